Context: an optimization exercise on an open-source flow, tuned for small area and a short achievable clock period. The choices shown serve that exercise and are no tape-out recipe.
The RTL was checked by simulation tests, not by an equivalence proof against the original design.
Runs are listed by start time; runs that overlapped did not see each other's results, and the first one shown may already differ from the original design.
The series may have gaps, and a smaller design here may also do less where the tests do not look.
Power and IR drop assume default switching activity.

File: design/flow/config.mk
export PLATFORM = sky130hd
export DESIGN_NAME = SimpleQuaternion_mul
export DESIGN_NICKNAME = SimpleQuaternion_mul
export VERILOG_FILES = /design/flow/design.v
export SDC_FILE = /design/flow/constraint.sdc
export NUM_CORES = 4
export LEC_CHECK = 0
export CAP_MARGIN = 20
export CORE_MARGIN = 2
export CORE_UTILIZATION = 40
export SLEW_MARGIN = 20
File: design/flow/constraint.sdc
create_clock -name core_clock -period 22.0 [get_ports {clk}]
set_input_delay 4.4000 -clock core_clock [delete_from_list [all_inputs] [get_ports {clk}]]
set_output_delay 4.4000 -clock core_clock [all_outputs]
set_load 0.01 [all_outputs]
File: design/flow/design.v
`timescale 1ns / 1ps
module Full_Adder(   
	input signed p,
    input signed q,
    input signed cin,
    output signed cout,
    output signed sum
    );
    wire signed w1, w2, w3, w4;
    xor(w1, p, q);
    xor(sum, w1, cin);
    and(w2, p, q);
    and(w3, p, cin);
    and(w4, q, cin);
    or(cout, w2, w3, w4);
endmodule
`timescale 1ns / 1ps
module Adder(
    input signed [15:0] p,
    input signed [15:0] q,
    input signed cin,
    output signed [15:0] sum,
    output signed cout
);
    wire [15:0] t;
    assign t={16{cin}} ^q ;
    wire signed [15:0] carry;
    Full_Adder FA0 (
        .p(p[0]),
        .q(t[0]),
        .cin(cin),
        .sum(sum[0]),
        .cout(carry[0])
    );
    genvar i;
    generate
        for (i = 1; i < 16; i = i + 1) begin : full_adder_chain
            Full_Adder FA (
                .p(p[i]),
                .q(t[i]),
                .cin(carry[i-1]),
                .sum(sum[i]),
                .cout(carry[i])
            );
        end
    endgenerate
    assign cout = carry[15];
endmodule
`timescale 1ns / 1ps
module Multiplication(
    input signed [15:0] a,
    input signed [15:0] b,
    output reg signed [15:0] out    
);
    reg signed [15:0] accm;
    reg signed [15:0] tempb;
    reg signed [16:0] sum;
    reg signed carry;
    integer i;
    reg [31:0] temmmp;
    always @(*) begin
        accm = 0;
        tempb = b;
        carry = 0;
        for (i = 0; i < 16; i = i + 1) begin
            if (tempb[0] == 0) begin
                tempb = {accm[0], tempb[15:1]};
                accm = {carry, accm[15:1]};
            end
            else begin
                sum = accm + a;
                carry = sum[16];
                accm = sum[15:0];
                tempb = {accm[0], tempb[15:1]};
                accm = {carry, accm[15:1]};
            end
        end
         temmmp= {accm, tempb};
         out=temmmp[15:0];
    end
endmodule
module SimpleQuaternion_mul(
    input signed [15:0] x0, x1, x2, x3,
    input signed [15:0] b0, b1, b2, b3,
    input clk,
    output reg signed [15:0] y0, y1, y2, y3
);
wire signed [15:0] O0, O1, O2, O3;
wire signed [15:0] O4, O5, O6, O7;
wire signed [15:0] O8, O9, O10, O11;
wire signed [15:0] O12, O13, O14, O15;
Multiplication M0  (.a(x0), .b(b0), .out(O0));
Multiplication M1  (.a(x1), .b(b1), .out(O1));
Multiplication M2  (.a(x2), .b(b2), .out(O2));
Multiplication M3  (.a(x3), .b(b3), .out(O3));
Multiplication M4  (.a(x0), .b(b1), .out(O4));
Multiplication M5  (.a(x1), .b(b0), .out(O5));
Multiplication M6  (.a(x2), .b(b3), .out(O6));
Multiplication M7  (.a(x3), .b(b2), .out(O7));
Multiplication M8  (.a(x0), .b(b2), .out(O8));
Multiplication M9  (.a(x1), .b(b3), .out(O9));
Multiplication M10 (.a(x2), .b(b0), .out(O10));
Multiplication M11 (.a(x3), .b(b1), .out(O11));
Multiplication M12 (.a(x0), .b(b3), .out(O12));
Multiplication M13 (.a(x1), .b(b2), .out(O13));
Multiplication M14 (.a(x2), .b(b1), .out(O14));
Multiplication M15 (.a(x3), .b(b0), .out(O15));
reg signed [15:0] m0, m1, m2, m3;
reg signed [15:0] m4, m5, m6, m7;
reg signed [15:0] m8, m9, m10, m11;
reg signed [15:0] m12, m13, m14, m15;
always @(posedge clk) begin
    m0  <= O0;   m1  <= O1;   m2  <= O2;   m3  <= O3;
    m4  <= O4;   m5  <= O5;   m6  <= O6;   m7  <= O7;
    m8  <= O8;   m9  <= O9;   m10 <= O10;  m11 <= O11;
    m12 <= O12;  m13 <= O13;  m14 <= O14;  m15 <= O15;
end
wire signed [31:0] t0, t1, t2, t3;
Adder A0 (.p(m1),  .q(m2),   .cin(1'd0), .sum(t0), .cout());
Adder A1 (.p(m4),  .q(m5),   .cin(1'd0), .sum(t1), .cout());
Adder A2 (.p(m8),  .q(m10),  .cin(1'd0), .sum(t2), .cout());
Adder A3 (.p(m12), .q(m13),  .cin(1'd0), .sum(t3), .cout());
reg signed [15:0] T0, T1, T2, T3;
reg signed [15:0] m0_R, m3_R, m6_R, m7_R;
reg signed [15:0] m9_R, m11_R, m14_R, m15_R;
always @(posedge clk) begin
    T0 <= t0;   T1 <= t1;   T2 <= t2;   T3 <= t3;
    m0_R  <= m0;    m3_R  <= m3;    m6_R  <= m6;    m7_R  <= m7;
    m9_R  <= m9;    m11_R <= m11;   m14_R <= m14;   m15_R <= m15;
end
wire signed [31:0] t4, t5, t6, t7;
Adder A4 (.p(T0),  .q(m3_R),   .cin(1'd0), .sum(t4), .cout());
Adder A5 (.p(T1),  .q(m6_R),   .cin(1'd0), .sum(t5), .cout());
Adder A6 (.p(T2),  .q(m11_R),  .cin(1'd0), .sum(t6), .cout());
Adder A7 (.p(T3),  .q(m15_R),  .cin(1'd0), .sum(t7), .cout());
reg signed [15:0] T4, T5, T6, T7;
reg signed [15:0] m0_r1, m7_r1, m9_r1, m14_r1;
always @(posedge clk) begin
    T4 <= t4;    T5 <= t5;    T6 <= t6;    T7 <= t7;
    m0_r1  <= m0_R;   m7_r1  <= m7_R;
    m9_r1  <= m9_R;   m14_r1 <= m14_R;
end
wire signed [31:0] y0_wire, y1_wire, y2_wire, y3_wire;
    Adder S0 (.p(m0_r1),  .q(T4),    .cin(1'd1), .sum(y0_wire), .cout());
   Adder S1 (.p(T5),     .q(m7_r1), .cin(1'd1), .sum(y1_wire), .cout());
   Adder S2 (.p(T6),     .q(m9_r1), .cin(1'd1), .sum(y2_wire), .cout());
   Adder S3 (.p(T7),     .q(m14_r1),.cin(1'd1), .sum(y3_wire), .cout());
always @(posedge clk) begin
    y0 <= y0_wire;
    y1 <= y1_wire;
    y2 <= y2_wire;
    y3 <= y3_wire;
end
endmodule
File: design/flow/run.sh
#!/bin/bash
# synth_recipe.tcl (not shown) runs the flow's synth.tcl, then flattens the netlist and writes it again
# the make line also repeats each setting of config.mk as NAME=value (left out here)
make -C /OpenROAD-flow-scripts/flow DESIGN_CONFIG=/design/flow/config.mk WORK_HOME=/design/flow/orfs CLKGATE_MAP_FILE= SYNTH_SCRIPT=/design/flow/synth_recipe.tcl finish
==> results.txt, run 1 <==
Clocking
Counting along the longest clock path gives a buffer depth of 3. TritonCTS created 79 clock buffers. The later pin in the worst-skew pair is clocked with a latency of 760 ps. The clock net in this run drives a total of 640 sinks. After clock tree synthesis, the clock-pin slew on the worst setup and hold paths is 80 ps. Buffers inserted to repair hold after CTS numbered 0. The number of H-tree branching levels is 3. The tree is rooted in a sky130_fd_sc_hd__clkbuf_16. TritonCTS built the clock tree.

Final layout
Of the cells placed in the final design, the portion with a size suffix greater than 1 is 0.0781. After filler insertion, the fill cell instance count of the layout stands at 27500. The area of all sequential standard cells is 12800 sq um. The share of the core filled with cells in the final layout is 0.439.

Compared with the post-synthesis result, the final layout area differs by 9.13%. The final net count is 16400. The footprint of the multi-input gates is 91700 sq um.

Power
The static power due to leakage is 56.0 nW. The power density over the cells is 204 nW/um^2. After layout, the design draws a total of 24.6 mW. VDD sags by at most 0.000147 V.

Run
The max-cap check violation count is 0.

GRT
In the global route stage, overall resource usage came out at 0.293. The sum of overflow across all layers after global routing is 0. The pin count of the biggest net entering global routing is 62.

The wire length of the first global-routing pass is 621 mm. The number of global-route vias before repair is 96000. The number of antenna violations at the first check in global routing is 44.

Logic synthesis
The biggest area consumer among synthesized cells is sky130_fd_sc_hd__ha_1. Of the post-synthesis cell area, the dominant cell type holds 0.194. By area the synthesized netlist is led by sky130_fd_sc_hd__ha_1 19%, sky130_fd_sc_hd__dfxtp_1 12%, sky130_fd_sc_hd__xnor2_1 8.0%, sky130_fd_sc_hd__fa_1 6.8%, sky130_fd_sc_hd__a21oi_1 5.2%.

The Yosys step of the flow raised 14 warnings. The number of flops mapped to enable cells by yosys is 0. Counting flops with an async set or reset pin after synthesis yields a share of 0. Synthesis produced a netlist with a net count of 16200. The number of storage elements in the synthesis netlist is 640. The share of the yosys chip area belonging to registers is 0.116. Synthesis instantiated 92 different standard cells from the library.

The most repeated cell in the gate-level netlist after synthesis is sky130_fd_sc_hd__ha_1. Synthesis handed over a netlist of 14000 instances. The most used flip-flop cell after synthesis is sky130_fd_sc_hd__dfxtp_1. The post-synth design cell area is 110000 sq um. The synthesized area per cell is 7.85 sq um. Ranked by instance count, the synthesized netlist is headed by 1708 x sky130_fd_sc_hd__ha_1, 1385 x sky130_fd_sc_hd__nand2_1, 1143 x sky130_fd_sc_hd__a21oi_1.

Worst setup path
The critical path is of the primary input to flip-flop type. The data arrival time of the critical path is 21510 ps. Together, buffers and inverters on the worst path number 4. The stage delay of the slowest cell on the critical path is 470 ps. The reg-to-reg endpoint is y3[15]. The critical path's slowest cell is sky130_fd_sc_hd__fa_1.

Setup slack on the worst reg-to-reg path comes out at 14450 ps. The required time at the endpoint of the critical path is 22630 ps. The worst flop-to-flop path startpoint is T7[0].

Among the stages of the critical path, the cell type that occurs most often is sky130_fd_sc_hd__ha_1. In this design, the largest share of critical-path delay is due to adder cells. STA classifies the critical path endpoint as a flip-flop. The worst setup path is launched from a primary input.

The worst reg2reg path depth is 18. The top fanout value on the critical path is 19.

Drt
The routed design has 422 mm of wire. The post-detailed-route DRC marker count is 0. The detailed router placed 103000 vias in this run.

The count of TritonRoute iterations in the first routing pass is 8. Once detail routing completed, the nets flagged for antenna violations numbered 0. The iteration-0 DRC count of the detailed router is 9425. In the routed layout, each cell is associated on average with a via count of 5.80. In the final routed layout, each cell accounts on average for 23.6 microns.

Run status
The run finished with no timing, DRC or antenna violations.

Timing
Derived from the worst setup path, the maximum achievable clock frequency is 47.9 MHz. The hold violation total from the final report was 0. For the pin with the worst max-slew slack, the measured transition is 1250 ps. The clock arrives with 82.2 ps of skew. After layout, the minimum clock period comes to 20890 ps. The relative slew slack is 0.165.

The number of slew-limit violations in the final report was 0. The count of final setup violators is 0. The portion of the clock cycle consumed by the worst path in the final layout is 0.949.

Min path
The class of the worst hold path is flip-flop to flip-flop. The capture endpoint of the worst hold path is m14_r1[12]. The cell depth of the worst hold path is 0. The hold path startpoint is m14_R[12].

Die
The die boundary height is 529 microns. Row generation in the floorplan step produced 192 rows. The number of top-level design ports is 193. The chip width is 529 microns. For this configuration, the core starts out at a cell density of 0.402. The core region is 274000 sq um. The die outline area is 279000 sq um.

Placed design
The number of I/O port buffers is 192. The congestion estimate from routability-driven global placement came to 0.979. The placed wire-length estimate after detailed placement is 340 mm.
[per-stage QoR]
step	std cells	worst slack [ps]	TNS (ps)	cell area, sq um	hold WS [ps]
5_1_grt	17800	-16.0	-16.0	120000	310
6_report	17800	1110	0	120000	309
3_3_place_gp	17700	344	0	117000	310
2_1_floorplan	14000	896	0	110000	310
4_1_cts	17800	945	0	120000	302
3_5_place_dp	17700	308	0	117000	312
[kinds of logic after synthesis]
logic type / synth area share
adders and majority gates: 0.263
and+or+nand+nor: 0.150
muxes: 0.0590
AOI/OAI and AO/OA: 0.239
buffers and inverters: 0.0521
xor gates and xnor gates: 0.120
DFF: 0.116
[repair_timing]
action / 4_1_cts / 5_1_grt
gates resized for setup: 0 / 39
endpoints found under the setup margin: 0 / 8
buffers inserted: 0 / 0
[layout by cell type, fill, tap and decap left out, types with 231 or more instances in the layout]
cell type                 instances
sky130_fd_sc_hd__nand2_1       1385
sky130_fd_sc_hd__xnor2_1       1000
sky130_fd_sc_hd__fa_1           376
sky130_fd_sc_hd__a21o_1         511
sky130_fd_sc_hd__xor2_1         446
sky130_fd_sc_hd__dfxtp_1        640
sky130_fd_sc_hd__a21oi_1       1142
sky130_fd_sc_hd__o21ai_0       1013
sky130_fd_sc_hd__and2_1         231
sky130_fd_sc_hd__o21a_1         234
sky130_fd_sc_hd__ha_1          1708
sky130_fd_sc_hd__mux2_2         389
sky130_fd_sc_hd__nor2_1         851
sky130_fd_sc_hd__buf_4          349
sky130_fd_sc_hd__nor2b_1        275
sky130_fd_sc_hd__inv_1         1033
[metal layers]
layer	up-vias	GRT usage	wire [microns]
li1	50000	-	-
met1	49100	0.405	189000
met2	3694	0.446	176000
met3	598	0.0421	33600
met4	12	0.137	23200
met5	-	0	79
[how the worst max path moves through the flow]
stage	startpoint	to	cells past startpoint	slack [ps]
3_5_place_dp	b0[0]	m10[15]	88	310
3_3_place_gp	b1[0]	m4[15]	80	340
6_report	x2[1]	m14[15]	79	1110
5_1_grt	x0[2]	m8[15]	89	-20
4_1_cts	b0[0]	m10[15]	88	950
2_1_floorplan	x0[1]	m0[15]	81	900
[layout make-up]
type,count,area share
Sequential cell,640,0.107
Multi-Input combinational cell,11900,0.763
Clock inverter,51,0.00614
Timing Repair Buffer,534,0.0358
Inverter,1052,0.0329
Antenna cell,18,0.000375
Tap cell,3589,0.0374
Clock buffer,96,0.0177
[where the power goes]
group	internal [mW]	switching (mW)	total, mW
Combinational	9.75	11.2	20.9
Sequential	1.79	0.412	2.21
Clock	0.833	0.626	1.46
[worst register-to-register path, stage by stage (launching register included)]
cell                      delay, ps
sky130_fd_sc_hd__dfxtp_1        310
sky130_fd_sc_hd__inv_1           40
sky130_fd_sc_hd__ha_1           290
sky130_fd_sc_hd__fa_1           500
sky130_fd_sc_hd__fa_1           420
sky130_fd_sc_hd__fa_1           390
sky130_fd_sc_hd__fa_1           460
sky130_fd_sc_hd__fa_1           440
sky130_fd_sc_hd__fa_1           420
sky130_fd_sc_hd__fa_1           410
sky130_fd_sc_hd__fa_1           410
sky130_fd_sc_hd__fa_1           650
sky130_fd_sc_hd__fa_1           500
sky130_fd_sc_hd__fa_1           390
sky130_fd_sc_hd__fa_1           390
sky130_fd_sc_hd__fa_1           390
sky130_fd_sc_hd__fa_1           390
sky130_fd_sc_hd__xnor2_1        150
sky130_fd_sc_hd__xnor2_1        410
## Run 2: large edit since run 1, in outline
design/flow/design.v: 154 -> 3810 lines; modules unchanged: 0
  Full_Adder: edited, 15 -> 10 lines
  Half_Adder: new, 9 lines
  Adder: edited, 31 -> 15 lines
  Booth_Encoder: new, 12 lines
  Booth_Row: new, 11 lines
  SimpleQuaternion_mul: edited, 73 -> 3753 lines, shown in part
  removed: Multiplication
  code outside the modules changed too, not shown
==> module Full_Adder as of run 2 <==
module Full_Adder(
    input p,
    input q,
    input cin,
    output cout,
    output sum
);
    assign sum  = p ^ q ^ cin;
    assign cout = (p & q) | (p & cin) | (q & cin);
endmodule
==> module Half_Adder as of run 2 <==
module Half_Adder(
    input p,
    input q,
    output cout,
    output sum
);
    assign sum  = p ^ q;
    assign cout = p & q;
endmodule
==> module Adder as of run 2 <==
module Adder(
    input [15:0] p,
    input [15:0] q,
    output [15:0] sum
);
    wire [15:0] carry;
    Half_Adder HA0 (.p(p[0]), .q(q[0]), .sum(sum[0]), .cout(carry[0]));
    genvar i;
    generate
        for (i = 1; i < 15; i = i + 1) begin : chain
            Full_Adder FA (.p(p[i]), .q(q[i]), .cin(carry[i-1]), .sum(sum[i]), .cout(carry[i]));
        end
    endgenerate
    assign sum[15] = p[15] ^ q[15] ^ carry[14];
endmodule
==> module Booth_Encoder as of run 2 <==
module Booth_Encoder(
    input b2,
    input b1,
    input b0,
    output one,
    output two,
    output neg
);
    assign one = b1 ^ b0;
    assign two = (b2 & ~b1 & ~b0) | (~b2 & b1 & b0);
    assign neg = b2;
endmodule
==> module Booth_Row as of run 2 <==
module Booth_Row #(parameter N = 16) (
    input [N-1:0] x1,
    input [N-1:0] x2,
    input one,
    input two,
    input neg,
    output [N-1:0] pp
);
    wire [N-1:0] sel = ({N{one}} & x1) | ({N{two}} & x2);
    assign pp = {sel[N-1:1] ^ {(N-1){neg}}, sel[0]};
endmodule
==> module SimpleQuaternion_mul as of run 2, first 112 of 3753 lines <==
module SimpleQuaternion_mul(
    input signed [15:0] x0, x1, x2, x3,
    input signed [15:0] b0, b1, b2, b3,
    input clk,
    output reg signed [15:0] y0, y1, y2, y3
);
  reg [15:0] xr0, xr1, xr2, xr3, br0, br1, br2, br3;
  always @(posedge clk) begin
    xr0 <= x0; xr1 <= x1; xr2 <= x2; xr3 <= x3;
    br0 <= b0; br1 <= b1; br2 <= b2; br3 <= b3;
  end
  wire [15:0] pp1;
  wire h2;
  wire [13:0] pp3;
  wire h4;
  wire [11:0] pp5;
  wire h6;
  wire [9:0] pp7;
  wire h8;
  wire [7:0] pp9;
  wire h10;
  wire [5:0] pp11;
  wire h12;
  wire [3:0] pp13;
  wire h14;
  wire [1:0] pp15;
  wire h16;
  wire [15:0] pp17;
  wire h18;
  wire [13:0] pp19;
  wire h20;
  wire [11:0] pp21;
  wire h22;
  wire [9:0] pp23;
  wire h24;
  wire [7:0] pp25;
  wire h26;
  wire [5:0] pp27;
  wire h28;
  wire [3:0] pp29;
  wire h30;
  wire [1:0] pp31;
  wire h32;
  wire [15:0] pp33;
  wire h34;
  wire [13:0] pp35;
  wire h36;
  wire [11:0] pp37;
  wire h38;
  wire [9:0] pp39;
  wire h40;
  wire [7:0] pp41;
  wire h42;
  wire [5:0] pp43;
  wire h44;
  wire [3:0] pp45;
  wire h46;
  wire [1:0] pp47;
  wire h48;
  wire [15:0] pp49;
  wire h50;
  wire [13:0] pp51;
  wire h52;
  wire [11:0] pp53;
  wire h54;
  wire [9:0] pp55;
  wire h56;
  wire [7:0] pp57;
  wire h58;
  wire [5:0] pp59;
  wire h60;
  wire [3:0] pp61;
  wire h62;
  wire [1:0] pp63;
  wire h64;
  wire s65;
  wire c66;
  wire s67;
  wire c68;
  wire s69;
  wire c70;
  wire s71;
  wire c72;
  wire s73;
  wire c74;
  wire s75;
  wire c76;
  wire s77;
  wire c78;
  wire s79;
  wire c80;
  wire s81;
  wire c82;
  wire s83;
  wire c84;
  wire s85;
  wire c86;
  wire s87;
  wire c88;
  wire s89;
  wire c90;
  wire s91;
  wire c92;
  wire s93;
  wire c94;
  wire s95;
  wire c96;
  wire s97;
  wire c98;
  wire s99;
  wire c100;
  wire s101;
==> results.txt, run 2 <==
GRT
The number of antenna violations at the first check in global routing is 48. The all-layer global routing usage is 0.495. The sum of overflow across all layers after global routing is 0. The number of global-route vias before repair came to 67700.

The first global-routing pass estimated 589 mm of wire. Entering global routing, the biggest net connects 150 pins.

Drt
The via total after detailed routing is 74100. For this run, design rule violations remaining after detail routing come to 0. The count of antenna-violating nets left after detailed routing is 0.

After the first detailed-routing iteration, the DRC count stood at 14600. For this run, the detailed router's first-pass iteration total came to 10. The wire length reported by the detailed router is 439 mm. In the routed layout, each cell is associated on average with a via count of 7.09. After detailed routing, the average wire length per cell comes to 42.0 microns.

Timing
In the final timing run, aggregate negative setup slack is 0 ps. The hold violation total from the final report is 0. Of the available clock period, the critical path in the final layout requires 0.423.

The smallest clock period supported by the final layout is computed as 9310 ps. Setup violations remaining at the end of the flow were counted as 0. Headroom to the max-slew limit came out at 0.0976. The final worst setup slack is 12690 ps. The number of slew-limit violations in the final report is 0. For the pin with the worst max-slew slack, the measured transition is 1350 ps.

The post-route clock skew is 80.8 ps. Setup repair after global routing left no endpoint under its margin. Timing would allow up to 107 MHz.

Run status
The flow ran to the end and the layout has no timing, DRC or antenna violations.

Die
The die is 416 microns tall. The die covers 173000 sq um. 193 I/O pins were placed.

The total area inside the core boundary comes to 169000 sq um. The initial utilization of the core area, before any placement, comes to 0.401. The chip width is 416 microns.

The floorplan row count is 151.

Power
The design draws 14.5 mW. The clock group share of total power is 0.057. Summed over all nets, the switching power comes to 7.72 mW.

The static power due to leakage is 28.9 nW. Of the total power, the share spent switching nets is 0.533. The worst-case IR drop observed on VDD is 0.000330 V. The fraction of power consumed by combinational cells is 0.857.

The proportion of power drawn by flip-flops and latches is 0.086. Cell internal power was estimated by the tool at 6.76 mW. The power density over the cells is 198 nW/um^2.

Clocking
At the later pin of the worst-skew pair, clock insertion delay measures 730 ps. Once the clock tree was built, the setup fixing pass inserted 0 buffers. The number of gates resized after CTS was 0.

The CTS buffer count is 45. The cell sitting at the root of the clock tree is a sky130_fd_sc_hd__clkbuf_16. TritonCTS built the clock tree. Counting along the longest clock path gives a buffer depth of 3.

The number of H-tree branching levels is 2. The number of clock sinks is 352. The post-CTS clock slew at the launch and capture registers of the worst setup and hold paths is 60 ps. In this run, post-CTS hold repair placed 0 buffers.

Worst setup path
On the worst path, the slowest cell contributes a delay of 860 ps. The type of origin of the critical path is a flip-flop. Traced cell by cell, the critical path runs through buf_4, buf_4, and2_1, a211oi_1, o21ai_0, fa_1, fa_1, fa_1, fa_1, fa_1, fa_1, inv_1, fa_1, xnor2_1, xnor2_1, xnor3_1, xnor2_1, xnor2_1, xnor3_1. The most numerous cell type found on the critical path is sky130_fd_sc_hd__fa_1. The number of buffers and inverters on the critical path is 3. STA puts the critical path data required time at 22580 ps. The critical path's slowest cell is sky130_fd_sc_hd__and2_1. The worst setup path is of the flip-flop to flip-flop kind. The worst setup path is captured at a flip-flop. The data arrival time of the critical path is 9900 ps. The cell family contributing the most delay on the critical path is adder cells. Of all nets on the critical path, the largest fanout is 58.

Final layout
The proportion of layout cells with a drive suffix above 1 is 0.0736. In the final design database the tool counted 9250 nets. In the layout the commonest cells are 1118 x sky130_fd_sc_hd__a21oi_1, 956 x sky130_fd_sc_hd__fa_1, 766 x sky130_fd_sc_hd__inv_1, 592 x sky130_fd_sc_hd__nor2_1, 515 x sky130_fd_sc_hd__nand2_1. The filler cells instantiated in the layout total 17200. Leaving out fill and tap cells, the most frequent cell in the layout is sky130_fd_sc_hd__a21oi_1.

Relative to the synthesized area, the layout overhead comes to 7.69%. The finished layout holds 10400 standard cells, fillers aside.

Min path
The class of the worst hold path is flip-flop to flip-flop.

Logic synthesis
Counting instances in the post-synthesis netlist gives the leading cell types as 1122 x sky130_fd_sc_hd__a21oi_1, 956 x sky130_fd_sc_hd__fa_1, 896 x sky130_fd_sc_hd__clkbuf_1. Of the synthesized area, sequential elements account for 0.104. For this run, the number of Yosys warnings is 1. The most repeated cell in the gate-level netlist after synthesis is sky130_fd_sc_hd__a21oi_1. For this run, the leading register cell type out of synthesis is sky130_fd_sc_hd__dfxtp_1. The synthesized design contains 0 enable-type register cells.

The share of synthesized flip-flops with an asynchronous set or reset is 0. The post-synth design cell area is 67800 sq um. The number of storage elements in the synthesis netlist is 352.

The synthesized netlist contains 61 unique library cells. The biggest area contributor in the post-synthesis netlist is sky130_fd_sc_hd__fa_1. Yosys attributes the largest share of cell area to sky130_fd_sc_hd__fa_1 28%, sky130_fd_sc_hd__dfxtp_1 10%, sky130_fd_sc_hd__a21oi_1 8.3%, sky130_fd_sc_hd__clkbuf_1 5.0%, sky130_fd_sc_hd__inv_1 4.3%. The synthesized area per cell is 7.78 sq um. The total nets after synthesis is 9824.

The share of synthesized area in the top cell type comes to 0.282. In the synthesized netlist, the number of instances is 8707.

Placed design
The congestion estimate from routability-driven global placement came to 1.08. Timing analysis after detailed placement gives a worst setup slack of 13050 ps. Port buffering added 192 buffers. The HPWL after detailed placement is 307 mm.

The cell count after placement is 10300.

Run
The max-cap check violation count is 0.
run 2: cell count changes in the layout (fill, tap and decap cells not counted), sizes merged, moves of 288 or more:
| cell | change |
|---|---|
| ha | -1676 |
| nand2 | -865 |
| xnor2 | -756 |
| o21ai | -645 |
| fa | +580 |
| a21o | -484 |
| mux2 | -384 |
| dfxtp | -288 |
run 2: path summary, 6_finish.rpt:
check               from  cells past startpoint  slack (ps)       to
hold reg to reg   rr3[7]                      0         320    y3[7]
setup reg to reg  br3[1]                     19       12690  ca3[15]
setup / recovery  br3[1]                     19       12690  ca3[15]
hold / removal    rr3[7]                      0         320    y3[7]
run 2: stage by stage:
stage / area (sq um) / hold slack, ps / utilization
6_report: 73000 / 321 / 0.432
4_1_cts: 72700 / 320 / 0.430
3_3_place_gp: 71000 / 310 / 0.421
3_5_place_dp: 71100 / 312 / 0.421
2_1_floorplan: 67800 / 310 / -
5_1_grt: 72900 / 321 / 0.432
run 2: layout make-up:
type / count / area [sq um] / share of cell area
diodes: 64 / 160 / 0.00219
clock buffers: 59 / 1250 / 0.0171
clock inverters: 22 / 354 / 0.00485
inverters: 793 / 2980 / 0.0408
multi-input cells: 6391 / 53500 / 0.733
flip-flops and latches: 352 / 7250 / 0.0993
well taps: 2218 / 2780 / 0.0380
repair buffers: 550 / 4690 / 0.0642
run 2: cell families (layout without fill, tap and decap cells):
group,Yosys count,count (layout),share of synthesized area
compound gates,3043,3043,0.285
flops,352,352,0.104
other cells,0,64,0
simple gates,1736,1736,0.123
mux,16,16,0.00249
xor+xnor,527,527,0.0753
fa+ha+maj,1069,1069,0.300
buf+inv,1964,1424,0.110
run 2: metal layers:
layer / GRT usage / vias up / part of all wire
met3: 0.208 / 2168 / 0.15
met1: 0.587 / 36000 / 0.34
met4: 0.438 / 30 / 0.12
met2: 0.680 / 7223 / 0.39
li1: - / 28800 / -
met5: 0 / - / 0.00039
run 2: power by group through the flow:
stage	Sequential, mW	Clock [mW]	Combinational [mW]
2_1_floorplan	1.19	0	7.42
3_3_place_gp	1.24	0	12.0
3_5_place_dp	1.25	0	12.1
4_1_cts	1.24	0.843	12.2
5_1_grt	1.26	0.858	13.3
6_report	1.24	0.825	12.4
--- run 3: outline of the changes from run 2 ---
design/flow/design.v: 3810 -> 6363 lines; modules unchanged: 2
  Booth_Encoder: edited, 12 -> 16 lines
  SimpleQuaternion_mul: edited, 3753 -> 6328 lines, shown in part
  removed: Adder, Booth_Row
==> module Booth_Encoder as of run 3 <==
module Booth_Encoder(
    input [15:0] b,
    output [7:0] one,
    output [7:0] two,
    output [7:0] neg
);
    wire [16:0] e = {b, 1'b0};
    genvar r;
    generate
        for (r = 0; r < 8; r = r + 1) begin : dig
            assign one[r] = e[2*r+1] ^ e[2*r];
            assign two[r] = (e[2*r+2] & ~e[2*r+1] & ~e[2*r]) | (~e[2*r+2] & e[2*r+1] & e[2*r]);
            assign neg[r] = e[2*r+2];
        end
    endgenerate
endmodule
==> module SimpleQuaternion_mul, changes in run 3, first 74 of 7475 lines <==
@@ -6,327 +6,339 @@
 );
-  reg [15:0] xr0, xr1, xr2, xr3, br0, br1, br2, br3;
+  wire [7:0] one0_d, two0_d, neg0_d;
+  Booth_Encoder be0 (.b(b0), .one(one0_d), .two(two0_d), .neg(neg0_d));
+  wire [7:0] one1_d, two1_d, neg1_d;
+  Booth_Encoder be1 (.b(b1), .one(one1_d), .two(two1_d), .neg(neg1_d));
+  wire [7:0] one2_d, two2_d, neg2_d;
+  Booth_Encoder be2 (.b(b2), .one(one2_d), .two(two2_d), .neg(neg2_d));
+  wire [7:0] one3_d, two3_d, neg3_d;
+  Booth_Encoder be3 (.b(b3), .one(one3_d), .two(two3_d), .neg(neg3_d));
+  reg [15:0] xr0, xr1, xr2, xr3;
+  reg [7:0] one0, one1, one2, one3, two0, two1, two2, two3, neg0, neg1, neg2, neg3;
   always @(posedge clk) begin
     xr0 <= x0; xr1 <= x1; xr2 <= x2; xr3 <= x3;
-    br0 <= b0; br1 <= b1; br2 <= b2; br3 <= b3;
+    one0 <= one0_d; two0 <= two0_d; neg0 <= neg0_d;
+    one1 <= one1_d; two1 <= two1_d; neg1 <= neg1_d;
+    one2 <= one2_d; two2 <= two2_d; neg2 <= neg2_d;
+    one3 <= one3_d; two3 <= two3_d; neg3 <= neg3_d;
   end
-  wire [15:0] pp1;
+  wire a1;
   wire h2;
-  wire [13:0] pp3;
-  wire h4;
-  wire [11:0] pp5;
-  wire h6;
-  wire [9:0] pp7;
-  wire h8;
-  wire [7:0] pp9;
-  wire h10;
-  wire [5:0] pp11;
-  wire h12;
-  wire [3:0] pp13;
-  wire h14;
-  wire [1:0] pp15;
-  wire h16;
-  wire [15:0] pp17;
-  wire h18;
-  wire [13:0] pp19;
-  wire h20;
-  wire [11:0] pp21;
-  wire h22;
-  wire [9:0] pp23;
-  wire h24;
-  wire [7:0] pp25;
-  wire h26;
-  wire [5:0] pp27;
-  wire h28;
-  wire [3:0] pp29;
-  wire h30;
-  wire [1:0] pp31;
-  wire h32;
-  wire [15:0] pp33;
+  wire p3;
+  wire p4;
+  wire p5;
+  wire p6;
+  wire p7;
+  wire p8;
+  wire p9;
+  wire p10;
+  wire p11;
+  wire p12;
+  wire p13;
+  wire p14;
+  wire p15;
+  wire p16;
+  wire p17;
+  wire a18;
+  wire h19;
+  wire p20;
+  wire p21;
==> results.txt, run 3 <==
Clocking
The number of setup buffers added after CTS is 0. Clock-pin slew was measured on the worst setup and hold paths at 70 ps. Counting the buffers created by CTS gives 52. The post-cts resize count is 0. The clock passes through at most 3 buffers.

The number of H-tree branching levels is 2. The clock latency of the later-clocked register in the worst-skew pair is 700 ps. The cell sitting at the root of the clock tree is a sky130_fd_sc_hd__clkbuf_16. The CTS tree is built.

The cts-stage hold buffer count is 0. CTS saw 412 sinks.

Final layout
The signed area change from the synthesized netlist to the final layout is 10.1%. For this run, the post-layout net count is 6397. The footprint of the multi-input gates is 40000 sq um. The filler cells instantiated in the layout total 12800.

At the end of the flow the core is filled with cells to 0.443. The commonest non-fill, non-tap cell in the layout is sky130_fd_sc_hd__a22oi_1. Registers take 8420 sq um. After routing the design area is 59000 sq um. In the final layout, the share of cells above drive strength 1 is 0.0703.

Leaving out fill and tap cells, the most frequent cells in the layout are 1022 x sky130_fd_sc_hd__a22oi_1, 956 x sky130_fd_sc_hd__fa_1, 856 x sky130_fd_sc_hd__inv_1, 632 x sky130_fd_sc_hd__xnor2_1, 583 x sky130_fd_sc_hd__xor2_1.

Timing
Across the routed clock network, the largest skew measured is 67.9 ps. The tightest hold path in the finished design has a slack of 317 ps. The routed design could run at a clock period as short as 5990 ps. For the pin with the worst max-slew slack, the measured transition is 1300 ps.

The setup TNS after final layout is 0 ps. For this run, the top clock speed supported by timing is 167 MHz. The count of final setup violators is 0. Setup repair after global routing left no endpoint under its margin. In the finished design, the share of the clock period the worst path needs comes to 0.272. The number of slew-limit violations in the final report is 0. The relative slew slack is 0.133.

The hold violation total from the final report came to 0.

Worst setup path
The cell family contributing the most delay on the critical path is buffers and inverters. The worst register-to-register path has a depth of 15. STA classifies the critical path endpoint as a primary output. The signal on the critical path passes through clkdlybuf4s50_1.

Together, buffers and inverters on the worst path number 1. The worst flop-to-flop path startpoint is xr0[0]. For flop-to-flop paths, the worst setup slack is 16260 ps.

The stage delay of the slowest cell on the critical path is 590 ps. The slowest stage of the critical path belongs to the cell sky130_fd_sc_hd__clkdlybuf4s50_1. The required time at the endpoint of the critical path is 17600 ps. The top fanout value on the critical path is 1.

The critical path start-end classification is flip-flop to primary output. The worst register-to-register path ends at q1_s1753. The data arrival time of the critical path is 1590 ps. The type of origin of the critical path is a flip-flop.

Drt
Dividing the detail-routed wire length by the instance count gives 35.0 microns. In this run the remaining antenna-violating nets after routing total 0. After the first detailed-routing iteration, the DRC count stood at 8566. For this block, the via count after detailed routing is 45800.

The wire length reported by the detailed router is 248 mm. After detailed routing, the number of remaining DRC violations is 0. The vias per cell is 6.45. The pre-antenna-repair detailed-routing pass consisted of 12 iterations.

Power
Across the VDD grid, the largest voltage drop is 0.000158 V. The share of total power dissipated in combinational logic is 0.788. The share of total power dissipated in the clock network is 0.087. In this run the power spent charging and discharging nets is 5.68 mW. The static power due to leakage is 24.5 nW. Of the total power, the share spent switching nets is 0.506. The internal power summed over all cells is 5.55 mW. Of the total power, registers draw 0.125. The power density over the cells is 190 nW/um^2.

Logic synthesis
The total nets after synthesis is 6542. The synthesized netlist contains 28 unique library cells. The share of the Yosys chip area taken by registers is 0.154.

The share of synthesized flip-flops with an asynchronous set or reset is 0. Ranked by total cell area, the synthesized netlist is headed by sky130_fd_sc_hd__fa_1 36%, sky130_fd_sc_hd__dfxtp_1 15%, sky130_fd_sc_hd__a22oi_1 14%, sky130_fd_sc_hd__xnor2_1 10%, sky130_fd_sc_hd__xor2_1 9.5%. Of the post-synthesis cell area, the dominant cell type holds 0.357. For this run, the number of Yosys warnings is 1. The biggest area consumer among synthesized cells is sky130_fd_sc_hd__fa_1. The number of flops mapped to enable cells by yosys is 0.

The flip-flop cell with the highest count after synthesis is sky130_fd_sc_hd__dfxtp_1. The number of storage elements in the synthesis netlist is 412. The cell area that synthesis handed to floorplanning was 53600 sq um.

After synthesis, the most frequently instantiated cells are 1022 x sky130_fd_sc_hd__a22oi_1, 956 x sky130_fd_sc_hd__fa_1, 856 x sky130_fd_sc_hd__inv_1. The synthesized area per cell is 9.88 sq um. The synthesized netlist cell count is 5425. Among all cell types in the netlist, the one instantiated most often is sky130_fd_sc_hd__a22oi_1.

Die
The number of top-level design ports is 193. The chip width is 370 microns. The floorplan row count is 134.

The floorplan core area is 133000 sq um. The initial utilization of the core area, before any placement, comes to 0.402. The die is 370 microns tall. The die covers 137000 sq um.

Min path
The capture endpoint of the worst hold path is y0[0]. The class of the worst hold path is flip-flop to flip-flop. The worst hold path was traced through 0 stages.

The hold path startpoint is q2_s323.

Placed design
The number of I/O port buffers is 192. The HPWL after detailed placement is 151 mm. At the end of routability-driven placement, the weighted congestion stood at 0.991. The post-detailed-placement cell area is 57100 sq um.

Run
The max-cap check violation count is 0.

GRT
The pin count of the biggest net entering global routing is 52. For this run, the total global-route usage over all layers was measured as 0.359. Summed over all layers, the global routing overflow is 0.

The number of antenna violations at the first check in global routing was 7. The number of global-route vias before repair is 48100. The wire length of the first global-routing pass is 350 mm.

Run status
The flow ran to the end and the layout has no timing, DRC or antenna violations.
-- run 3: changes by cell type in the layout (fill, tap and decap cells not counted), sizes merged, moves of 218 or more --
cell | previous run | this run
nor2 | 607 | 21
nand2 | 520 | 49
o22ai | 313 | 1
xnor2 | 246 | 633
a22oi | 337 | 1022
o21ai | 395 | 31
a221oi | 218 | 0
xor2 | 246 | 584
a211oi | 301 | 0
a21oi | 1122 | 12
-- run 3: layout make-up --
cell class / instances / share of cell area
Multi-Input combinational cell: 3588 / 0.677
Antenna cell: 8 / 0.000339
Timing Repair Buffer: 370 / 0.0552
Tap cell: 1768 / 0.0375
Clock inverter: 29 / 0.00706
Clock buffer: 68 / 0.0260
Sequential cell: 412 / 0.143
Inverter: 856 / 0.0544
-- run 3: kinds of logic after synthesis --
logic type	share of synthesized area
fa+ha+maj	0.365
xor+xnor	0.199
buf+inv	0.101
flops	0.154
simple gates	0.0343
compound gates	0.148
-- run 3: power by group through the flow --
stage | combinational, mW | sequential, mW | clock (mW)
2_1_floorplan | 5.79 | 1.36 | 0
3_3_place_gp | 8.63 | 1.40 | 0
3_5_place_dp | 8.76 | 1.41 | 0
4_1_cts | 8.85 | 1.40 | 1.01
5_1_grt | 10.0 | 1.42 | 1.03
6_report | 8.85 | 1.40 | 0.980
-- run 3: per-layer routing --
metal  global-route usage  vias to the layer above  share of wire
met4                0.248                       16          0.095
li1                     -                    16800              -
met5             0.000350                        -        0.00063
met2                0.488                     5130           0.38
met1                0.435                    22200           0.34
met3                0.188                     1692           0.18
-- run 3: worst max path at each step --
stage	slack, ps	from	end	depth (start not counted)
floorplan	17140	xr1[3]	q1_s2633	17
CTS	15970	y3[2]	y3[2]	1
global placement	16170	b0[1]	two0[1]	3
finish	16010	y3[2]	y3[2]	1
global route	15970	y3[2]	y3[2]	1
detailed placement	16120	b0[1]	two0[1]	3
-- run 3: through the flow --
step | setup slack (ps) | total power [mW] | instances
after floorplan | 17140 | 7.14 | 5425
after global placement | 16170 | 10.0 | 6994
after detailed placement | 16120 | 10.2 | 6994
after CTS | 15970 | 11.3 | 7091
after global routing | 15970 | 12.5 | 7091
final | 16010 | 11.2 | 7099
## Run 4: large edit since run 3, in outline
design/flow/design.v: 6363 -> 6487 lines; modules unchanged: 3
  SimpleQuaternion_mul: edited, 6328 -> 6452 lines, shown in part
==> module SimpleQuaternion_mul, changes in run 4, first 127 of 7887 lines <==
@@ -837,70 +837,70 @@
   wire c814;
-  wire s815;
-  wire c816;
-  wire s817;
-  wire c818;
-  wire s819;
-  wire c820;
-  wire s821;
-  wire c822;
-  wire s823;
-  wire c824;
-  wire s825;
-  wire c826;
-  wire s827;
-  wire c828;
-  wire s829;
-  wire c830;
-  wire s831;
-  wire c832;
-  wire s833;
-  wire c834;
-  wire s835;
-  wire c836;
-  wire s837;
-  wire c838;
-  wire s839;
-  wire c840;
-  wire s841;
-  wire c842;
-  wire s843;
-  wire c844;
-  wire s845;
-  wire c846;
-  wire s847;
-  wire c848;
-  wire s849;
-  wire c850;
-  wire s851;
-  wire c852;
-  wire s853;
-  wire c854;
-  wire s855;
-  wire c856;
-  wire s857;
-  wire c858;
-  wire s859;
-  wire c860;
-  wire s861;
-  wire c862;
-  wire s863;
-  wire c864;
-  wire s865;
-  wire c866;
-  wire s867;
-  wire c868;
-  wire s869;
-  wire c870;
-  wire s871;
-  wire c872;
-  wire s873;
-  wire c874;
-  wire s875;
-  wire c876;
-  wire s877;
-  wire c878;
-  wire s879;
-  wire c880;
-  wire a881;
-  wire h882;
+  wire x815;
+  wire x816;
+  wire x817;
+  wire x818;
+  wire x819;
+  wire x820;
+  wire x821;
+  wire x822;
+  wire x823;
+  wire x824;
+  wire x825;
+  wire x826;
+  wire x827;
+  wire x828;
+  wire x829;
+  wire x830;
+  wire x831;
+  wire x832;
+  wire x833;
+  wire x834;
+  wire x835;
+  wire x836;
+  wire x837;
+  wire x838;
+  wire x839;
+  wire x840;
+  wire x841;
+  wire x842;
+  wire x843;
+  wire x844;
+  wire x845;
+  wire x846;
+  wire x847;
+  wire x848;
+  wire x849;
+  wire x850;
+  wire x851;
+  wire x852;
+  wire x853;
+  wire x854;
+  wire x855;
+  wire x856;
+  wire x857;
+  wire x858;
+  wire x859;
+  wire x860;
+  wire x861;
+  wire x862;
+  wire x863;
+  wire x864;
+  wire x865;
+  wire x866;
+  wire x867;
+  wire x868;
+  wire x869;
+  wire x870;
+  wire x871;
removed: design/flow/run.sh
==> design/flow/flow/run.sh (new file) <==
#!/bin/bash
set -euo pipefail
export BUFFER_PORTS_ARGS="-buffer_cell sky130_fd_sc_hd__buf_2"
bash standard.sh finish > standard_flow.log 2>&1
==> design/flow/standard.sh (new file) <==
#!/bin/bash
# synth_recipe.tcl (not shown) runs the flow's synth.tcl, then flattens the netlist and writes it again
# the make line also repeats each setting of config.mk as NAME=value (left out here)
make -C /OpenROAD-flow-scripts/flow DESIGN_CONFIG=/design/flow/config.mk WORK_HOME=/design/flow/orfs CLKGATE_MAP_FILE= SYNTH_SCRIPT=/design/flow/synth_recipe.tcl "${@:-finish}"
--- a/design/flow/config.mk
+++ b/design/flow/config.mk
@@ -11 +11,3 @@
 export SLEW_MARGIN = 20
+export SYNTH_HIERARCHICAL = 1
+export SYNTH_MINIMUM_KEEP_SIZE = 0
==> results.txt, run 4 <==
Timing
Between clock sinks in the finished design, the worst skew comes to 67.4 ps. The setup TNS after final layout is 0 ps. The transition time of the tightest slew-check pin is 1350 ps. The portion of the clock cycle consumed by the worst path in the final layout is 0.270. The relative slew slack is 0.0992.

The final worst setup slack is 16060 ps. Derived from the worst setup path, the maximum achievable clock frequency is 168 MHz. The final critical delay including setup and external delays is 5940 ps. Setup repair after global routing left no endpoint under its margin. The hold violation total from the final report is 0. The count of final setup violators is 0. The number of slew-limit violations in the final report is 0.

Clocking
Buffers added to address setup during post-CTS repair amount to 0. The number of clock sinks is 412. The maximum buffer depth of the clock tree is 3. The post-cts resize count is 0.

After clock tree synthesis, the clock-pin slew on the worst setup and hold paths is 70 ps. The cts-stage hold buffer count is 0. TritonCTS built the clock tree.

The number of H-tree branching levels is 2. The later pin in the worst-skew pair is clocked with a latency of 700 ps. The CTS buffer count is 51.

The library cell used as clock root buffer is sky130_fd_sc_hd__clkbuf_16.

Worst setup path
The setup check on the worst reg-to-reg path leaves a slack of 16060 ps. The type of origin of the critical path is a flip-flop. The worst reg2reg path depth is 14. The most critical setup path has its endpoint at q1_x3513. In this run the critical register-to-register path is captured at q1_x3513.

The worst setup path is captured at a flip-flop. For the worst setup path, the data required time is 22570 ps. The critical path start-end classification is flip-flop to flip-flop. The worst register-to-register path begins at xr0[13].

The launch point of the worst path is xr0[13]. The data arrival time of the critical path is 6510 ps. Along the worst path, the maximum fanout reaches 12.

GRT
Across every metal layer, demand over resource in global routing totals 0.353. For this run the aggregate overflow at the end of global routing stands at 0. The met1 track utilization from global routing is 0.443. The wire length of the first global-routing pass is 329 mm. For met2 alone, demand over resource in global routing was 0.468.

Entering global routing, the biggest net connects 68 pins. The number of antenna violations at the first check in global routing came to 6. The global-route track usage on met3 is 0.192.

met2 is the most crowded layer. The number of global-route vias before repair is 44800.

Die
The initial standard-cell utilization of the core is 0.404. The die boundary height is 360 microns. The region available for standard cell placement spans 126000 sq um. The number of top-level design ports is 193. In this run the core area contains 130 standard-cell rows. The die outline area is 130000 sq um.

The chip width is 360 microns.

Logic synthesis
For this run, asynchronously set or reset flops after synthesis account for 0. sky130_fd_sc_hd__fa_1 takes more of the synthesized area than any other cell. The count of yosys warnings during synthesis is 7. The number of storage elements in the synthesis netlist is 412. The most repeated cell in the gate-level netlist after synthesis is sky130_fd_sc_hd__a22oi_1. The cell area that synthesis handed to floorplanning was 50700 sq um.

The share of the synthesized area in the top cell type is 0.377. The synthesized netlist contains 28 unique library cells. The synthesized area per cell is 11.0 sq um. The commonest cells after synthesis are 1022 x sky130_fd_sc_hd__a22oi_1, 956 x sky130_fd_sc_hd__fa_1, 794 x sky130_fd_sc_hd__xnor2_1. The synthesized netlist cell count is 4594. The share of the yosys chip area belonging to registers is 0.163. For this run, the leading register cell type out of synthesis is sky130_fd_sc_hd__dfxtp_1.

The total nets after synthesis is 5711. Ranked by total cell area, the synthesized netlist is headed by sky130_fd_sc_hd__fa_1 38%, sky130_fd_sc_hd__dfxtp_1 16%, sky130_fd_sc_hd__a22oi_1 15%, sky130_fd_sc_hd__xnor2_1 14%, sky130_fd_sc_hd__xor2_1 7.1%. Yosys mapped a number of flops with a built-in enable equal to 0.

Min path
The tightest min-delay check is of the flip-flop to flip-flop type.

Final layout
The signed area change from the synthesized netlist to the final layout is 6.70%. The count of fill cells added during filler insertion is 11900. The proportion of layout cells with a drive suffix above 1 is 0.110.

The library cell used most frequently in the layout, excluding fill and tap cells, is sky130_fd_sc_hd__a22oi_1. The final net count is 5454. Leaving out fill and tap cells, the most frequent cells in the layout are 1022 x sky130_fd_sc_hd__a22oi_1, 956 x sky130_fd_sc_hd__fa_1, 794 x sky130_fd_sc_hd__xnor2_1, 410 x sky130_fd_sc_hd__xor2_1, 319 x sky130_fd_sc_hd__dfxtp_1. Leaving out filler cells and counting taps, the final layout contains 6035.

Drt
The via total after detailed routing is 42200. The count of antenna-violating nets left after detailed routing is 0. Wires add up to 233 mm.

After the first detailed-routing iteration, the DRC count stood at 7917. The post-detailed-route DRC marker count is 0. Dividing the detail-routed via count by the number of cells gives 7.00. In the final routed layout, each cell accounts on average for 38.6 microns. The count of TritonRoute iterations in the first routing pass is 13.

Placed design
During placement, the flow inserted port buffers numbering 192. The placed wire-length estimate after detailed placement is 123 mm. Once placement completed, the tool counted placed cells totaling 5932. At the end of routability-driven placement, the weighted congestion stood at 0.944. At the placement stage, the worst setup path has a slack of 16340 ps.

Run status
The run finished with no timing, DRC or antenna violations.

Power
The static power due to leakage is 19.6 nW. The power density over the cells is 193 nW/um^2. IR analysis of the VDD net gives a maximum drop of 0.000250 V. The total chip power is 10.4 mW.

Run
Across the run, the number of max-cap violations was 0.
run 4: cell types whose count changed after synthesis, moves of 7 or more:
cell / previous run / this run
sky130_fd_sc_hd__buf_4: 5 / 39
sky130_fd_sc_hd__xnor2_1: 632 / 794
sky130_fd_sc_hd__and2_1: 104 / 128
sky130_fd_sc_hd__o21ai_0: 31 / 2
sky130_fd_sc_hd__nor2b_1: 22 / 74
sky130_fd_sc_hd__inv_1: 856 / 0
sky130_fd_sc_hd__nand2b_1: 70 / 30
sky130_fd_sc_hd__buf_1: 169 / 159
sky130_fd_sc_hd__or2_2: 18 / 0
sky130_fd_sc_hd__o21ai_1: 0 / 24
sky130_fd_sc_hd__xor2_1: 583 / 410
sky130_fd_sc_hd__nand2_1: 49 / 4
sky130_fd_sc_hd__buf_2: 12 / 19
sky130_fd_sc_hd__nor2_1: 21 / 47
run 4: metrics by stage:
stage / instance area (sq um) / hold slack (ps) / util
global placement: 52300 / 313 / 0.416
finish: 54100 / 316 / 0.431
floorplan: 50700 / 310 / -
global route: 54100 / 318 / 0.430
detailed placement: 52300 / 312 / 0.416
CTS: 54100 / 316 / 0.430
run 4: worst max-delay path: stages, from the launching register on:
cell and delay [ps]:
sky130_fd_sc_hd__dfxtp_1 1140, sky130_fd_sc_hd__a22oi_1 250, sky130_fd_sc_hd__xnor2_1 890, sky130_fd_sc_hd__fa_1 590, sky130_fd_sc_hd__fa_1 470, sky130_fd_sc_hd__fa_1 460, sky130_fd_sc_hd__fa_1 500, sky130_fd_sc_hd__fa_1 420
sky130_fd_sc_hd__xnor2_1 150, sky130_fd_sc_hd__xnor2_1 200, sky130_fd_sc_hd__xnor2_1 160, sky130_fd_sc_hd__xnor2_1 170, sky130_fd_sc_hd__xnor2_1 120, sky130_fd_sc_hd__xnor2_1 160, sky130_fd_sc_hd__xnor2_1 130
run 4: how the worst min path moves through the flow:
stage                        start       end  slack (ps)  cells past startpoint
after global routing      q2_s3020     y3[4]         320                      0
after detailed placement  q2_s1262     y1[4]         310                      0
after global placement    q1_s2982  q2_s2982         310                      0
after floorplan           q1_s1202  q2_s1202         310                      0
after CTS                 q2_s3020     y3[4]         320                      0
final                     q2_s3020     y3[4]         320                      0
run 4: power breakdown:
| group | switching [mW] | internal (mW) |
|---|---|---|
| Sequential | 0.270 | 1.23 |
| Combinational | 4.22 | 3.82 |
| Clock | 0.376 | 0.524 |
| Total | 4.87 | 5.57 |
run 4: cell type report:
cell class,instances,area [sq um],area share
clock buffer,65,1460,0.0270
sequential,412,8460,0.156
timing repair buffer,292,1740,0.0322
antenna,6,15.0,0.000277
clock inverter,30,348,0.00643
tap,1650,2060,0.0381
multi-input combinational,3580,40000,0.740
run 4: cells by family (layout without fill, tap and decap cells):
logic type	Yosys count	in the layout	synth area share
flip-flops	412	412	0.163
XOR/XNOR	1212	1212	0.211
AND/OR/NAND/NOR	313	313	0.0369
adder cells (fa/ha/maj)	988	988	0.385
other	0	6	0
buffers and inverters	602	387	0.0482
AO/OA/AOI/OAI	1067	1067	0.156
run 4: Yosys stat by module (local to each module, per instance):
| module | flops+latches | cell area (sq um) | cells inside | copies in the design |
|---|---|---|---|---|
| SimpleQuaternion_mul | 412 | 30100 | 3454 | 1 |
| Full_Adder | 0 | 20.0 | 1 | 956 |
| Booth_Encoder | 0 | 264 | 38 | 4 |
| Half_Adder | 0 | 12.5 | 1 | 32 |
run 4: metal layers:
layer,wire [microns],part of all wire
met5,170,0.00073
met2,88000,0.38
met4,20200,0.087
met1,80500,0.35
met3,43800,0.19
## Run 5: large edit since run 4, in outline
design/flow/design.v: 6487 -> 6567 lines; modules unchanged: 3
  SimpleQuaternion_mul: edited, 6452 -> 6532 lines, shown in part
==> module SimpleQuaternion_mul, changes in run 5, first 25 of 1591 lines <==
@@ -3861,5 +3861,5 @@
   Half_Adder u324 (.p(a241), .q(s321), .sum(s323), .cout(c324));
-  Full_Adder u326 (.p(p3), .q(p83), .cin(p163), .sum(s325), .cout(c326));
-  Full_Adder u328 (.p(p243), .q(h2), .cin(h82), .sum(s327), .cout(c328));
-  Full_Adder u330 (.p(h162), .q(h242), .cin(c322), .sum(s329), .cout(c330));
+  Full_Adder u326 (.p(h2), .q(h82), .cin(h162), .sum(s325), .cout(c326));
+  Full_Adder u328 (.p(h242), .q(p3), .cin(p83), .sum(s327), .cout(c328));
+  Full_Adder u330 (.p(p163), .q(p243), .cin(c322), .sum(s329), .cout(c330));
   Full_Adder u332 (.p(c324), .q(s325), .cin(s327), .sum(s331), .cout(c332));
@@ -3872,6 +3872,6 @@
   Full_Adder u346 (.p(s341), .q(c334), .cin(s343), .sum(s345), .cout(c346));
-  Full_Adder u348 (.p(p5), .q(p20), .cin(p85), .sum(s347), .cout(c348));
-  Full_Adder u350 (.p(p100), .q(p165), .cin(p180), .sum(s349), .cout(c350));
-  Full_Adder u352 (.p(p245), .q(p260), .cin(h19), .sum(s351), .cout(c352));
-  Full_Adder u354 (.p(h99), .q(h179), .cin(h259), .sum(s353), .cout(c354));
+  Full_Adder u348 (.p(h19), .q(h99), .cin(h179), .sum(s347), .cout(c348));
+  Full_Adder u350 (.p(h259), .q(p5), .cin(p20), .sum(s349), .cout(c350));
+  Full_Adder u352 (.p(p85), .q(p100), .cin(p165), .sum(s351), .cout(c352));
+  Full_Adder u354 (.p(p180), .q(p245), .cin(p260), .sum(s353), .cout(c354));
   Full_Adder u356 (.p(c336), .q(c338), .cin(s347), .sum(s355), .cout(c356));
@@ -3888,11 +3888,11 @@
   Full_Adder u378 (.p(s369), .q(s371), .cin(c356), .sum(s377), .cout(c378));
-  Full_Adder u380 (.p(s373), .q(c358), .cin(s375), .sum(s379), .cout(c380));
+  Full_Adder u380 (.p(c358), .q(s373), .cin(s375), .sum(s379), .cout(c380));
   Full_Adder u382 (.p(c360), .q(s377), .cin(s379), .sum(s381), .cout(c382));
==> results.txt, run 5 <==
Run status
The run finished with no timing, DRC or antenna violations.

Placed design
Once placement completed, the tool counted placed cells totaling 5989. At the placement stage, the worst setup path has a slack of 16810 ps. The wire-length estimate of the detail-placed layout is 127 mm. The number of I/O port buffers is 192. Routability-driven placement finished with a final weighted congestion of 0.950.

Clocking
The maximum buffer depth of the clock tree is 3. The post-cts resize count is 0. TritonCTS created 57 clock buffers. TritonCTS built the clock tree. The post-CTS clock slew at the launch and capture registers of the worst setup and hold paths is 50 ps. The number of clock sinks is 452. In this run, post-CTS hold repair placed 0 buffers. The root buffer cell chosen for the clock tree is sky130_fd_sc_hd__clkbuf_16.

At the later pin of the worst-skew pair, clock insertion delay measures 700 ps. CTS built an H-tree with a depth of 2. The number of setup buffers added after CTS is 0.

Power
The switching part of the total power is 0.461. For this design the ratio of total power to cell area is 170 nW/um^2. The largest vdd supply drop is 0.000138 V. The static power due to leakage is 20.1 nW. Power comes to 9.36 mW. The fraction of power consumed by combinational cells is 0.726.

Of the total power, the clock network draws 0.103. The internal power summed over all cells is 5.04 mW. Summed over all nets, the switching power comes to 4.31 mW.

Of the total power, registers draw 0.170.

Logic synthesis
Counting flops and latches in the post-synthesis netlist gives 452. The share of the yosys chip area belonging to registers is 0.176. Yosys printed 7 warnings. The count of cell types in the netlist is 23. The post-synth design cell area is 51500 sq um. The total nets after synthesis is 5743.

Of the post-synthesis cell area, the dominant cell type holds 0.371. Among all cell types in the netlist, the one instantiated most often is sky130_fd_sc_hd__a22oi_1. The share of synthesized flip-flops with an asynchronous set or reset is 0.

The biggest area contributor in the post-synthesis netlist is sky130_fd_sc_hd__fa_1. Synthesis produced a netlist whose cell count is 4626. Sorting the synthesized cells by area gives the leading types as sky130_fd_sc_hd__fa_1 37%, sky130_fd_sc_hd__dfxtp_1 18%, sky130_fd_sc_hd__a22oi_1 15%, sky130_fd_sc_hd__xnor2_1 13%, sky130_fd_sc_hd__xor2_1 7.0%.

The commonest cells after synthesis are 1024 x sky130_fd_sc_hd__a22oi_1, 956 x sky130_fd_sc_hd__fa_1, 793 x sky130_fd_sc_hd__xnor2_1. A synthesized cell averages 11.1 sq um. The number of flops mapped to enable cells by yosys is 0. The most used flip-flop cell after synthesis is sky130_fd_sc_hd__dfxtp_1.

Worst setup path
For this run, the slowest stage of the critical path takes 370 ps. The endpoint type of the worst setup path is a primary output. The critical path is of the flip-flop to primary output type. The signal on the critical path passes through buf_2. The slowest stage of the critical path is the sky130_fd_sc_hd__dfxtp_1 cell. The cell family contributing the most delay on the critical path is flip-flops.

For the worst flop-to-flop path, the logic depth is 13. For the worst setup path, the data arrival time is 1180 ps. The type of origin of the critical path is a flip-flop.

The required time at the endpoint of the critical path is 17600 ps. The critical path ends at y0[3]. The launch point of the worst path is y0[3]. The worst reg-to-reg setup slack is 16540 ps. In this run the number of cells on the critical path is 1. The number of buffers and inverters on the critical path is 1. Of all nets on the critical path, the largest fanout is 1. The worst flop-to-flop path startpoint is xr2[2].

The reg-to-reg endpoint is q1_x873.

Timing
In the post-route analysis, the smallest setup slack over all paths is 16420 ps. Setup repair after global routing left no endpoint under its margin. The post-route clock skew is 54.1 ps.

The hold violation total from the final report is 0. The transition time of the tightest slew-check pin is 1350 ps. The final critical delay including setup and external delays is 5580 ps.

The count of final setup violators is 0. After routing, the total negative slack on setup checks comes to 0 ps. The relative slew slack is 0.0988. The number of slew-limit violations in the final report is 0. The portion of the clock cycle consumed by the worst path in the final layout is 0.254. The maximum clock frequency is 179 MHz.

Drt
The wire length reported by the detailed router is 233 mm. The vias per cell is 7.06. In this run the remaining antenna-violating nets after routing total 0.

Dividing the detail-routed wire length by the instance count gives 38.1 microns. The via total after detailed routing is 43100. The count of TritonRoute iterations in the first routing pass is 12.

The iteration-0 DRC count of the detailed router is 8692. The post-detailed-route DRC marker count is 0.

Die
The floorplan row count is 131. The die boundary height is 363 microns. The number of top-level design ports is 193. The chip width is 363 microns. The die covers 132000 sq um. The initial standard-cell utilization of the core is 0.404.

The floorplan core area is 128000 sq um.

Final layout
The signed area change from the synthesized netlist to the final layout is 6.92%. The post-layout instance count excluding filler cells is 6102. Once layout is complete, the utilization of the core stands at 0.432. In the final layout, the share of cells above drive strength 1 is 0.110. In the layout the commonest cells are 1024 x sky130_fd_sc_hd__a22oi_1, 956 x sky130_fd_sc_hd__fa_1, 793 x sky130_fd_sc_hd__xnor2_1, 413 x sky130_fd_sc_hd__xor2_1, 361 x sky130_fd_sc_hd__dfxtp_1.

After the last flow step, the layout net total stands at 5503. The commonest non-fill, non-tap cell in the layout is sky130_fd_sc_hd__a22oi_1.

GRT
The pin count of the biggest net entering global routing is 69. The number of global-route vias before repair is 45100. The number of antenna violations at the first check in global routing came to 7. The first global-routing pass estimated 328 mm of wire. The sum of overflow across all layers after global routing is 0. Across every metal layer, demand over resource in global routing totals 0.349.

Run
Across the run, the number of max-cap violations was 0.

Min path
The class of the worst hold path is flip-flop to flip-flop.
## run 5: final cells by class
type | count | area, sq um
multi-input cells | 3574 | 40100
clock buffers | 73 | 1590
clock inverters | 34 | 315
repair buffers | 301 | 1780
well taps | 1662 | 2080
fillers | 12000 | 72600
diodes | 6 | 15.0
flip-flops and latches | 452 | 9250
## run 5: routing by layer
| metal | share of wire | track usage |
|---|---|---|
| met4 | 0.087 | 0.211 |
| met5 | 0.00069 | 0.0160 |
| met3 | 0.18 | 0.190 |
| met2 | 0.38 | 0.467 |
| met1 | 0.35 | 0.434 |
## run 5: worst min-delay path by stage
stage | from | end | cells past startpoint
2_1_floorplan | q1_s1202 | q2_s1202 | 0
3_3_place_gp | q2_s3280 | y3[11] | 0
3_5_place_dp | q1_s2960 | q2_s2960 | 0
4_1_cts | q1_s3000 | q2_s3000 | 0
5_1_grt | q2_s2982 | y3[2] | 0
6_report | q2_s1386 | y1[8] | 0
## run 5: cell families after synthesis
family          share of synthesized area
fa+ha+maj                           0.379
xor+xnor                            0.210
flops                               0.176
compound gates                      0.154
simple gates                       0.0348
buf+inv                            0.0468
## run 5: power by group through the flow
stage                     registers [mW]  logic [mW]  clock network, mW
final                               1.59        6.80              0.968
after global routing                1.61        7.53               1.02
after CTS                           1.58        6.82              0.991
after detailed placement            1.59        6.78                  0
after global placement              1.59        6.69                  0
after floorplan                     1.46        4.58                  0
## run 5: modules after synthesis, one instance, submodules excluded
module,cell area [sq um],flops+latches,cells inside
Full_Adder,20.0,0,1
Booth_Encoder,264,0,38
SimpleQuaternion_mul,31000,452,3486
Half_Adder,12.5,0,1
## run 5: through the flow
| step | instance area, sq um | hold WS [ps] |
|---|---|---|
| floorplan | 51500 | 310 |
| global route | 55100 | 329 |
| finish | 55100 | 324 |
| global placement | 53200 | 313 |
| CTS | 55100 | 322 |
| detailed placement | 53200 | 312 |
==> run 6: changes to the inputs <==
--- a/design/flow/config.mk
+++ b/design/flow/config.mk
@@ -9,3 +9,3 @@
 export CORE_MARGIN = 2
-export CORE_UTILIZATION = 40
+export CORE_UTILIZATION = 55
 export SLEW_MARGIN = 20
==> results.txt, run 6 <==
Power
The design draws 9.33 mW. The static power due to leakage is 20.1 nW. VDD sags by at most 0.000162 V. For this design the ratio of total power to cell area is 171 nW/um^2.

Worst setup path
Of all nets on the critical path, the largest fanout is 36. The setup path with the least slack is of type flip-flop to flip-flop. For the worst setup path, the data required time is 22560 ps. STA classifies the critical path endpoint as a flip-flop.

For the worst setup path, the data arrival time is 6250 ps. The worst setup path is launched from a flip-flop.

Placed design
At the end of routability-driven placement, the weighted congestion stood at 0.953. The post-detailed-placement cell area is 52700 sq um. Once placement completed, the tool counted placed cells totaling 5585.

Detailed placement ended at an HPWL of 124 mm. The number of I/O port buffers is 192.

Timing
The worst hold slack is 321 ps. The hold violation total from the final report was 0. The final critical delay including setup and external delays is 5680 ps. The post-route clock skew is 33.2 ps. The relative slew slack is 0.0499. The transition time of the tightest slew-check pin is 1420 ps. The number of slew-limit violations in the final report came to 0. The portion of the clock cycle consumed by the worst path in the final layout is 0.258. The count of final setup violators is 0.

Setup repair after global routing left no endpoint under its margin. The setup TNS after final layout is 0 ps. The maximum clock frequency is 176 MHz.

Final layout
In the final layout, the share of cells above drive strength 1 is 0.112. At the end of the flow, the number of nets in the layout was 5503. Once layout is complete, the cells apart from fillers number 5691. Once layout is done, the placed cells without fillers occupy 54700 sq um. In the layout the commonest cells are 1024 x sky130_fd_sc_hd__a22oi_1, 956 x sky130_fd_sc_hd__fa_1, 793 x sky130_fd_sc_hd__xnor2_1, 413 x sky130_fd_sc_hd__xor2_1, 359 x sky130_fd_sc_hd__dfxtp_1. The signed area change from the synthesized netlist to the final layout is 6.08%. The commonest non-fill, non-tap cell in the layout is sky130_fd_sc_hd__a22oi_1. The count of fill cells added during filler insertion is 7917.

Drt
The routed wirelength normalized by instance count is 40.5 microns. The iteration-0 DRC count of the detailed router is 8416. The count of antenna-violating nets left after detailed routing is 0. The detailed router placed 42400 vias in this run. In the routed design, unresolved DRC markers number 0.

The first TritonRoute pass finished after 13 iterations. The wire length reported by the detailed router is 231 mm. The vias per cell is 7.46.

Logic synthesis
The share of synthesized flip-flops with an asynchronous set or reset is 0. Of the synthesized area, sequential elements account for 0.176. The cell area that synthesis handed to floorplanning was 51500 sq um. The synthesized area per cell is 11.1 sq um. After synthesis, the most frequently instantiated cells are 1024 x sky130_fd_sc_hd__a22oi_1, 956 x sky130_fd_sc_hd__fa_1, 793 x sky130_fd_sc_hd__xnor2_1. When the netlist entered floorplanning its net count stood at 5743. The count of yosys warnings during synthesis is 7.

The synthesized netlist cell count is 4626. The flip-flop cell with the highest count after synthesis is sky130_fd_sc_hd__dfxtp_1. Yosys mapped the design onto 23 distinct sky130hd cell types. The number of storage elements in the synthesis netlist is 452. The most repeated cell in the gate-level netlist after synthesis is sky130_fd_sc_hd__a22oi_1. Ranked by total cell area, the synthesized netlist is headed by sky130_fd_sc_hd__fa_1 37%, sky130_fd_sc_hd__dfxtp_1 18%, sky130_fd_sc_hd__a22oi_1 15%, sky130_fd_sc_hd__xnor2_1 13%, sky130_fd_sc_hd__xor2_1 7.0%.

The synthesized design contains 0 enable-type register cells. The share of the synthesized area in the top cell type is 0.371. sky130_fd_sc_hd__fa_1 takes more of the synthesized area than any other cell.

Die
The die outline area is 96200 sq um. Measured along the y axis, the die boundary spans 310 microns. The floorplan row count is 112.

The initial utilization of the core area, before any placement, comes to 0.554. The number of top-level design ports is 193. The die is 310 microns wide. The floorplan step defined a core boundary enclosing 93000 sq um.

Clocking
Clock tree synthesis inserted a total of 53 buffers. The maximum buffer depth of the clock tree is 3. The cell sitting at the root of the clock tree is a sky130_fd_sc_hd__clkbuf_16. Counting every sink on the clock net gives 452. The number of H-tree branching levels is 2. For this design, the CTS-stage hold fixing added 0 buffers. TritonCTS built the clock tree. The post-cts resize count is 0. For the worst-skew pair, the clock arrives at the later sink with an insertion delay of 680 ps. Clock-pin slew was measured on the worst setup and hold paths at 70 ps. Buffers added to address setup during post-CTS repair amount to 0.

Min path
The class of the worst hold path is flip-flop to flip-flop.

GRT
The wire length of the first global-routing pass is 323 mm. The number of global-route vias before repair came to 43400. The sum of overflow across all layers after global routing is 0. The number of antenna violations at the first check in global routing is 6. Entering global routing, the biggest net connects 61 pins. For this run, the total global-route usage over all layers was measured as 0.482.

Run
The max-cap check violation count is 0.

Run status
The flow ran to the end and the layout has no timing, DRC or antenna violations.
[run 6: cell counts after synthesis]
Identical to the previous run, type by type.
[run 6: Yosys stat by module, one instance, submodules excluded]
| module | cells | area [sq um] | flip-flops and latches |
|---|---|---|---|
| Full_Adder | 1 | 20.0 | 0 |
| Booth_Encoder | 38 | 264 | 0 |
| SimpleQuaternion_mul | 3486 | 31000 | 452 |
| Half_Adder | 1 | 12.5 | 0 |
[run 6: logic make-up after synthesis]
group,share of synthesized area
xor gates and xnor gates,0.210
AOI/OAI and AO/OA,0.154
adders and majority gates,0.379
buffers and inverters,0.0468
DFF,0.176
and+or+nand+nor,0.0348
[run 6: routing by layer]
layer / vias up / routed length (microns) / GRT usage
li1: 15100 / - / -
met1: 20900 / 80800 / 0.619
met2: 5027 / 86600 / 0.629
met3: 1449 / 43500 / 0.265
met4: 15 / 19400 / 0.283
met5: - / 258 / 0.0228
[run 6: final timing paths]
path / slack, ps / end / cells past startpoint / startpoint
max: 16320 / q1_x873 / 13 / one2[0]
min: 320 / y1[14] / 0 / q2_s1692
max reg2reg: 16320 / q1_x873 / 13 / one2[0]
min reg2reg: 320 / y1[14] / 0 / q2_s1692
[run 6: area by class of cell]
cell class,count,area [sq um],area share
well taps,1254,1570,0.0287
flip-flops and latches,452,9240,0.169
clock buffers,64,1490,0.0273
clock inverters,35,467,0.00853
diodes,7,17.5,0.000320
multi-input cells,3574,40100,0.733
repair buffers,305,1810,0.0331
[run 6: report_power, final]
group,total [mW],internal [mW],leakage (nW),switching [mW]
sequential,1.58,1.31,3.82,0.272
combinational,6.76,3.18,15.3,3.58
clock,0.985,0.585,0.971,0.400
[run 6: metrics by stage]
step	util	worst slack, ps
after floorplan	-	17270
after global placement	0.566	16770
after detailed placement	0.566	16680
after CTS	0.587	16420
after global routing	0.587	16330
final	0.588	16320
[run 6: critical path: stages (launching register included)]
cell and delay, ps:
sky130_fd_sc_hd__dfxtp_2 830, sky130_fd_sc_hd__buf_4 670, sky130_fd_sc_hd__a22oi_1 410, sky130_fd_sc_hd__xor2_1 280
sky130_fd_sc_hd__fa_1 570, sky130_fd_sc_hd__fa_1 570, sky130_fd_sc_hd__fa_1 430, sky130_fd_sc_hd__fa_1 400
sky130_fd_sc_hd__xor2_1 160, sky130_fd_sc_hd__xnor2_1 200, sky130_fd_sc_hd__xnor2_1 120, sky130_fd_sc_hd__xnor2_1 270
sky130_fd_sc_hd__xnor3_1 380, sky130_fd_sc_hd__xnor2_1 140
==> run 7: changes to the inputs <==
--- a/design/flow/config.mk
+++ b/design/flow/config.mk
@@ -9,3 +9,5 @@
 export CORE_MARGIN = 2
-export CORE_UTILIZATION = 55
+export CORE_UTILIZATION = 40
+export CTS_CLUSTER_DIAMETER = 100
+export CTS_CLUSTER_SIZE = 20
 export SLEW_MARGIN = 20
==> results.txt, run 7 <==
Timing
Setup repair after global routing left no endpoint under its margin. The transition time of the tightest slew-check pin is 1420 ps. The hold violation total from the final report is 0. The count of final setup violators is 0. The portion of the clock cycle consumed by the worst path in the final layout is 0.252.

The number of slew-limit violations in the final report is 0. The final critical delay including setup and external delays is 5550 ps. The post-route clock skew is 37.4 ps. Measured against its own limit, the worst slew margin works out to 0.0502. Derived from the worst setup path, the maximum achievable clock frequency is 180 MHz. Adding up every negative setup slack in the final design gives 0 ps.

Logic synthesis
For this run, the number of Yosys warnings is 7. Of the total synthesized cell area, the portion taken by AND, OR, NAND and NOR gates is 0.0348. Synthesis inferred 452 register bits. After synthesis, the most frequently instantiated cells are 1024 x sky130_fd_sc_hd__a22oi_1, 956 x sky130_fd_sc_hd__fa_1, 793 x sky130_fd_sc_hd__xnor2_1. Summing every instance area after synthesis gives 51500 sq um.

The synthesized netlist cell count is 4626. The count of cell types in the netlist is 23. The share of synthesized flip-flops with an asynchronous set or reset is 0. The synthesized-area fraction occupied by ao, oa, aoi and oai cells is 0.154. The average instance in the mapped netlist occupies 11.1 sq um.

Of the total synthesized cell area, the portion taken by XOR and XNOR cells is 0.210. After synthesis, the share of cell area in mux cells is 0. The share of the yosys chip area belonging to registers is 0.176. Counting every net in the synthesized netlist gives 5743. In this run, synthesis inferred 0 flip-flops with an integrated enable. Among all cell types in the netlist, the one instantiated most often is sky130_fd_sc_hd__a22oi_1. The biggest area consumer among synthesized cells is sky130_fd_sc_hd__fa_1. By area, the combinational part of the netlist is dominated by adder cells. In the synthesized netlist the dominant register cell turns out to be sky130_fd_sc_hd__dfxtp_1.

The synthesized-area fraction occupied by adder cells is 0.379. The share of the synthesized area in the top cell type is 0.371. By area the synthesized netlist is led by sky130_fd_sc_hd__fa_1 37%, sky130_fd_sc_hd__dfxtp_1 18%, sky130_fd_sc_hd__a22oi_1 15%, sky130_fd_sc_hd__xnor2_1 13%, sky130_fd_sc_hd__xor2_1 7.0%.

Worst setup path
Together, buffers and inverters on the worst path number 1. The cell family contributing the most delay on the critical path is flip-flops. The required time at the endpoint of the critical path is 17600 ps. The worst register-to-register path begins at neg0[2]. STA puts the critical path data arrival time at 1150 ps. The reg-to-reg endpoint is q1_x2632.

The top fanout value on the critical path is 1. The worst reg-to-reg setup slack is 16500 ps. The critical path start-end classification is flip-flop to primary output. The worst setup path is captured at a primary output. The critical path's slowest cell is sky130_fd_sc_hd__dfxtp_1. Measured in cells, the most critical reg-to-reg path has a length of 12. Walking the worst path, the cells encountered are buf_2. The stage delay of the slowest cell on the critical path is 370 ps.

The type of origin of the critical path is a flip-flop.

Final layout
The footprint of the multi-input gates is 40100 sq um. Compared with the post-synthesis result, the final layout area differs by 5.44%. The proportion of layout cells with a drive suffix above 1 is 0.102. The area of all sequential standard cells is 9250 sq um. In the final design database the tool counted 5481 nets. The library cells used most frequently in the layout, excluding fill and tap cells, are 1024 x sky130_fd_sc_hd__a22oi_1, 956 x sky130_fd_sc_hd__fa_1, 793 x sky130_fd_sc_hd__xnor2_1, 413 x sky130_fd_sc_hd__xor2_1, 361 x sky130_fd_sc_hd__dfxtp_1. The share of the core filled with cells in the final layout is 0.426. The library cell used most frequently in the layout, excluding fill and tap cells, is sky130_fd_sc_hd__a22oi_1. After filler insertion, the fill cell instance count of the layout stands at 12100.

Die
In this run the count of I/O pins placed on the die edge is 193. In this run the standard cell core region covers 128000 sq um. The initial utilization of the core area, before any placement, comes to 0.404. The die boundary height is 363 microns. From left edge to right edge, the die measures 363 microns.

The die covers 132000 sq um. The floorplan row count is 131.

Drt
Dividing the detail-routed wire length by the instance count gives 38.2 microns. The routed layout has 42600 vias. The count of antenna-violating nets left after detailed routing is 0. Dividing the detail-routed via count by the number of cells gives 7.03.

The count of TritonRoute iterations in the first routing pass is 10. The routed design has 232 mm of wire. The iteration-0 DRC count of the detailed router is 8325. For this run, design rule violations remaining after detail routing come to 0.

Min path
The hold path startpoint is q2_s3074. The capture endpoint of the worst hold path is y3[6]. The cell depth of the worst hold path is 0. The min-delay analysis places its worst path in the category flip-flop to flip-flop.

Clocking
The number of H-tree branching levels is 2. The tree built by TritonCTS fans out to 452 sinks. The CTS tree is built. Clock-pin slew was measured on the worst setup and hold paths at 80 ps.

After clock tree synthesis, the repair step resized 0 gates. Buffers added to address setup during post-CTS repair amount to 0. The cts-stage hold buffer count is 0. The CTS buffer count is 35. The clock latency of the later-clocked register in the worst-skew pair is 650 ps. The tree is rooted in a sky130_fd_sc_hd__clkbuf_16.

In this run the deepest clock path goes through 3 buffers.

Run
The max-cap check violation count is 0.

GRT
The all-layer global routing usage is 0.348. The pin count of the biggest net entering global routing is 69. The first global-routing pass estimated 328 mm of wire. The sum of overflow across all layers after global routing is 0. The number of global-route vias before repair was 44800. The number of antenna violations at the first check in global routing is 9.

Power
In this run the static leakage power is 19.7 nW. In this run the power density over the cells is 167 nW/um^2. VDD sags by at most 0.000135 V. Summing internal, switching and leakage power gives 9.07 mW.

Placed design
Routability-driven placement finished with a final weighted congestion of 0.950. The number of I/O port buffers is 192. Once detailed placement completed, the half-perimeter wirelength came to 127 mm.

Run status
The flow ran to the end and the layout has no timing, DRC or antenna violations.
## run 7: cell count changes in the layout (fill, tap and decap cells not counted), sizes merged
cell / delta
clkbuf: -19
clkinv: -11
bufinv: -8
buf: -4
diode: +1
inv: -1
## run 7: routing by layer
layer,global-route usage,vias to the layer above,part of all wire
met5,0.0113,-,0.00022
met4,0.204,8,0.086
met3,0.186,1545,0.18
met2,0.468,5006,0.38
met1,0.437,21100,0.35
li1,-,15000,-
## run 7: area by class of cell
type,count,share of cell area
Antenna cell,8,0.000368
Clock buffer,45,0.0178
Clock inverter,15,0.00315
Multi-Input combinational cell,3574,0.738
Sequential cell,452,0.170
Tap cell,1662,0.0383
Timing Repair Buffer,301,0.0327
## run 7: where the power goes
group / total [mW] / switching, mW / internal, mW
combinational: 6.79 / 3.61 / 3.18
clock: 0.685 / 0.360 / 0.326
sequential: 1.59 / 0.283 / 1.31
total: 9.07 / 4.25 / 4.82
## run 7: per-module statistics from Yosys, one instance, submodules excluded
| module | copies in the design | area (sq um) |
|---|---|---|
| Half_Adder | 32 | 12.5 |
| Full_Adder | 956 | 20.0 |
| SimpleQuaternion_mul | 1 | 31000 |
| Booth_Encoder | 4 | 264 |
## run 7: worst register-to-register path: cells and delay by family, from the launching register on
family / cells / cell delay [ps]
xor+xnor: 7 / 1600
fa+ha+maj: 4 / 1950
buf+inv: 1 / 840
flops: 1 / 990
## run 7: cell families (layout without fill, tap and decap cells)
| kind of cell | count (synthesis) | after routing |
|---|---|---|
| buffers and inverters | 600 | 361 |
| xor gates and xnor gates | 1218 | 1218 |
| other | 0 | 8 |
| adders and majority gates | 988 | 988 |
| DFF | 452 | 452 |
| AOI/OAI and AO/OA | 1068 | 1068 |
| and+or+nand+nor | 300 | 300 |
## run 7: metrics by stage
step | cell area [sq um] | setup slack, ps | hold WS [ps] | instances
after global placement | 53200 | 16820 | 313 | 5989
final | 54400 | 16450 | 326 | 6057
after floorplan | 51500 | 17270 | 310 | 4626
after detailed placement | 53200 | 16810 | 312 | 5989
after global routing | 54300 | 16420 | 331 | 6050
after CTS | 54300 | 16410 | 325 | 6049
## run 7: how the worst max path moves through the flow
stage                        from       end  depth (start not counted)
after floorplan             y0[0]     y0[0]                          0
after global placement    one3[1]  q1_x2631                         13
after detailed placement  one3[1]  q1_x2631                         13
after CTS                   y0[3]     y0[3]                          1
after global routing        y0[3]     y0[3]                          1
final                       y0[3]     y0[3]                          1
==> run 8: changes to the inputs <==
--- a/design/flow/design.v
+++ b/design/flow/design.v
@@ -4006,4 +4006,4 @@
   Full_Adder u544 (.p(s537), .q(c500), .cin(s539), .sum(s543), .cout(c544));
-  Full_Adder u546 (.p(q1_c502), .q(q1_s541), .cin(q1_s543), .sum(s545), .cout(c546));
-  Full_Adder u548 (.p(q1_c504), .q(c506), .cin(s545), .sum(s547), .cout(c548));
+  Full_Adder u546 (.p(c502), .q(s541), .cin(s543), .sum(s545), .cout(c546));
+  Full_Adder u548 (.p(q1_c504), .q(q1_s545), .cin(c506), .sum(s547), .cout(c548));
   Half_Adder u550 (.p(s547), .q(c508), .sum(s549), .cout(c550));
@@ -4029,4 +4029,4 @@
   Full_Adder u590 (.p(s583), .q(s585), .cin(c544), .sum(s589), .cout(c590));
-  Full_Adder u592 (.p(q1_s587), .q(q1_s589), .cin(c546), .sum(s591), .cout(c592));
-  Full_Adder u594 (.p(c548), .q(s591), .cin(c550), .sum(s593), .cout(c594));
+  Full_Adder u592 (.p(q1_s587), .q(q1_c546), .cin(q1_s589), .sum(s591), .cout(c592));
+  Full_Adder u594 (.p(s591), .q(c548), .cin(c550), .sum(s593), .cout(c594));
   Full_Adder u596 (.p(h67), .q(h147), .cin(h227), .sum(s595), .cout(c596));
@@ -4054,3 +4054,3 @@
   Full_Adder u640 (.p(q1_c588), .q(q1_s635), .cin(q1_s637), .sum(s639), .cout(c640));
-  Full_Adder u642 (.p(q1_c590), .q(s639), .cin(c592), .sum(s641), .cout(c642));
+  Full_Adder u642 (.p(q1_c590), .q(c592), .cin(s639), .sum(s641), .cout(c642));
   Half_Adder u644 (.p(s641), .q(c594), .sum(s643), .cout(c644));
@@ -4081,3 +4081,3 @@
   Full_Adder u694 (.p(q1_s689), .q(c640), .cin(s691), .sum(s693), .cout(c694));
-  Full_Adder u696 (.p(s693), .q(c642), .cin(c644), .sum(s695), .cout(c696));
+  Full_Adder u696 (.p(c642), .q(s693), .cin(c644), .sum(s695), .cout(c696));
   Full_Adder u698 (.p(h74), .q(h154), .cin(h234), .sum(s697), .cout(c698));
@@ -4107,5 +4107,5 @@
   Full_Adder u746 (.p(c684), .q(c686), .cin(s739), .sum(s745), .cout(c746));
-  Full_Adder u748 (.p(q1_s741), .q(q1_s743), .cin(q1_c688), .sum(s747), .cout(c748));
-  Full_Adder u750 (.p(q1_c690), .q(q1_s745), .cin(c692), .sum(s749), .cout(c750));
-  Full_Adder u752 (.p(s747), .q(c694), .cin(s749), .sum(s751), .cout(c752));
+  Full_Adder u748 (.p(s741), .q(s743), .cin(c688), .sum(s747), .cout(c748));
+  Full_Adder u750 (.p(q1_c690), .q(q1_s745), .cin(q1_s747), .sum(s749), .cout(c750));
+  Full_Adder u752 (.p(c692), .q(s749), .cin(c694), .sum(s751), .cout(c752));
   Half_Adder u754 (.p(s751), .q(c696), .sum(s753), .cout(c754));
@@ -4138,5 +4138,5 @@
   Full_Adder u808 (.p(c744), .q(s801), .cin(s803), .sum(s807), .cout(c808));
-  Full_Adder u810 (.p(q1_c746), .q(q1_s805), .cin(q1_s807), .sum(s809), .cout(c810));
-  Full_Adder u812 (.p(c748), .q(s809), .cin(c750), .sum(s811), .cout(c812));
-  Full_Adder u814 (.p(c752), .q(s811), .cin(c754), .sum(s813), .cout(c814));
+  Full_Adder u810 (.p(q1_c746), .q(q1_s805), .cin(q1_c748), .sum(s809), .cout(c810));
+  Full_Adder u812 (.p(q1_s807), .q(c750), .cin(s809), .sum(s811), .cout(c812));
+  Full_Adder u814 (.p(s811), .q(c752), .cin(c754), .sum(s813), .cout(c814));
   assign x815 = h79 ^ h159;
@@ -4201,5 +4201,5 @@
   assign x874 = x872 ^ c806;
-  assign x875 = q1_x873 ^ q1_c808;
-  assign x876 = q1_x874 ^ x875;
-  assign x877 = c810 ^ x876;
+  assign x875 = x873 ^ c808;
+  assign x876 = q1_x874 ^ q1_x875;
+  assign x877 = x876 ^ c810;
   assign x878 = x877 ^ c812;
@@ -4638,4 +4638,4 @@
   Full_Adder u1423 (.p(s1416), .q(c1379), .cin(s1418), .sum(s1422), .cout(c1423));
-  Full_Adder u1425 (.p(q1_c1381), .q(q1_s1420), .cin(q1_s1422), .sum(s1424), .cout(c1425));
-  Full_Adder u1427 (.p(q1_c1383), .q(c1385), .cin(s1424), .sum(s1426), .cout(c1427));
+  Full_Adder u1425 (.p(c1381), .q(s1420), .cin(s1422), .sum(s1424), .cout(c1425));
+  Full_Adder u1427 (.p(q1_c1383), .q(q1_s1424), .cin(c1385), .sum(s1426), .cout(c1427));
   Half_Adder u1429 (.p(s1426), .q(c1387), .sum(s1428), .cout(c1429));
@@ -4661,4 +4661,4 @@
   Full_Adder u1469 (.p(s1462), .q(s1464), .cin(c1423), .sum(s1468), .cout(c1469));
-  Full_Adder u1471 (.p(q1_s1466), .q(q1_s1468), .cin(c1425), .sum(s1470), .cout(c1471));
-  Full_Adder u1473 (.p(c1427), .q(s1470), .cin(c1429), .sum(s1472), .cout(c1473));
+  Full_Adder u1471 (.p(q1_s1466), .q(q1_c1425), .cin(q1_s1468), .sum(s1470), .cout(c1471));
+  Full_Adder u1473 (.p(s1470), .q(c1427), .cin(c1429), .sum(s1472), .cout(c1473));
   Full_Adder u1475 (.p(h946), .q(h1026), .cin(h1106), .sum(s1474), .cout(c1475));
@@ -4686,3 +4686,3 @@
   Full_Adder u1519 (.p(q1_c1467), .q(q1_s1514), .cin(q1_s1516), .sum(s1518), .cout(c1519));
-  Full_Adder u1521 (.p(q1_c1469), .q(s1518), .cin(c1471), .sum(s1520), .cout(c1521));
+  Full_Adder u1521 (.p(q1_c1469), .q(c1471), .cin(s1518), .sum(s1520), .cout(c1521));
   Half_Adder u1523 (.p(s1520), .q(c1473), .sum(s1522), .cout(c1523));
@@ -4713,3 +4713,3 @@
   Full_Adder u1573 (.p(q1_s1568), .q(c1519), .cin(s1570), .sum(s1572), .cout(c1573));
-  Full_Adder u1575 (.p(s1572), .q(c1521), .cin(c1523), .sum(s1574), .cout(c1575));
+  Full_Adder u1575 (.p(c1521), .q(s1572), .cin(c1523), .sum(s1574), .cout(c1575));
   Full_Adder u1577 (.p(h953), .q(h1033), .cin(h1113), .sum(s1576), .cout(c1577));
@@ -4739,5 +4739,5 @@
   Full_Adder u1625 (.p(c1563), .q(c1565), .cin(s1618), .sum(s1624), .cout(c1625));
-  Full_Adder u1627 (.p(q1_s1620), .q(q1_s1622), .cin(q1_c1567), .sum(s1626), .cout(c1627));
-  Full_Adder u1629 (.p(q1_c1569), .q(q1_s1624), .cin(c1571), .sum(s1628), .cout(c1629));
-  Full_Adder u1631 (.p(s1626), .q(c1573), .cin(s1628), .sum(s1630), .cout(c1631));
+  Full_Adder u1627 (.p(s1620), .q(s1622), .cin(c1567), .sum(s1626), .cout(c1627));
+  Full_Adder u1629 (.p(q1_c1569), .q(q1_s1624), .cin(q1_s1626), .sum(s1628), .cout(c1629));
+  Full_Adder u1631 (.p(c1571), .q(s1628), .cin(c1573), .sum(s1630), .cout(c1631));
   Half_Adder u1633 (.p(s1630), .q(c1575), .sum(s1632), .cout(c1633));
@@ -4770,5 +4770,5 @@
   Full_Adder u1687 (.p(c1623), .q(s1680), .cin(s1682), .sum(s1686), .cout(c1687));
-  Full_Adder u1689 (.p(q1_c1625), .q(q1_s1684), .cin(q1_s1686), .sum(s1688), .cout(c1689));
-  Full_Adder u1691 (.p(c1627), .q(s1688), .cin(c1629), .sum(s1690), .cout(c1691));
-  Full_Adder u1693 (.p(c1631), .q(s1690), .cin(c1633), .sum(s1692), .cout(c1693));
+  Full_Adder u1689 (.p(q1_c1625), .q(q1_s1684), .cin(q1_c1627), .sum(s1688), .cout(c1689));
+  Full_Adder u1691 (.p(q1_s1686), .q(c1629), .cin(s1688), .sum(s1690), .cout(c1691));
+  Full_Adder u1693 (.p(s1690), .q(c1631), .cin(c1633), .sum(s1692), .cout(c1693));
   assign x1694 = h958 ^ h1038;
@@ -4833,5 +4833,5 @@
   assign x1753 = x1751 ^ c1685;
-  assign x1754 = q1_x1752 ^ q1_c1687;
-  assign x1755 = q1_x1753 ^ x1754;
-  assign x1756 = c1689 ^ x1755;
+  assign x1754 = x1752 ^ c1687;
+  assign x1755 = q1_x1753 ^ q1_x1754;
+  assign x1756 = x1755 ^ c1689;
   assign x1757 = x1756 ^ c1691;
@@ -5270,4 +5270,4 @@
   Full_Adder u2302 (.p(s2295), .q(c2258), .cin(s2297), .sum(s2301), .cout(c2302));
-  Full_Adder u2304 (.p(q1_c2260), .q(q1_s2299), .cin(q1_s2301), .sum(s2303), .cout(c2304));
-  Full_Adder u2306 (.p(q1_c2262), .q(c2264), .cin(s2303), .sum(s2305), .cout(c2306));
+  Full_Adder u2304 (.p(c2260), .q(s2299), .cin(s2301), .sum(s2303), .cout(c2304));
+  Full_Adder u2306 (.p(q1_c2262), .q(q1_s2303), .cin(c2264), .sum(s2305), .cout(c2306));
   Half_Adder u2308 (.p(s2305), .q(c2266), .sum(s2307), .cout(c2308));
@@ -5293,4 +5293,4 @@
   Full_Adder u2348 (.p(s2341), .q(s2343), .cin(c2302), .sum(s2347), .cout(c2348));
-  Full_Adder u2350 (.p(q1_s2345), .q(q1_s2347), .cin(c2304), .sum(s2349), .cout(c2350));
-  Full_Adder u2352 (.p(c2306), .q(s2349), .cin(c2308), .sum(s2351), .cout(c2352));
+  Full_Adder u2350 (.p(q1_s2345), .q(q1_c2304), .cin(q1_s2347), .sum(s2349), .cout(c2350));
+  Full_Adder u2352 (.p(s2349), .q(c2306), .cin(c2308), .sum(s2351), .cout(c2352));
   Full_Adder u2354 (.p(h1825), .q(h1905), .cin(h1985), .sum(s2353), .cout(c2354));
@@ -5318,3 +5318,3 @@
   Full_Adder u2398 (.p(q1_c2346), .q(q1_s2393), .cin(q1_s2395), .sum(s2397), .cout(c2398));
-  Full_Adder u2400 (.p(q1_c2348), .q(s2397), .cin(c2350), .sum(s2399), .cout(c2400));
+  Full_Adder u2400 (.p(q1_c2348), .q(c2350), .cin(s2397), .sum(s2399), .cout(c2400));
   Half_Adder u2402 (.p(s2399), .q(c2352), .sum(s2401), .cout(c2402));
@@ -5345,3 +5345,3 @@
   Full_Adder u2452 (.p(q1_s2447), .q(c2398), .cin(s2449), .sum(s2451), .cout(c2452));
-  Full_Adder u2454 (.p(s2451), .q(c2400), .cin(c2402), .sum(s2453), .cout(c2454));
+  Full_Adder u2454 (.p(c2400), .q(s2451), .cin(c2402), .sum(s2453), .cout(c2454));
   Full_Adder u2456 (.p(h1832), .q(h1912), .cin(h1992), .sum(s2455), .cout(c2456));
@@ -5371,5 +5371,5 @@
   Full_Adder u2504 (.p(c2442), .q(c2444), .cin(s2497), .sum(s2503), .cout(c2504));
-  Full_Adder u2506 (.p(q1_s2499), .q(q1_s2501), .cin(q1_c2446), .sum(s2505), .cout(c2506));
-  Full_Adder u2508 (.p(q1_c2448), .q(q1_s2503), .cin(c2450), .sum(s2507), .cout(c2508));
-  Full_Adder u2510 (.p(s2505), .q(c2452), .cin(s2507), .sum(s2509), .cout(c2510));
+  Full_Adder u2506 (.p(s2499), .q(s2501), .cin(c2446), .sum(s2505), .cout(c2506));
+  Full_Adder u2508 (.p(q1_c2448), .q(q1_s2503), .cin(q1_s2505), .sum(s2507), .cout(c2508));
+  Full_Adder u2510 (.p(c2450), .q(s2507), .cin(c2452), .sum(s2509), .cout(c2510));
   Half_Adder u2512 (.p(s2509), .q(c2454), .sum(s2511), .cout(c2512));
@@ -5402,5 +5402,5 @@
   Full_Adder u2566 (.p(c2502), .q(s2559), .cin(s2561), .sum(s2565), .cout(c2566));
-  Full_Adder u2568 (.p(q1_c2504), .q(q1_s2563), .cin(q1_s2565), .sum(s2567), .cout(c2568));
-  Full_Adder u2570 (.p(c2506), .q(s2567), .cin(c2508), .sum(s2569), .cout(c2570));
-  Full_Adder u2572 (.p(c2510), .q(s2569), .cin(c2512), .sum(s2571), .cout(c2572));
+  Full_Adder u2568 (.p(q1_c2504), .q(q1_s2563), .cin(q1_c2506), .sum(s2567), .cout(c2568));
+  Full_Adder u2570 (.p(q1_s2565), .q(c2508), .cin(s2567), .sum(s2569), .cout(c2570));
+  Full_Adder u2572 (.p(s2569), .q(c2510), .cin(c2512), .sum(s2571), .cout(c2572));
   assign x2573 = h1837 ^ h1917;
@@ -5465,5 +5465,5 @@
   assign x2632 = x2630 ^ c2564;
-  assign x2633 = q1_x2631 ^ q1_c2566;
-  assign x2634 = q1_x2632 ^ x2633;
-  assign x2635 = c2568 ^ x2634;
+  assign x2633 = x2631 ^ c2566;
+  assign x2634 = q1_x2632 ^ q1_x2633;
+  assign x2635 = x2634 ^ c2568;
   assign x2636 = x2635 ^ c2570;
@@ -5902,4 +5902,4 @@
   Full_Adder u3181 (.p(s3174), .q(c3137), .cin(s3176), .sum(s3180), .cout(c3181));
-  Full_Adder u3183 (.p(q1_c3139), .q(q1_s3178), .cin(q1_s3180), .sum(s3182), .cout(c3183));
-  Full_Adder u3185 (.p(q1_c3141), .q(c3143), .cin(s3182), .sum(s3184), .cout(c3185));
+  Full_Adder u3183 (.p(c3139), .q(s3178), .cin(s3180), .sum(s3182), .cout(c3183));
+  Full_Adder u3185 (.p(q1_c3141), .q(q1_s3182), .cin(c3143), .sum(s3184), .cout(c3185));
   Half_Adder u3187 (.p(s3184), .q(c3145), .sum(s3186), .cout(c3187));
@@ -5925,4 +5925,4 @@
   Full_Adder u3227 (.p(s3220), .q(s3222), .cin(c3181), .sum(s3226), .cout(c3227));
-  Full_Adder u3229 (.p(q1_s3224), .q(q1_s3226), .cin(c3183), .sum(s3228), .cout(c3229));
-  Full_Adder u3231 (.p(c3185), .q(s3228), .cin(c3187), .sum(s3230), .cout(c3231));
+  Full_Adder u3229 (.p(q1_s3224), .q(q1_c3183), .cin(q1_s3226), .sum(s3228), .cout(c3229));
+  Full_Adder u3231 (.p(s3228), .q(c3185), .cin(c3187), .sum(s3230), .cout(c3231));
   Full_Adder u3233 (.p(h2704), .q(h2784), .cin(h2864), .sum(s3232), .cout(c3233));
@@ -5950,3 +5950,3 @@
   Full_Adder u3277 (.p(q1_c3225), .q(q1_s3272), .cin(q1_s3274), .sum(s3276), .cout(c3277));
-  Full_Adder u3279 (.p(q1_c3227), .q(s3276), .cin(c3229), .sum(s3278), .cout(c3279));
+  Full_Adder u3279 (.p(q1_c3227), .q(c3229), .cin(s3276), .sum(s3278), .cout(c3279));
   Half_Adder u3281 (.p(s3278), .q(c3231), .sum(s3280), .cout(c3281));
@@ -5977,3 +5977,3 @@
   Full_Adder u3331 (.p(q1_s3326), .q(c3277), .cin(s3328), .sum(s3330), .cout(c3331));
-  Full_Adder u3333 (.p(s3330), .q(c3279), .cin(c3281), .sum(s3332), .cout(c3333));
+  Full_Adder u3333 (.p(c3279), .q(s3330), .cin(c3281), .sum(s3332), .cout(c3333));
   Full_Adder u3335 (.p(h2711), .q(h2791), .cin(h2871), .sum(s3334), .cout(c3335));
@@ -6003,5 +6003,5 @@
   Full_Adder u3383 (.p(c3321), .q(c3323), .cin(s3376), .sum(s3382), .cout(c3383));
-  Full_Adder u3385 (.p(q1_s3378), .q(q1_s3380), .cin(q1_c3325), .sum(s3384), .cout(c3385));
-  Full_Adder u3387 (.p(q1_c3327), .q(q1_s3382), .cin(c3329), .sum(s3386), .cout(c3387));
-  Full_Adder u3389 (.p(s3384), .q(c3331), .cin(s3386), .sum(s3388), .cout(c3389));
+  Full_Adder u3385 (.p(s3378), .q(s3380), .cin(c3325), .sum(s3384), .cout(c3385));
+  Full_Adder u3387 (.p(q1_c3327), .q(q1_s3382), .cin(q1_s3384), .sum(s3386), .cout(c3387));
+  Full_Adder u3389 (.p(c3329), .q(s3386), .cin(c3331), .sum(s3388), .cout(c3389));
   Half_Adder u3391 (.p(s3388), .q(c3333), .sum(s3390), .cout(c3391));
@@ -6034,5 +6034,5 @@
   Full_Adder u3445 (.p(c3381), .q(s3438), .cin(s3440), .sum(s3444), .cout(c3445));
-  Full_Adder u3447 (.p(q1_c3383), .q(q1_s3442), .cin(q1_s3444), .sum(s3446), .cout(c3447));
-  Full_Adder u3449 (.p(c3385), .q(s3446), .cin(c3387), .sum(s3448), .cout(c3449));
-  Full_Adder u3451 (.p(c3389), .q(s3448), .cin(c3391), .sum(s3450), .cout(c3451));
+  Full_Adder u3447 (.p(q1_c3383), .q(q1_s3442), .cin(q1_c3385), .sum(s3446), .cout(c3447));
+  Full_Adder u3449 (.p(q1_s3444), .q(c3387), .cin(s3446), .sum(s3448), .cout(c3449));
+  Full_Adder u3451 (.p(s3448), .q(c3389), .cin(c3391), .sum(s3450), .cout(c3451));
   assign x3452 = h2716 ^ h2796;
@@ -6097,5 +6097,5 @@
   assign x3511 = x3509 ^ c3443;
-  assign x3512 = q1_x3510 ^ q1_c3445;
-  assign x3513 = q1_x3511 ^ x3512;
-  assign x3514 = c3447 ^ x3513;
+  assign x3512 = x3510 ^ c3445;
+  assign x3513 = q1_x3511 ^ q1_x3512;
+  assign x3514 = x3513 ^ c3447;
   assign x3515 = x3514 ^ c3449;
@@ -6114,7 +6114,6 @@
   reg q1_s503;
-  reg q1_c502;
-  reg q1_s541;
-  reg q1_s543;
   reg q1_c504;
+  reg q1_s545;
   reg q1_s587;
+  reg q1_c546;
   reg q1_s589;
@@ -6128,13 +6127,11 @@
   reg q1_s689;
-  reg q1_s741;
-  reg q1_s743;
-  reg q1_c688;
   reg q1_c690;
   reg q1_s745;
+  reg q1_s747;
   reg q1_c746;
   reg q1_s805;
+  reg q1_c748;
   reg q1_s807;
-  reg q1_x873;
-  reg q1_c808;
   reg q1_x874;
+  reg q1_x875;
   reg q1_s323;
@@ -6171,7 +6168,6 @@
   reg q1_s1382;
-  reg q1_c1381;
-  reg q1_s1420;
-  reg q1_s1422;
   reg q1_c1383;
+  reg q1_s1424;
   reg q1_s1466;
+  reg q1_c1425;
   reg q1_s1468;
@@ -6185,13 +6181,11 @@
   reg q1_s1568;
-  reg q1_s1620;
-  reg q1_s1622;
-  reg q1_c1567;
   reg q1_c1569;
   reg q1_s1624;
+  reg q1_s1626;
   reg q1_c1625;
   reg q1_s1684;
+  reg q1_c1627;
   reg q1_s1686;
-  reg q1_x1752;
-  reg q1_c1687;
   reg q1_x1753;
+  reg q1_x1754;
   reg q1_s1202;
@@ -6228,7 +6222,6 @@
   reg q1_s2261;
-  reg q1_c2260;
-  reg q1_s2299;
-  reg q1_s2301;
   reg q1_c2262;
+  reg q1_s2303;
   reg q1_s2345;
+  reg q1_c2304;
   reg q1_s2347;
@@ -6242,13 +6235,11 @@
   reg q1_s2447;
-  reg q1_s2499;
-  reg q1_s2501;
-  reg q1_c2446;
   reg q1_c2448;
   reg q1_s2503;
+  reg q1_s2505;
   reg q1_c2504;
   reg q1_s2563;
+  reg q1_c2506;
   reg q1_s2565;
-  reg q1_x2631;
-  reg q1_c2566;
   reg q1_x2632;
+  reg q1_x2633;
   reg q1_s2081;
@@ -6285,7 +6276,6 @@
   reg q1_s3140;
-  reg q1_c3139;
-  reg q1_s3178;
-  reg q1_s3180;
   reg q1_c3141;
+  reg q1_s3182;
   reg q1_s3224;
+  reg q1_c3183;
   reg q1_s3226;
@@ -6299,13 +6289,11 @@
   reg q1_s3326;
-  reg q1_s3378;
-  reg q1_s3380;
-  reg q1_c3325;
   reg q1_c3327;
   reg q1_s3382;
+  reg q1_s3384;
   reg q1_c3383;
   reg q1_s3442;
+  reg q1_c3385;
   reg q1_s3444;
-  reg q1_x3510;
-  reg q1_c3445;
   reg q1_x3511;
+  reg q1_x3512;
   reg q1_s2960;
@@ -6343,7 +6331,6 @@
     q1_s503 <= s503;
-    q1_c502 <= c502;
-    q1_s541 <= s541;
-    q1_s543 <= s543;
     q1_c504 <= c504;
+    q1_s545 <= s545;
     q1_s587 <= s587;
+    q1_c546 <= c546;
     q1_s589 <= s589;
@@ -6357,13 +6344,11 @@
     q1_s689 <= s689;
-    q1_s741 <= s741;
-    q1_s743 <= s743;
-    q1_c688 <= c688;
     q1_c690 <= c690;
     q1_s745 <= s745;
+    q1_s747 <= s747;
     q1_c746 <= c746;
     q1_s805 <= s805;
+    q1_c748 <= c748;
     q1_s807 <= s807;
-    q1_x873 <= x873;
-    q1_c808 <= c808;
     q1_x874 <= x874;
+    q1_x875 <= x875;
     q1_s323 <= s323;
@@ -6400,7 +6385,6 @@
     q1_s1382 <= s1382;
-    q1_c1381 <= c1381;
-    q1_s1420 <= s1420;
-    q1_s1422 <= s1422;
     q1_c1383 <= c1383;
+    q1_s1424 <= s1424;
     q1_s1466 <= s1466;
+    q1_c1425 <= c1425;
     q1_s1468 <= s1468;
@@ -6414,13 +6398,11 @@
     q1_s1568 <= s1568;
-    q1_s1620 <= s1620;
-    q1_s1622 <= s1622;
-    q1_c1567 <= c1567;
     q1_c1569 <= c1569;
     q1_s1624 <= s1624;
+    q1_s1626 <= s1626;
     q1_c1625 <= c1625;
     q1_s1684 <= s1684;
+    q1_c1627 <= c1627;
     q1_s1686 <= s1686;
-    q1_x1752 <= x1752;
-    q1_c1687 <= c1687;
     q1_x1753 <= x1753;
+    q1_x1754 <= x1754;
     q1_s1202 <= s1202;
@@ -6457,7 +6439,6 @@
     q1_s2261 <= s2261;
-    q1_c2260 <= c2260;
-    q1_s2299 <= s2299;
-    q1_s2301 <= s2301;
     q1_c2262 <= c2262;
+    q1_s2303 <= s2303;
     q1_s2345 <= s2345;
+    q1_c2304 <= c2304;
     q1_s2347 <= s2347;
@@ -6471,13 +6452,11 @@
     q1_s2447 <= s2447;
-    q1_s2499 <= s2499;
-    q1_s2501 <= s2501;
-    q1_c2446 <= c2446;
     q1_c2448 <= c2448;
     q1_s2503 <= s2503;
+    q1_s2505 <= s2505;
     q1_c2504 <= c2504;
     q1_s2563 <= s2563;
+    q1_c2506 <= c2506;
     q1_s2565 <= s2565;
-    q1_x2631 <= x2631;
-    q1_c2566 <= c2566;
     q1_x2632 <= x2632;
+    q1_x2633 <= x2633;
     q1_s2081 <= s2081;
@@ -6514,7 +6493,6 @@
     q1_s3140 <= s3140;
-    q1_c3139 <= c3139;
-    q1_s3178 <= s3178;
-    q1_s3180 <= s3180;
     q1_c3141 <= c3141;
+    q1_s3182 <= s3182;
     q1_s3224 <= s3224;
+    q1_c3183 <= c3183;
     q1_s3226 <= s3226;
@@ -6528,13 +6506,11 @@
     q1_s3326 <= s3326;
-    q1_s3378 <= s3378;
-    q1_s3380 <= s3380;
-    q1_c3325 <= c3325;
     q1_c3327 <= c3327;
     q1_s3382 <= s3382;
+    q1_s3384 <= s3384;
     q1_c3383 <= c3383;
     q1_s3442 <= s3442;
+    q1_c3385 <= c3385;
     q1_s3444 <= s3444;
-    q1_x3510 <= x3510;
-    q1_c3445 <= c3445;
     q1_x3511 <= x3511;
+    q1_x3512 <= x3512;
     q1_s2960 <= s2960;
==> results.txt, run 8 <==
Run status
The flow ran to the end and the layout has no timing, DRC or antenna violations.

Logic synthesis
In the synthesized netlist the async set-or-reset flop fraction comes to 0. During synthesis, Yosys emitted a total of 7 warnings. The share of the yosys chip area belonging to registers is 0.172. The flip-flop cell with the highest count after synthesis is sky130_fd_sc_hd__dfxtp_1. After synthesis, the mean cell area works out to 11.1 sq um. The post-synth design cell area is 51300 sq um. Ranked by total cell area, the synthesized netlist is headed by sky130_fd_sc_hd__fa_1 37%, sky130_fd_sc_hd__dfxtp_1 17%, sky130_fd_sc_hd__a22oi_1 15%, sky130_fd_sc_hd__xnor2_1 13%, sky130_fd_sc_hd__xor2_1 7.0%. The synthesized netlist cell count is 4616. The biggest area consumer among synthesized cells is sky130_fd_sc_hd__fa_1. The synthesized design contains 440 register bits.

In the post-synthesis netlist, the cell with the most instances is sky130_fd_sc_hd__a22oi_1. By count the netlist is led by 1023 x sky130_fd_sc_hd__a22oi_1, 956 x sky130_fd_sc_hd__fa_1, 791 x sky130_fd_sc_hd__xnor2_1. The count of cell types in the netlist is 25. The share of the synthesized area in the top cell type is 0.373.

Counting every net in the synthesized netlist gives 5733. The synthesized design contains 0 enable-type register cells.

Die
The die is 362 microns wide. The number of top-level design ports is 193. The initial utilization of the core area, before any placement, comes to 0.403. The core region is 128000 sq um. The floorplan row count is 131. The die boundary height is 362 microns. The die covers 131000 sq um.

GRT
met2 is the most crowded layer. The number of antenna violations at the first check in global routing came to 8. In the global route stage, met3 resource usage came out at 0.132.

In the global route stage, overall resource usage came out at 0.343. Global routing finished with a remaining overflow of 0. The number of global-route vias before repair was 43700. In the global route stage, met2 resource usage came out at 0.480. Entering global routing, the biggest net connects 70 pins. The wire length of the first global-routing pass is 322 mm. The met1 track utilization from global routing is 0.421.

Clocking
The number of H-tree branching levels is 2. The clock drives 440 sinks. The maximum buffer depth of the clock tree is 3. The tree is rooted in a sky130_fd_sc_hd__clkbuf_16. The CTS tree is built. Clock tree synthesis inserted a total of 34 buffers.

The post-CTS clock slew at the launch and capture registers of the worst setup and hold paths is 90 ps. In this run, post-CTS repair resized a total of 0 instances. At the later pin of the worst-skew pair, clock insertion delay measures 680 ps. The cts-stage hold buffer count is 0. Once the clock tree was built, the setup fixing pass inserted 0 buffers.

Final layout
The final net count is 5492. The proportion of layout cells with a drive suffix above 1 is 0.103. From synthesis to final layout, the design area changed by 5.65%. The filler cells instantiated in the layout total 12200. Leaving out fill and tap cells, the most frequent cells in the layout are 1023 x sky130_fd_sc_hd__a22oi_1, 956 x sky130_fd_sc_hd__fa_1, 791 x sky130_fd_sc_hd__xnor2_1, 408 x sky130_fd_sc_hd__xor2_1, 364 x sky130_fd_sc_hd__dfxtp_1. Leaving out fill and tap cells, the most frequent cell in the layout is sky130_fd_sc_hd__a22oi_1. The share of the core filled with cells in the final layout is 0.425.

Worst setup path
STA classifies the critical path endpoint as a flip-flop. At the worst endpoint, the required time is 22510 ps. The critical path start-end classification is flip-flop to flip-flop. The type of origin of the critical path is a flip-flop. The top fanout value on the critical path is 32.

The worst reg-to-reg setup slack is 16160 ps. STA puts the critical path data arrival time at 6350 ps.

Min path
The class of the worst hold path is flip-flop to flip-flop.

Drt
After the first detailed-routing iteration, the DRC count stood at 6845. The first TritonRoute pass finished after 10 iterations. The count of antenna-violating nets left after detailed routing is 0. Using the TritonRoute via totals, the vias-per-cell ratio works out to 6.75.

The final layout contains routed wiring with a total length of 227 mm. The routed wirelength normalized by instance count is 37.4 microns. The post-detailed-route DRC marker count is 0. Across all layers, the routed design uses 40900 vias.

Timing
The number of slew-limit violations in the final report is 0. The final critical delay including setup and external delays is 5840 ps. Derived from the worst setup path, the maximum achievable clock frequency is 171 MHz. The transition time of the tightest slew-check pin is 1300 ps.

Measured against its own limit, the worst slew margin works out to 0.131. The hold violation total from the final report is 0. Setup slack on the critical path of the routed design comes to 16160 ps.

Setup repair after global routing left no endpoint under its margin. Setup violations remaining at the end of the flow were counted as 0. Setup total negative slack on the finished layout was measured at 0 ps. The portion of the clock cycle consumed by the worst path in the final layout is 0.265.

The clock arrives with 77.0 ps of skew.

Run
The max-cap check violation count is 0.

Placed design
OpenSTA, run right after detailed placement, puts the worst setup slack at 16300 ps. The number of I/O port buffers is 192. At the end of routability-driven placement, the weighted congestion stood at 0.962. The placed wire-length estimate after detailed placement is 133 mm.

Power
Summed over all cells, the static leakage comes to 19.7 nW. The total chip power is 9.73 mW. IR analysis of the VDD net gives a maximum drop of 0.000183 V. Power spread over the standard cell area amounts to 179 nW/um^2.
## run 8: cell types whose count changed in the layout (fill, tap and decap cells not counted), moves of 4 or more
| cell | delta |
|---|---|
| sky130_fd_sc_hd__a21boi_1 | -6 |
| sky130_fd_sc_hd__a21boi_0 | +6 |
| sky130_fd_sc_hd__xor2_1 | -5 |
| sky130_fd_sc_hd__dfxtp_4 | -21 |
| sky130_fd_sc_hd__buf_4 | +23 |
| sky130_fd_sc_hd__inv_12 | -5 |
| sky130_fd_sc_hd__inv_6 | +4 |
| sky130_fd_sc_hd__dfxtp_2 | +6 |
| sky130_fd_sc_hd__diode_2 | -5 |
## run 8: cell families after synthesis
kind of cell | after synthesis | synth area share
xor+xnor | 1213 | 0.211
compound gates | 1070 | 0.155
fa+ha+maj | 988 | 0.381
buf+inv | 601 | 0.0469
flops | 440 | 0.172
simple gates | 304 | 0.0353
## run 8: path summary, 6_finish.rpt
check / startpoint / end / cells past startpoint
hold / removal: q1_s1202 / q2_s1202 / 0
hold reg to reg: q1_s1202 / q2_s1202 / 0
setup / recovery: neg0[0] / q1_x875 / 13
setup reg to reg: neg0[0] / q1_x875 / 13
## run 8: where the power goes
group / internal (mW) / switching, mW / leakage [nW]
logic: 3.59 / 3.99 / 15.5
registers: 1.28 / 0.179 / 3.72
clock network: 0.327 / 0.356 / 0.558
## run 8: cell type report
cell class / instances / area, sq um / area share
Clock buffer: 43 / 925 / 0.0171
Tap cell: 1662 / 2080 / 0.0383
Clock inverter: 15 / 219 / 0.00404
Antenna cell: 3 / 7.51 / 0.000138
Sequential cell: 440 / 8940 / 0.165
Timing Repair Buffer: 324 / 1950 / 0.0360
Multi-Input combinational cell: 3575 / 40100 / 0.740
## run 8: routing by layer
metal	vias up	part of all wire	wire length, microns
met2	4239	0.40	91500
met4	4	0.10	23700
met3	1371	0.15	33000
li1	15000	-	-
met1	20300	0.35	78500
met5	-	0.00021	47
## run 8: stage by stage
stage / std cells / area [sq um] / hold WS (ps)
floorplan: 4616 / 51300 / 310
global placement: 6001 / 53100 / 313
detailed placement: 6001 / 53100 / 312
CTS: 6059 / 54200 / 319
global route: 6059 / 54200 / 322
finish: 6062 / 54200 / 320
## run 8: critical path, cell delays in order, from the launching register on
cell	delay [ps]
sky130_fd_sc_hd__dfxtp_4	810
sky130_fd_sc_hd__buf_4	700
sky130_fd_sc_hd__xnor2_1	210
sky130_fd_sc_hd__fa_1	560
sky130_fd_sc_hd__fa_1	450
sky130_fd_sc_hd__fa_1	590
sky130_fd_sc_hd__fa_1	430
sky130_fd_sc_hd__fa_1	390
sky130_fd_sc_hd__xnor2_1	210
sky130_fd_sc_hd__xnor2_1	170
sky130_fd_sc_hd__xnor3_1	340
sky130_fd_sc_hd__xnor3_1	210
sky130_fd_sc_hd__xnor3_1	390
sky130_fd_sc_hd__xnor2_1	130
## run 8: modules after synthesis, one instance, submodules excluded
module | copies in the design | flops+latches | cells
SimpleQuaternion_mul | 1 | 440 | 3476
Booth_Encoder | 4 | 0 | 38
Half_Adder | 32 | 0 | 1
Full_Adder | 956 | 0 | 1

==> static timing again, ports no longer ideal <==
The flow's constraints put no driver on any port. The routed layouts listed below were extracted and timed again, unchanged, in two steps. Step 1 assumes that a clkbuf_16 drives the clock port and a buf_2 every other input. Step 2 also shifts input and output timing later by t, the mid clock arrival at the registers, as if the neighbouring blocks saw the same clock. a / b / c = no drivers / after step 1 / after step 2; a / b = the first two.
| run | t (ns) | setup slack, ns | clock arrival spread, ns |
|---|---|---|---|
| run 1 | 0.786 | 1.115 / 1.144 / 0.358 | 0.089 / 0.089 |
| run 2 | 0.779 | 12.686 / 12.686 / 12.686 | 0.084 / 0.084 |
| run 3 | 0.749 | 16.005 / 15.919 / 16.063 | 0.067 / 0.068 |
| run 4 | 0.750 | 16.058 / 16.058 / 16.058 | 0.067 / 0.067 |
| run 5 | 0.753 | 16.423 / 16.347 / 16.539 | 0.054 / 0.054 |
| run 6 | 0.744 | 16.319 / 16.319 / 16.319 | 0.034 / 0.033 |
| run 7 | 0.704 | 16.447 / 16.375 / 16.504 | 0.039 / 0.039 |
| run 8 | 0.723 | 16.161 / 16.161 / 16.161 | 0.077 / 0.077 |
After both steps every run listed still meets setup and hold. The setup slack of run 1, which loses most, moves by +0.029 ns with the drivers and by -0.757 ns with both steps.
